Context: an optimization exercise on an open-source flow, tuned for small area and a short achievable clock period. The choices shown serve that exercise and are no tape-out recipe.
In this exercise RTL edits were held to simulation tests only and were not proved equivalent to the original.
Runs are listed by start time; runs that overlapped did not see each other's results, and the first one shown may already differ from the original design.
Not every run is shown, and edits may drop behaviour that the tests do not exercise.
Power and IR drop assume default switching activity.

==> flow/design.v <==
module invert (input wire i, output wire o);
   assign o = !i;
endmodule
module and2 (input wire i0, i1, output wire o);
  assign o = i0 & i1;
endmodule
module or2 (input wire i0, i1, output wire o);
  assign o = i0 | i1;
endmodule
module xor2 (input wire i0, i1, output wire o);
  assign o = i0 ^ i1;
endmodule
module nand2 (input wire i0, i1, output wire o);
   wire t;
   and2 and2_0 (i0, i1, t);
   invert invert_0 (t, o);
endmodule
module nor2 (input wire i0, i1, output wire o);
   wire t;
   or2 or2_0 (i0, i1, t);
   invert invert_0 (t, o);
endmodule
module xnor2 (input wire i0, i1, output wire o);
   wire t;
   xor2 xor2_0 (i0, i1, t);
   invert invert_0 (t, o);
endmodule
module and3 (input wire i0, i1, i2, output wire o);
   wire t;
   and2 and2_0 (i0, i1, t);
   and2 and2_1 (i2, t, o);
endmodule
module or3 (input wire i0, i1, i2, output wire o);
   wire t;
   or2 or2_0 (i0, i1, t);
   or2 or2_1 (i2, t, o);
endmodule
module nor3 (input wire i0, i1, i2, output wire o);
   wire t;
   or2 or2_0 (i0, i1, t);
   nor2 nor2_0 (i2, t, o);
endmodule
module nand3 (input wire i0, i1, i2, output wire o);
   wire t;
   and2 and2_0 (i0, i1, t);
   nand2 nand2_1 (i2, t, o);
endmodule
module xor3 (input wire i0, i1, i2, output wire o);
   wire t;
   xor2 xor2_0 (i0, i1, t);
   xor2 xor2_1 (i2, t, o);
endmodule
module xnor3 (input wire i0, i1, i2, output wire o);
   wire t;
   xor2 xor2_0 (i0, i1, t);
   xnor2 xnor2_0 (i2, t, o);
endmodule
module mux2 (input wire i0, i1, j, output wire o);
  assign o = (j==0)?i0:i1;
endmodule
module mux4 (input wire [0:3] i, input wire j1, j0, output wire o);
  wire  t0, t1;
  mux2 mux2_0 (i[0], i[1], j1, t0);
  mux2 mux2_1 (i[2], i[3], j1, t1);
  mux2 mux2_2 (t0, t1, j0, o);
endmodule
module mux8 (input wire [0:7] i, input wire j2, j1, j0, output wire o);
  wire  t0, t1;
  mux4 mux4_0 (i[0:3], j2, j1, t0);
  mux4 mux4_1 (i[4:7], j2, j1, t1);
  mux2 mux2_0 (t0, t1, j0, o);
endmodule
module demux2 (input wire i, j, output wire o0, o1);
  assign o0 = (j==0)?i:1'b0;
  assign o1 = (j==1)?i:1'b0;
endmodule
module demux4 (input wire i, j1, j0, output wire [0:3] o);
  wire  t0, t1;
  demux2 demux2_0 (i, j1, t0, t1);
  demux2 demux2_1 (t0, j0, o[0], o[1]);
  demux2 demux2_2 (t1, j0, o[2], o[3]);
endmodule
module demux8 (input wire i, j2, j1, j0, output wire [0:7] o);
  wire  t0, t1;
  demux2 demux2_0 (i, j2, t0, t1);
  demux4 demux4_0 (t0, j1, j0, o[0:3]);
  demux4 demux4_1 (t1, j1, j0, o[4:7]);
endmodule
module df (input wire clk, in, output wire out);
  reg df_out;
  always@(posedge clk) df_out <= in;
  assign out = df_out;
endmodule
module dfr (input wire clk, reset, in, output wire out);
  wire reset_, df_in;
  invert invert_0 (reset, reset_);
  and2 and2_0 (in, reset_, df_in);
  df df_0 (clk, df_in, out);
endmodule
module dfrl (input wire clk, reset, load, in, output wire out);
  wire _in;
  mux2 mux2_0(out, in, load, _in);
  dfr dfr_1(clk, reset, _in, out);
endmodule
module dfs (input wire clk, set, in, output wire out);
  wire dfr_in,dfr_out;
  invert invert_0(in, dfr_in);
  invert invert_1(dfr_out, out);
  dfr dfr_2(clk, set, dfr_in, dfr_out);
endmodule
module dfsl (input wire clk, set, load, in, output wire out);
  wire _in;
  mux2 mux2_0(out, in, load, _in);
  dfs dfs_1(clk, set, _in, out);
endmodule
module fa (input wire i0, i1, cin, output wire sum, cout);
   wire t0, t1, t2;
   xor3 _i0 (i0, i1, cin, sum);
   and2 _i1 (i0, i1, t0);
   and2 _i2 (i1, cin, t1);
   and2 _i3 (cin, i0, t2);
   or3 _i4 (t0, t1, t2, cout);
endmodule
module addsub (input wire addsub, i0, i1, cin, output wire sumdiff, cout);
  wire t;
  fa _i0 (i0, t, cin, sumdiff, cout);
  xor2 _i1 (i1, addsub, t);
endmodule
module alu_slice (input wire [1:0] op, input wire i0, i1, cin, output wire o, cout);
   wire t_sumdiff, t_and, t_or, t_andor;
   addsub _i0 (op[0], i0, i1, cin, t_sumdiff, cout);
   and2 _i1 (i0, i1, t_and);
   or2 _i2 (i0, i1, t_or);
   mux2 _i3 (t_and, t_or, op[0], t_andor);
   mux2 _i4 (t_sumdiff, t_andor, op[1], o);
endmodule
module alu (input wire [1:0] op, input wire [15:0] i0, i1,
    output wire [15:0] o, output wire cout);
   wire	[14:0] c;
   alu_slice _i0 (op, i0[0], i1[0], op[0] , o[0], c[0]);
   alu_slice _i1 (op, i0[1], i1[1], c[0], o[1], c[1]);
   alu_slice _i2 (op, i0[2], i1[2], c[1], o[2], c[2]);
   alu_slice _i3 (op, i0[3], i1[3], c[2], o[3], c[3]);
   alu_slice _i4 (op, i0[4], i1[4], c[3], o[4], c[4]);
   alu_slice _i5 (op, i0[5], i1[5], c[4], o[5], c[5]);
   alu_slice _i6 (op, i0[6], i1[6], c[5], o[6], c[6]);
   alu_slice _i7 (op, i0[7], i1[7], c[6], o[7], c[7]);
   alu_slice _i8 (op, i0[8], i1[8], c[7], o[8], c[8]);
   alu_slice _i9 (op, i0[9], i1[9], c[8], o[9], c[9]);
   alu_slice _i10 (op, i0[10], i1[10], c[9] , o[10], c[10]);
   alu_slice _i11 (op, i0[11], i1[11], c[10], o[11], c[11]);
   alu_slice _i12 (op, i0[12], i1[12], c[11], o[12], c[12]);
   alu_slice _i13 (op, i0[13], i1[13], c[12], o[13], c[13]);
   alu_slice _i14 (op, i0[14], i1[14], c[13], o[14], c[14]);
   alu_slice _i15 (op, i0[15], i1[15], c[14], o[15], cout);
endmodule
module reg_file (input wire clk, reset, wr, input wire [2:0] rd_addr_a, rd_addr_b, wr_addr, input wire [15:0] d_in, output wire [15:0] d_out_a, d_out_b);
	wire [15:0] t0, t1, t2, t3, t4, t5, t6, t7, reg_op0, reg_op1,  reg_op2,  reg_op3,  reg_op4,  reg_op5,  reg_op6,  reg_op7;
	wire [0:7] wrload;
	STBitDemux8 writer(wr_addr, d_in, t0, t1, t2, t3, t4, t5, t6, t7);
	demux8 load_demux(wr, wr_addr[2], wr_addr[1], wr_addr[0], wrload);
	STBitReg reg_0(clk, reset, wrload[0], d_in, reg_op0);
	STBitReg reg_1(clk, reset, wrload[1], d_in, reg_op1);
	STBitReg reg_2(clk, reset, wrload[2], d_in, reg_op2);
	STBitReg reg_3(clk, reset, wrload[3], d_in, reg_op3);
	STBitReg reg_4(clk, reset, wrload[4], d_in, reg_op4);
	STBitReg reg_5(clk, reset, wrload[5], d_in, reg_op5);
	STBitReg reg_6(clk, reset, wrload[6], d_in, reg_op6);
	STBitReg reg_7(clk, reset, wrload[7], d_in, reg_op7);
	STBitMux8 read_a(rd_addr_a, reg_op0, reg_op1,  reg_op2,  reg_op3,  reg_op4,  reg_op5,  reg_op6,  reg_op7, d_out_a);
	STBitMux8 read_b(rd_addr_b, reg_op0, reg_op1,  reg_op2,  reg_op3,  reg_op4,  reg_op5,  reg_op6,  reg_op7, d_out_b);
endmodule
module reg_alu (input wire clk, reset, sel, wr, input wire [1:0] op, input wire [2:0] rd_addr_a,
		rd_addr_b, wr_addr, input wire [15:0] d_in, output wire [15:0] d_out_a, d_out_b, output wire cout);
	wire [15:0] alu_outp, reg_din;
	wire alu_cout;
	reg_file reg_m(clk, reset, wr, rd_addr_a, rd_addr_b, wr_addr, reg_din, d_out_a, d_out_b);
	STBitMux2 din_mux(d_in, alu_outp, sel, reg_din);
	alu alu_m(op, d_out_a, d_out_b, alu_outp, alu_cout);
	dfr cout_dfr(clk, reset, alu_cout, cout);
endmodule
module STBitReg(input wire clk, rst, load, input wire[15:0] inp, output wire [15:0] outp);
	dfrl dfrl_0( clk, rst, load, inp[0], outp[0] );
	dfrl dfrl_1( clk, rst, load, inp[1], outp[1] );
	dfrl dfrl_2( clk, rst, load, inp[2], outp[2] );
	dfrl dfrl_3( clk, rst, load, inp[3], outp[3] );
	dfrl dfrl_4( clk, rst, load, inp[4], outp[4] );
	dfrl dfrl_5( clk, rst, load, inp[5], outp[5] );
	dfrl dfrl_6( clk, rst, load, inp[6], outp[6] );
	dfrl dfrl_7( clk, rst, load, inp[7], outp[7] );
	dfrl dfrl_8( clk, rst, load, inp[8], outp[8] );
	dfrl dfrl_9( clk, rst, load, inp[9], outp[9] );
	dfrl dfrl_10( clk, rst, load, inp[10], outp[10] );
	dfrl dfrl_11( clk, rst, load, inp[11], outp[11] );
	dfrl dfrl_12( clk, rst, load, inp[12], outp[12] );
	dfrl dfrl_13( clk, rst, load, inp[13], outp[13] );
	dfrl dfrl_14( clk, rst, load, inp[14], outp[14] );
	dfrl dfrl_15( clk, rst, load, inp[15], outp[15] );
endmodule
module STBitDemux8(input wire [2:0] s, input wire [15:0] inp, output [15:0] o0, o1, o2, o3, o4, o5, o6, o7);
	demux8 b_0( inp[0], s[2], s[1], s[0], { o0[0], o1[0], o2[0], o3[0], o4[0], o5[0], o6[0], o7[0] } );
	demux8 b_1( inp[1], s[2], s[1], s[0], { o0[1], o1[1], o2[1], o3[1], o4[1], o5[1], o6[1], o7[1] } );
	demux8 b_2( inp[2], s[2], s[1], s[0], { o0[2], o1[2], o2[2], o3[2], o4[2], o5[2], o6[2], o7[2] } );
	demux8 b_3( inp[3], s[2], s[1], s[0], { o0[3], o1[3], o2[3], o3[3], o4[3], o5[3], o6[3], o7[3] } );
	demux8 b_4( inp[4], s[2], s[1], s[0], { o0[4], o1[4], o2[4], o3[4], o4[4], o5[4], o6[4], o7[4] } );
	demux8 b_5( inp[5], s[2], s[1], s[0], { o0[5], o1[5], o2[5], o3[5], o4[5], o5[5], o6[5], o7[5] } );
	demux8 b_6( inp[6], s[2], s[1], s[0], { o0[6], o1[6], o2[6], o3[6], o4[6], o5[6], o6[6], o7[6] } );
	demux8 b_7( inp[7], s[2], s[1], s[0], { o0[7], o1[7], o2[7], o3[7], o4[7], o5[7], o6[7], o7[7] } );
	demux8 b_8( inp[8], s[2], s[1], s[0], { o0[8], o1[8], o2[8], o3[8], o4[8], o5[8], o6[8], o7[8] } );
	demux8 b_9( inp[9], s[2], s[1], s[0], { o0[9], o1[9], o2[9], o3[9], o4[9], o5[9], o6[9], o7[9] } );
	demux8 b_10( inp[10], s[2], s[1], s[0], { o0[10], o1[10], o2[10], o3[10], o4[10], o5[10], o6[10], o7[10] } );
	demux8 b_11( inp[11], s[2], s[1], s[0], { o0[11], o1[11], o2[11], o3[11], o4[11], o5[11], o6[11], o7[11] } );
	demux8 b_12( inp[12], s[2], s[1], s[0], { o0[12], o1[12], o2[12], o3[12], o4[12], o5[12], o6[12], o7[12] } );
	demux8 b_13( inp[13], s[2], s[1], s[0], { o0[13], o1[13], o2[13], o3[13], o4[13], o5[13], o6[13], o7[13] } );
	demux8 b_14( inp[14], s[2], s[1], s[0], { o0[14], o1[14], o2[14], o3[14], o4[14], o5[14], o6[14], o7[14] } );
	demux8 b_15( inp[15], s[2], s[1], s[0], { o0[15], o1[15], o2[15], o3[15], o4[15], o5[15], o6[15], o7[15] } );
endmodule
module STBitMux8(input wire [2:0] s, input wire [15:0] i0, i1, i2, i3, i4, i5, i6, i7, output wire [15:0] out);
	mux8 b_0( { i0[0], i1[0], i2[0], i3[0], i4[0], i5[0], i6[0], i7[0] }, s[0], s[1], s[2], out[0] );
	mux8 b_1( { i0[1], i1[1], i2[1], i3[1], i4[1], i5[1], i6[1], i7[1] }, s[0], s[1], s[2], out[1] );
	mux8 b_2( { i0[2], i1[2], i2[2], i3[2], i4[2], i5[2], i6[2], i7[2] }, s[0], s[1], s[2], out[2] );
	mux8 b_3( { i0[3], i1[3], i2[3], i3[3], i4[3], i5[3], i6[3], i7[3] }, s[0], s[1], s[2], out[3] );
	mux8 b_4( { i0[4], i1[4], i2[4], i3[4], i4[4], i5[4], i6[4], i7[4] }, s[0], s[1], s[2], out[4] );
	mux8 b_5( { i0[5], i1[5], i2[5], i3[5], i4[5], i5[5], i6[5], i7[5] }, s[0], s[1], s[2], out[5] );
	mux8 b_6( { i0[6], i1[6], i2[6], i3[6], i4[6], i5[6], i6[6], i7[6] }, s[0], s[1], s[2], out[6] );
	mux8 b_7( { i0[7], i1[7], i2[7], i3[7], i4[7], i5[7], i6[7], i7[7] }, s[0], s[1], s[2], out[7] );
	mux8 b_8( { i0[8], i1[8], i2[8], i3[8], i4[8], i5[8], i6[8], i7[8] }, s[0], s[1], s[2], out[8] );
	mux8 b_9( { i0[9], i1[9], i2[9], i3[9], i4[9], i5[9], i6[9], i7[9] }, s[0], s[1], s[2], out[9] );
	mux8 b_10( { i0[10], i1[10], i2[10], i3[10], i4[10], i5[10], i6[10], i7[10] }, s[0], s[1], s[2], out[10] );
	mux8 b_11( { i0[11], i1[11], i2[11], i3[11], i4[11], i5[11], i6[11], i7[11] }, s[0], s[1], s[2], out[11] );
	mux8 b_12( { i0[12], i1[12], i2[12], i3[12], i4[12], i5[12], i6[12], i7[12] }, s[0], s[1], s[2], out[12] );
	mux8 b_13( { i0[13], i1[13], i2[13], i3[13], i4[13], i5[13], i6[13], i7[13] }, s[0], s[1], s[2], out[13] );
	mux8 b_14( { i0[14], i1[14], i2[14], i3[14], i4[14], i5[14], i6[14], i7[14] }, s[0], s[1], s[2], out[14] );
	mux8 b_15( { i0[15], i1[15], i2[15], i3[15], i4[15], i5[15], i6[15], i7[15] }, s[0], s[1], s[2], out[15] );
endmodule
module STBitMux2(input [15:0] i0, i1, input s, output [15:0] o);
    mux2 op_0( i0[0], i1[0], s, o[0] );
    mux2 op_1( i0[1], i1[1], s, o[1] );
    mux2 op_2( i0[2], i1[2], s, o[2] );
    mux2 op_3( i0[3], i1[3], s, o[3] );
    mux2 op_4( i0[4], i1[4], s, o[4] );
    mux2 op_5( i0[5], i1[5], s, o[5] );
    mux2 op_6( i0[6], i1[6], s, o[6] );
    mux2 op_7( i0[7], i1[7], s, o[7] );
    mux2 op_8( i0[8], i1[8], s, o[8] );
    mux2 op_9( i0[9], i1[9], s, o[9] );
    mux2 op_10( i0[10], i1[10], s, o[10] );
    mux2 op_11( i0[11], i1[11], s, o[11] );
    mux2 op_12( i0[12], i1[12], s, o[12] );
    mux2 op_13( i0[13], i1[13], s, o[13] );
    mux2 op_14( i0[14], i1[14], s, o[14] );
    mux2 op_15( i0[15], i1[15], s, o[15] );
endmodule
==> flow/run.sh <==
#!/bin/bash
# synth_recipe.tcl (not shown) runs the flow's synth.tcl, then flattens the netlist and writes it again
# the make line also repeats each setting of config.mk as NAME=value (left out here)
make -C /OpenROAD-flow-scripts/flow DESIGN_CONFIG=/design/flow/config.mk WORK_HOME=/design/flow/orfs CLKGATE_MAP_FILE= SYNTH_SCRIPT=/design/flow/synth_recipe.tcl finish
==> flow/config.mk <==
export PLATFORM = sky130hd
export DESIGN_NAME = reg_alu
export DESIGN_NICKNAME = reg_alu
export VERILOG_FILES = /design/flow/design.v
export SDC_FILE = /design/flow/constraint.sdc
export NUM_CORES = 4
export LEC_CHECK = 0
export CAP_MARGIN = 20
export CORE_MARGIN = 2
export CORE_UTILIZATION = 40
export SLEW_MARGIN = 20
==> flow/constraint.sdc <==
create_clock -name core_clock -period 10.0 [get_ports {clk}]
set_input_delay 2.0000 -clock core_clock [delete_from_list [all_inputs] [get_ports {clk}]]
set_output_delay 2.0000 -clock core_clock [all_outputs]
set_load 0.01 [all_outputs]
==> results of run 1 <==
[Yosys cell counts, drive strengths merged (3+ instances only)]
| library cell | count | area (um2) |
|---|---|---|
| a211oi | 3 | 22.5 |
| o2bb2ai | 5 | 43.8 |
| fa | 15 | 300 |
| maj3 | 15 | 169 |
| clkbuf | 53 | 199 |
| inv | 32 | 120 |
| buf | 51 | 427 |
| a311oi | 4 | 35.0 |
| dfxtp | 129 | 2580 |
| o22ai | 3 | 18.8 |
| mux2 | 30 | 394 |
| o21ai | 138 | 691 |
| xnor2 | 12 | 105 |
| nor2 | 126 | 473 |
| xor2 | 3 | 26.3 |
| a21oi | 126 | 631 |
| mux4 | 64 | 1440 |
| nor2b | 6 | 37.5 |
| nand2 | 129 | 484 |
| a22o | 6 | 52.6 |
[worst paths after layout]
path / startpoint / endpoint / slack, ns / cells past startpoint
max: rd_addr_b[2] / reg_m.reg_2.dfrl_15.dfr_1.df_0.df_out / 0.48 / 26
min reg2reg: reg_m.reg_6.dfrl_12.dfr_1.df_0.df_out / reg_m.reg_6.dfrl_12.dfr_1.df_0.df_out / 0.46 / 2
max reg2reg: reg_m.reg_2.dfrl_1.dfr_1.df_0.df_out / reg_m.reg_2.dfrl_15.dfr_1.df_0.df_out / 1.92 / 25
min: reg_m.reg_6.dfrl_12.dfr_1.df_0.df_out / reg_m.reg_6.dfrl_12.dfr_1.df_0.df_out / 0.46 / 2
[per-layer routing]
layer | GRT usage [%] | vias to the layer above | wire [um]
met1 | 30.4 | 3416 | 10700
met3 | 3.80 | 25 | 1420
met2 | 37.0 | 233 | 11600
met4 | 6.14 | 0 | 345
li1 | - | 3387 | -
met5 | 0 | - | 0
[where the power goes]
part           switching, mW  internal, mW  leakage (nW)
clock                  0.224         0.390         0.279
combinational          0.113        0.0756          2.03
sequential           0.00822         0.526          1.04
[metrics by stage]
step	cell area, um2	setup WS, ns
floorplan	8350	0.119
global placement	8950	0.118
detailed placement	8960	-0.00605
CTS	9530	0.431
global route	9530	0.136
finish	9530	0.478
[logic make-up after synthesis]
group                    Yosys count  synth area share, %
XOR/XNOR                          15                 1.57
flip-flops                       129                 30.9
multiplexers                      96                 22.3
adder cells (fa/ha/maj)           30                 5.62
AO/OA/AOI/OAI                    287                 18.2
buffers and inverters            136                 8.93
AND/OR/NAND/NOR                  270                 12.5
[worst min-delay path, delay by kind of cell, from the launching register on]
family           cells  cell delay, ns
AO/OA/AOI/OAI        1            0.05
flip-flops           1            0.31
AND/OR/NAND/NOR      1            0.05
[final cells by class]
class | count | share of cell area, %
timing repair buffer | 101 | 9.32
tap | 270 | 3.55
clock buffer | 25 | 5.20
inverter | 32 | 1.26
multi-input combinational | 698 | 52.8
clock inverter | 5 | 0.814
sequential | 129 | 27.1
==> metrics.md, run 1 <==
| Metric | Value |
|---|---|
| Status | `complete, no violations` |
| Total power | `between 1 and 1.5 mW` |
| Via density | `5.60` |
| Final GP Congestion | `between 0.8 and 0.9` |
| CP startpoint kind | `input pin` |
| All-Layer GR Usage | `approximately 22%` |
| Max Buffers Root-to-Sink | `2` |
| Setup violators final | `0` |
| Syn Area/Cell | `slightly below 9 um2` |
| WP data required | `around 10 ns` |
| Synthesis warning total | `1` |
| Cells after Synth | `963` |
| Setup TNS | `0 ns` |
| Relative slew margins | `a little over a third` |
| I/O Pins | `64` |
| Synthesized flop and latch total | `129` |
| Max H-tree Level | `4` |
| Worst path most repeated cell | `fa_1` |
| Worst slew pin tran | `0.958 ns` |
| Antenna violations before repair | `0` |
| Synth async-reset ratio | `0%` |
| TritonCTS Buffers | `17` |
| Leading cell types in the layout, fill and taps excluded | `o21ai_1 (137), nand2_1 (129), dfxtp_1 (129)` |
| DRC viols | `0` |
| DR iter-0 viols | `roughly 480` |
| Kind of critical path | `in -> reg` |
| Post-CTS Resized | `0` |
| Largest delay share family, worst path | `adder cells` |
| Clk_skew | `approximately 0.0085 ns` |
| GRT overflow | `0` |
| Utilization after layout | `about 47%` |
| Endpoints failing hold | `0` |
| Period minus WS final | `approximately 9.5 ns` |
| Postcts setup bufs | `0` |
| Post-Syn Area | `approximately 8400 um2` |
| Commonest register cell after synthesis | `dfxtp_1` |
| Total die area | `about 22,000 um2` |
| Syn Nets | `a little over 1,000` |
| Slowest CP cell | `mux4_2` |
| CTS sink count | `~130` |
| Critical path peak fanout | `8` |
| Area grow syn2layout | `14.1%` |
| Crit-path max cell delay | `approximately 0.50 ns` |
| Vias | `7,061` |
| Vias in the first global route | `6,769` |
| Maximum number of pins on one net before global-route repair | `86` |
| Hold WC Path Type | `reg -> reg` |
| Worst path arrival time | `~9.8 ns` |
| Post-synth EDFFs | `0` |
| Placed Cells | `roughly 1,200` |
| Die Ht | `roughly 150 um` |
| Synth cell types | `36` |
| Fin nets | `slightly above 1,000` |
| Worst IR Drop VDD | `between 0.1 and 0.15 mV` |
| RSZ-0062 raised after global routing | `no` |
| Diode count | `0` |
| Routed Antenna Nets | `0` |
| Final max-slew violation count | `0` |
| # rows | `52` |
| Multi-input gate area | `between 5000 and 6000 um2` |
| Final period util | `95.2%` |
| WL final | `around 24 mm` |
| Drt pass-1 iters | `5` |
| F_max | `between 100 and 150 MHz` |
| WL/cell | `roughly 19 um` |
| Max-Cap Viols | `0` |
| Most common cell after layout, fill and taps aside | `o21ai_1` |
| Core area | `20,400 um2` |
| Clock slew at reported path FFs | `0.05 ns` |
| Fillers | `about 2,000` |
| Ratio of cells with drive above 1 in the final layout | `between 10% and 20%` |
| Non-Filler Instances | `approximately 1,300` |
| Sequential fraction of the synthesis area | `about 30%` |
| Reg area | `around 2600 um2` |
| Clock latency (worst-skew pair) | `0.42 ns` |
| First-pass GRT wire length | `between 30 and 40 mm` |
| Clk root buf | `clkbuf_16` |
| Hold Slack | `between 0.4 and 0.5 ns` |
| CTS tree | `built` |
| Buffers & Inverters on Critical Path | `4` |
| Hold buffers post-CTS | `0` |
| PD cells | `about 140 nW/um2` |
| Endpoint class of the critical path | `flop` |
| Initial Util | `41.0%` |
| Leak | `between 3 and 4 nW` |
| Die outline width | `about 150 um` |
| Buffers on Ports | `between 60 and 70` |
| HPWL after DPL | `around 16 mm` |
==> run 2: changes to the inputs <==
==> flow/design.v (replaced) <==
module alu (input wire [1:0] op, input wire [15:0] a, b,
            output wire [15:0] y, output wire co);
   wire [15:0] bx = b ^ {16{op[0]}};
   wire [15:0] p  = a ^ bx;
   wire [15:0] g0 = a & bx;
   wire [15:0] t0 = a | bx;
   wire [15:0] G0 = {g0[15:1], g0[0] | (t0[0] & op[0])};
   wire [15:0] P0 = t0;
   wire [15:0] G1, P1, G2, P2, G3, P3, G4, P4;
   genvar i;
   generate
      for (i = 0; i < 16; i = i + 1) begin : pf
         if (i % 2 == 1) begin : l1
            assign G1[i] = G0[i] | (P0[i] & G0[i-1]);
            assign P1[i] = P0[i] & P0[i-1];
         end else begin : l1n
            assign G1[i] = G0[i];
            assign P1[i] = P0[i];
         end
         if (i % 4 >= 2) begin : l2
            assign G2[i] = G1[i] | (P1[i] & G1[(i/4)*4+1]);
            assign P2[i] = P1[i] & P1[(i/4)*4+1];
         end else begin : l2n
            assign G2[i] = G1[i];
            assign P2[i] = P1[i];
         end
         if (i % 8 >= 4) begin : l3
            assign G3[i] = G2[i] | (P2[i] & G2[(i/8)*8+3]);
            assign P3[i] = P2[i] & P2[(i/8)*8+3];
         end else begin : l3n
            assign G3[i] = G2[i];
            assign P3[i] = P2[i];
         end
         if (i % 16 >= 8) begin : l4
            assign G4[i] = G3[i] | (P3[i] & G3[7]);
            assign P4[i] = P3[i] & P3[7];
         end else begin : l4n
            assign G4[i] = G3[i];
            assign P4[i] = P3[i];
         end
      end
   endgenerate
   wire [15:0] ci = {G4[14:0], op[0]};
   wire [15:0] s  = p ^ ci;
   wire [15:0] l  = op[0] ? (a | b) : (a & b);
   assign y  = op[1] ? l : s;
   assign co = G4[15];
endmodule
module reg_alu (input wire clk, reset, sel, wr, input wire [1:0] op,
                input wire [2:0] rd_addr_a, rd_addr_b, wr_addr,
                input wire [15:0] d_in,
                output wire [15:0] d_out_a, d_out_b, output wire cout);
   reg [15:0] r0, r1, r2, r3, r4, r5, r6, r7;
   reg        c_q;
   wire [15:0] a, b, y;
   wire        c;
   rf_read rda (rd_addr_a, r0, r1, r2, r3, r4, r5, r6, r7, a);
   rf_read rdb (rd_addr_b, r0, r1, r2, r3, r4, r5, r6, r7, b);
   alu alu_m (op, a, b, y, c);
   wire [15:0] wd = reset ? 16'h0000 : (sel ? y : d_in);
   wire [7:0]  hit = {8{wr}} & (8'b1 << wr_addr);
   wire [7:0]  en  = hit | {8{reset}};
   always @(posedge clk) begin
      if (en[0]) r0 <= wd;
      if (en[1]) r1 <= wd;
      if (en[2]) r2 <= wd;
      if (en[3]) r3 <= wd;
      if (en[4]) r4 <= wd;
      if (en[5]) r5 <= wd;
      if (en[6]) r6 <= wd;
      if (en[7]) r7 <= wd;
      c_q <= c & ~reset;
   end
   assign d_out_a = a;
   assign d_out_b = b;
   assign cout = c_q;
endmodule
module rf_read (input wire [2:0] s, input wire [15:0] i0, i1, i2, i3, i4, i5, i6, i7,
                output reg [15:0] o);
   always @(*)
      case (s)
        3'd0: o = i0;
        3'd1: o = i1;
        3'd2: o = i2;
        3'd3: o = i3;
        3'd4: o = i4;
        3'd5: o = i5;
        3'd6: o = i6;
        default: o = i7;
      endcase
endmodule
==> metrics.md, run 2 <==
| Metric | Value |
|---|---|
| Status | `complete, no violations` |
| Max H-tree Level | `4 (unchanged)` |
| Commonest register cell after synthesis | `edfxtp_1` |
| Die outline width | `146 um (-2.0%)` |
| Placed Cells | `999 (-19%)` |
| F_max | `136 MHz (+30%)` |
| Initial Util | `40.9% (-0.12 points)` |
| RSZ-0062 raised after global routing | `no` |
| Clock latency (worst-skew pair) | `0.42 ns (about the same)` |
| Syn Nets | `769 (-24%)` |
| Switching Fraction | `30.6% (+4.8 points)` |
| Setup violators final | `0 (unchanged)` |
| Logic pwr share | `26.0% (+12 points)` |
| Vias in the first global route | `5,970 (-12%)` |
| Vias | `6,251 (-11%)` |
| Core area | `19,600 um2 (-3.8%)` |
| Clk root buf | `clkbuf_16` |
| Synthesized flop and latch total | `129 (unchanged)` |
| WP data required | `8.00 ns (-2.28 ns)` |
| CTS tree | `built` |
| Cells after Synth | `706 (-27%)` |
| Maximum number of pins on one net before global-route repair | `50 (-42%)` |
| Fin nets | `817 (-20%)` |
| Clock slew at reported path FFs | `0.06 ns (about the same)` |
| Post-DP Area | `8740 um2 (-2.4%)` |
| Hold WC Path Type | `reg -> reg` |
| Die Ht | `146 um (-2.0%)` |
| Period minus WS final | `7.34 ns (-2.18 ns)` |
| Antenna violations before repair | `0 (unchanged)` |
| Area grow syn2layout | `16.5%` |
| Clk_skew | `0.00730 ns (-0.00120 ns)` |
| DR iter-0 viols | `827 (+73%)` |
| Met2 routed WL | `11.0 mm (-4.8%)` |
| HPWL after DPL | `16.6 mm (+4.5%)` |
| I/O Pins | `64 (unchanged)` |
| Fin area | `9340 um2 (-2.0%)` |
| Worst IR Drop VDD | `0.139 mV (+18%)` |
| Leak | `3.49 nW (+4.0%)` |
| Area leader, netlist | `edfxtp_1` |
| Post-CTS Resized | `0 (unchanged)` |
| PD cells | `193 nW/um2 (+37%)` |
| WL final | `24.2 mm (+0.81%)` |
| DRC viols | `0 (unchanged)` |
| Synthesis warning total | `2 (+1)` |
| Synth cell types | `80 (+120%)` |
| Internal | `1.25 mW (+26%)` |
| All-Layer GR Usage | `22.8% (+0.45 points)` |
| Top cells by instance count after synthesis | `edfxtp_1 (128), nor2_1 (62), inv_1 (49), nand2_1 (41), a21oi_1 (38)` |
| Setup TNS | `0 ns (unchanged)` |
| Via density | `6.06 (+8.1%)` |
| Most common cell after layout, fill and taps aside | `edfxtp_1` |
| Synth area leaders | `edfxtp_1 (48%), ha_1 (4.4%), mux2_2 (3.7%)` |
| Syn Area/Cell | `11.3 um2 (+31%)` |
| Hold buffers post-CTS | `0 (unchanged)` |
| # rows | `51 (-1.9%)` |
| Postcts setup bufs | `0 (unchanged)` |
| Pre-CTS WS | `2.38 ns (+2.39 ns)` |
| Max Buffers Root-to-Sink | `2 (unchanged)` |
| M1 WL | `10.6 mm (-0.52%)` |
| Synth top area share | `48.0% (+17 points)` |
| Buffers on Ports | `63 (unchanged)` |
| Count leader, synth | `edfxtp_1` |
| Final period util | `73.4% (-22 points)` |
| Worst path arrival time | `5.34 ns (-4.46 ns)` |
| Reg power frac | `40.0% (about the same)` |
| Non-Filler Instances | `1,032 (-18%)` |
| Leading cell types in the layout, fill and taps excluded | `edfxtp_1 (128), nor2_1 (62), clkdlybuf4s50_1 (60)` |
| WL/cell | `23.5 um (+23%)` |
| Synth async-reset ratio | `0% (unchanged)` |
| GRT overflow | `0 (unchanged)` |
| Endpoint class of the critical path | `output port` |
| Critical path peak fanout | `20 (+12)` |
| Post-synth EDFFs | `128 (+128)` |
| Max-Cap Viols | `0 (unchanged)` |
| Kind of critical path | `in -> out` |
| Relative slew margins | `20.4% (-16 points)` |
| Endpoints failing hold | `0 (unchanged)` |
| Fin worst setup slack | `2.66 ns (+2.18 ns)` |
| Top routing layer in use | `met4` |
| Routed Antenna Nets | `0 (unchanged)` |
| Total die area | `21,200 um2 (-4.0%)` |
| Total power | `1.80 mW (+35%)` |
| Diode count | `0 (unchanged)` |
| Sequential fraction of the synthesis area | `48.2% (+17 points)` |
| Final GP Congestion | `0.913 (+12%)` |
| NetSw | `0.551 mW (+59%)` |
| Clock power frac | `34.1% (-12 points)` |
| Worst slew pin tran | `1.18 ns (+0.223 ns)` |
| Ratio of cells with drive above 1 in the final layout | `14.1% (-4.3 points)` |
| CP startpoint kind | `input pin` |
| Post-Syn Area | `8010 um2 (-4.1%)` |
| CTS sink count | `129 (unchanged)` |
| Final max-slew violation count | `0 (unchanged)` |
| First-pass GRT wire length | `36.9 mm (-2.4%)` |
| TritonCTS Buffers | `17 (unchanged)` |
| Drt pass-1 iters | `5 (unchanged)` |
| Met3 WL | `1.96 mm (+37%)` |
==> run 2: final timing paths <==
check,startpoint,to,slack (ns),cells past startpoint
hold / removal,r7[15],c_q,1.01,5
setup / recovery,rd_addr_a[0],d_out_a[3],2.66,6
setup reg to reg,r4[1],r4[5],5.71,13
hold reg to reg,r7[15],c_q,1.01,5
==> run 2: per-layer routing <==
layer  GRT usage, %  vias up
met4           8.24        0
met5              0        -
met2           35.4      311
met3           3.86       49
li1               -     2773
met1           32.3     3118
==> run 2: final cells by class <==
type / count / area, um2
well taps: 265 / 332
multi-input cells: 483 / 3680
flip-flops and latches: 129 / 3860
fillers: 1746 / 10300
clock buffers: 17 / 425
inverters: 52 / 195
repair buffers: 71 / 673
clock inverters: 15 / 161
==> run 2: worst max-delay path, stage by stage <==
cell,delay [ns]
clkdlybuf4s50_1,0.98
buf_4,0.39
nor2b_1,0.40
a221oi_1,0.15
o21ai_0,0.71
clkdlybuf4s50_1,0.69
==> run 2: kinds of logic (layout without fill, tap and decap cells) <==
kind of cell	after synthesis	in the layout	synth area share, %
AOI/OAI and AO/OA	191	191	17.6
and+or+nand+nor	173	173	10.1
DFF	129	129	48.2
buffers and inverters	94	155	5.86
muxes	59	59	9.62
adders and majority gates	38	38	6.17
xor gates and xnor gates	22	22	2.41
==> run 2: per-stage QoR <==
| step | utilization [%] | hold WS [ns] |
|---|---|---|
| 4_1_cts | 47.6 | 0.984 |
| 3_5_place_dp | 44.6 | 0.972 |
| 5_1_grt | 47.7 | 1.08 |
| 3_3_place_gp | 44.6 | 0.969 |
| 6_report | 47.7 | 1.01 |
| 2_1_floorplan | - | 0.865 |
==> run 2: power groups by stage <==
stage               logic [mW]  clock network, mW  registers, mW
finish                   0.467              0.612          0.719
global route             0.507              0.641          0.724
CTS                      0.461              0.616          0.717
global placement         0.449                  0          0.726
floorplan                0.310                  0          0.712
detailed placement       0.458                  0          0.726
==> run 3: changes to the inputs <==
==> flow/design.v (replaced) <==
module g_inv (input wire a, output wire y);
   assign y = ~a;
endmodule
module g_nand2 (input wire a, b, output wire y);
   assign y = ~(a & b);
endmodule
module g_nor2 (input wire a, b, output wire y);
   assign y = ~(a | b);
endmodule
module g_and2b (input wire an, b, output wire y);
   assign y = ~an & b;
endmodule
module g_nand3 (input wire a, b, c, output wire y);
   assign y = ~(a & b & c);
endmodule
module g_xor2 (input wire a, b, output wire y);
   assign y = a ^ b;
endmodule
module g_maj3 (input wire a, b, c, output wire y);
   assign y = (a & b) | (a & c) | (b & c);
endmodule
module g_mux2 (input wire a0, a1, s, output wire y);
   assign y = s ? a1 : a0;
endmodule
module g_a22o (input wire a1, a2, b1, b2, output wire y);
   assign y = (a1 & a2) | (b1 & b2);
endmodule
module g_a22oi (input wire a1, a2, b1, b2, output wire y);
   assign y = ~((a1 & a2) | (b1 & b2));
endmodule
module g_a222oi (input wire a1, a2, b1, b2, c1, c2, output wire y);
   assign y = ~((a1 & a2) | (b1 & b2) | (c1 & c2));
endmodule
module dec3 (input wire [2:0] s, output wire [7:0] h);
   assign h = 8'b1 << s;
endmodule
module rdbit (input wire [7:0] h, input wire [7:0] d, output wire o);
   wire y1, y2, y3;
   g_a222oi u1 (h[0], d[0], h[1], d[1], h[2], d[2], y1);
   g_a222oi u2 (h[3], d[3], h[4], d[4], h[5], d[5], y2);
   g_a22oi  u3 (h[6], d[6], h[7], d[7], y3);
   g_nand3  u4 (y1, y2, y3, o);
endmodule
module prefix16 (input wire [15:0] gn, tn, input wire cin, output wire [16:0] c);
   wire [15:0] G0 = {~gn[15:1], ~gn[0] | (~tn[0] & cin)};
   wire [15:0] P0 = ~tn;
   wire [15:0] G1, P1, G2, P2, G3, P3, G4;
   genvar i;
   generate
      for (i = 0; i < 16; i = i + 1) begin : pf
         if (i % 2 == 1) begin : l1
            assign G1[i] = G0[i] | (P0[i] & G0[i-1]);
            assign P1[i] = P0[i] & P0[i-1];
         end else begin : l1n
            assign G1[i] = G0[i];
            assign P1[i] = P0[i];
         end
         if (i % 4 >= 2) begin : l2
            assign G2[i] = G1[i] | (P1[i] & G1[(i/4)*4+1]);
            assign P2[i] = P1[i] & P1[(i/4)*4+1];
         end else begin : l2n
            assign G2[i] = G1[i];
            assign P2[i] = P1[i];
         end
         if (i % 8 >= 4) begin : l3
            assign G3[i] = G2[i] | (P2[i] & G2[(i/8)*8+3]);
            assign P3[i] = P2[i] & P2[(i/8)*8+3];
         end else begin : l3n
            assign G3[i] = G2[i];
            assign P3[i] = P2[i];
         end
         if (i >= 8) begin : l4
            assign G4[i] = G3[i] | (P3[i] & G3[7]);
         end else begin : l4n
            assign G4[i] = G3[i];
         end
      end
   endgenerate
   assign c = {G4, cin};
endmodule
module alu (input wire [1:0] op, input wire [15:0] a, b,
            output wire [15:0] y, output wire co);
   wire [15:0] bx, gn, tn, p, l, s;
   wire [16:0] c;
   wire op1n = ~op[1];
   genvar i;
   generate
      for (i = 0; i < 16; i = i + 1) begin : bs
         g_xor2  ux (b[i], op[0], bx[i]);
         g_nand2 ug (a[i], bx[i], gn[i]);
         g_nor2  ut (a[i], bx[i], tn[i]);
         g_xor2  up (a[i], bx[i], p[i]);
         g_maj3  ul (a[i], b[i], op[0], l[i]);    
         g_xor2  us (p[i], c[i], s[i]);
         g_a22o  uy (op[1], l[i], op1n, s[i], y[i]);
      end
   endgenerate
   prefix16 pfx (gn, tn, op[0], c);
   assign co = c[16];
endmodule
module reg_alu (input wire clk, reset, sel, wr, input wire [1:0] op,
                input wire [2:0] rd_addr_a, rd_addr_b, wr_addr,
                input wire [15:0] d_in,
                output wire [15:0] d_out_a, d_out_b, output wire cout);
   reg  [15:0] r [0:7];
   reg         c_q;
   wire [7:0]  ha, hb, hw;
   wire [15:0] a, b, y, wd;
   wire [15:0] nx [0:7];
   wire        c;
   dec3 deca (rd_addr_a, ha);
   dec3 decb (rd_addr_b, hb);
   dec3 decw (wr_addr, hw);
   genvar i, j;
   generate
      for (i = 0; i < 16; i = i + 1) begin : rd
         rdbit ua (ha, {r[7][i], r[6][i], r[5][i], r[4][i], r[3][i], r[2][i], r[1][i], r[0][i]}, a[i]);
         rdbit ub (hb, {r[7][i], r[6][i], r[5][i], r[4][i], r[3][i], r[2][i], r[1][i], r[0][i]}, b[i]);
      end
   endgenerate
   alu alu_m (op, a, b, y, c);
   wire s1 = sel & ~reset;
   wire s0 = ~sel & ~reset;
   generate
      for (i = 0; i < 16; i = i + 1) begin : wdb
         g_a22o uw (s1, y[i], s0, d_in[i], wd[i]);
      end
   endgenerate
   wire [7:0] en  = ({8{wr}} & hw) | {8{reset}};
   wire [7:0] enn = ~en;
   generate
      for (j = 0; j < 8; j = j + 1) begin : rg
         for (i = 0; i < 16; i = i + 1) begin : bt
            g_a22o uh (en[j], wd[i], enn[j], r[j][i], nx[j][i]);
         end
         always @(posedge clk) r[j] <= nx[j];
      end
   endgenerate
   always @(posedge clk) c_q <= c & ~reset;
   assign d_out_a = a;
   assign d_out_b = b;
   assign cout = c_q;
endmodule
--- a/flow/config.mk
+++ b/flow/config.mk
@@ -8,4 +8,7 @@
 export CAP_MARGIN = 20
 export CORE_MARGIN = 2
 export CORE_UTILIZATION = 40
+export CTS_BUF_LIST = sky130_fd_sc_hd__clkbuf_4
+export SETUP_SLACK_MARGIN = 4.5
 export SLEW_MARGIN = 20
+export SYNTH_HIERARCHICAL = 1
==> metrics.md, run 3 <==
| Metric | Value |
|---|---|
| Status | `complete, no violations` |
| Relative slew margins | `16.0% (-4.4 points)` |
| Critical path peak fanout | `9 (-55%)` |
| HPWL after DPL | `15.0 mm (-9.3%)` |
| Setup TNS | `0 ns (unchanged)` |
| DR iter-0 viols | `1,358 (+64%)` |
| Clock latency (worst-skew pair) | `0.56 ns (+0.14 ns)` |
| First-pass GRT wire length | `41.0 mm (+11%)` |
| WL/cell | `27.9 um (+19%)` |
| Pre-CTS WS | `3.59 ns (+1.21 ns)` |
| Count leader, synth | `a22o_1` |
| Top routing layer in use | `met4` |
| Area grow syn2layout | `27.6%` |
| Ratio of cells with drive above 1 in the final layout | `27.2% (+13 points)` |
| Vias in the first global route | `6,851 (+15%)` |
| Leading cell types in the layout, fill and taps excluded | `a22o_1 (160), dfxtp_1 (129), buf_4 (68)` |
| Period minus WS final | `5.50 ns (-1.84 ns)` |
| Sequential fraction of the synthesis area | `39.1% (-9.2 points)` |
| Via density | `6.99 (+15%)` |
| HP Start | `r[1][11]` |
| Post-synth EDFFs | `0 (-100%)` |
| TritonCTS Buffers | `17 (unchanged)` |
| Worst hold path cell count | `1 (-4)` |
| Met2 routed WL | `12.6 mm (+14%)` |
| Final max-slew violation count | `0 (unchanged)` |
| Most common cell after layout, fill and taps aside | `a22o_1` |
| Die Ht | `133 um (-8.9%)` |
| Clock slew at reported path FFs | `0.10 ns (+0.04 ns)` |
| F_max | `182 MHz (+33%)` |
| Hold WC Path Type | `reg -> reg` |
| Synth top area share | `39.1% (-8.9 points)` |
| RSZ-0062 raised after global routing | `no` |
| Hold Slack | `0.514 ns (-0.496 ns)` |
| Fin area | `8440 um2 (-9.6%)` |
| Area leader, netlist | `dfxtp_1` |
| R2r startpoint | `r[0][3]` |
| Clk root buf | `clkbuf_4` |
| Buffers on Ports | `63 (unchanged)` |
| Cells after Synth | `610 (-14%)` |
| WHS Endpoint | `r[1][11]` |
| Kind of critical path | `in -> out` |
| Max-Cap Viols | `0 (unchanged)` |
| All-Layer GR Usage | `30.9% (+8.1 points)` |
| CTS sink count | `129 (unchanged)` |
| Die outline width | `133 um (-8.9%)` |
| # rows | `47 (-7.8%)` |
| WL final | `27.7 mm (+14%)` |
| Max H-tree Level | `4 (unchanged)` |
| DRC viols | `0 (unchanged)` |
| Max FFs per register | `about 130` |
| Max Buffers Root-to-Sink | `2 (unchanged)` |
| Fin nets | `791 (-3.2%)` |
| Routed Antenna Nets | `0 (unchanged)` |
| Vias | `6,929 (+11%)` |
| Post-DP Area | `7610 um2 (-13%)` |
| Hold buffers post-CTS | `0 (unchanged)` |
| Endpoint class of the critical path | `output port` |
| M1 WL | `10.8 mm (+1.6%)` |
| Synth async-reset ratio | `0% (unchanged)` |
| Worst path arrival time | `3.50 ns (-1.84 ns)` |
| Setup violators final | `0 (unchanged)` |
| Total die area | `17,600 um2 (-17%)` |
| Worst IR Drop VDD | `0.0914 mV (-34%)` |
| Core area | `16,300 um2 (-17%)` |
| Largest registers | `r: 128 flops, c_q: 1 flops` |
| Leak | `3.56 nW (+2.3%)` |
| Crit Reg-Reg Endpoint | `r[6][13]` |
| Antenna violations before repair | `0 (unchanged)` |
| Met3 WL | `2.91 mm (+49%)` |
| Fin worst setup slack | `4.50 ns (+1.84 ns)` |
| WP data required | `8.00 ns (about the same)` |
| Final period util | `55.0% (-18 points)` |
| FF-to-FF path depth | `13 (unchanged)` |
| Syn Area/Cell | `10.8 um2 (-4.5%)` |
| I/O Pins | `64 (unchanged)` |
| Initial Util | `40.4% (-0.45 points)` |
| Synth area leaders | `dfxtp_1 (39%), a22o_1 (21%), a222oi_1 (9.7%)` |
| Syn Nets | `641 (-17%)` |
| GRT overflow | `0 (unchanged)` |
| Maximum number of pins on one net before global-route repair | `35 (-30%)` |
| CTS tree | `built` |
| PD cells | `188 nW/um2 (-2.4%)` |
| Worst slew pin tran | `1.26 ns (+0.0784 ns)` |
| Post-Syn Area | `6610 um2 (-17%)` |
| Commonest register cell after synthesis | `dfxtp_1` |
| Top cells by instance count after synthesis | `a22o_1 (160), dfxtp_1 (129), a222oi_1 (64), xor2_1 (48)` |
| Utilization after layout | `51.6% (+4.0 points)` |
| Clk_skew | `0.0131 ns (+0.00578 ns)` |
| Endpoints failing hold | `0 (unchanged)` |
| Drt pass-1 iters | `10 (+5)` |
| Diode count | `0 (unchanged)` |
| Synth cell types | `40 (-50%)` |
| Largest Register | `r` |
| CP startpoint kind | `input pin` |
| Synthesis warning total | `9 (+7)` |
| Final GP Congestion | `0.812 (-11%)` |
| Synthesized flop and latch total | `129 (unchanged)` |
| Setup slack, reg-to-reg | `6.30 ns (+0.59 ns)` |
run 3: cell types whose count changed after synthesis, sizes merged, moves of 28 or more:
cell,change
buf,-29
ha,-28
edfxtp,-128
dfxtp,+128
a21oi,-28
a22o,+159
xor2,+43
mux2,-28
inv,-44
a222oi,+64
nor2,-46
run 3: repair_timing:
item                       CTS  global route
buffers inserted            52             9
gates cloned                 2             0
pin swaps                   54            17
setup endpoints to repair  112            59
gates resized for setup     90            16
run 3: cell families (layout without fill, tap and decap cells):
logic type                 Yosys count  after routing  synth area share [%]
buffers and inverters               12            171                  1.25
adders and majority gates           16             16                  2.72
AOI/OAI and AO/OA                  299            299                  41.8
and+or+nand+nor                    106            108                  8.80
xor gates and xnor gates            48             48                  6.36
DFF                                129            129                  39.1
run 3: per-module statistics from Yosys (local to each module, per instance), a selection:
| module | cells inside | times used | cell area [um2] |
|---|---|---|---|
| dec3 | 8 | 3 | 65.1 |
| g_a22oi | 1 | 32 | 12.5 |
| g_a22o | 1 | 160 | 8.76 |
| g_nand3 | 1 | 32 | 5.00 |
| g_nand2 | 1 | 16 | 3.75 |
| alu | 1 | 1 | 3.75 |
run 3: stage by stage:
step	cells	power, mW
3_3_place_gp	898	1.18
6_report	991	1.59
3_5_place_dp	898	1.20
2_1_floorplan	610	1.02
4_1_cts	982	1.56
5_1_grt	991	1.65
run 3: critical path, stage by stage:
cell and delay, ns:
buf_4 0.16, and3b_4 0.29, buf_4 0.17, a222oi_1 0.38
nand3_1 0.18, clkdlybuf4s15_1 0.32
run 3: routing by layer:
| layer | track usage (%) | vias up |
|---|---|---|
| li1 | - | 2936 |
| met1 | 38.5 | 3361 |
| met2 | 48.8 | 514 |
| met3 | 7.55 | 118 |
| met4 | 17.9 | 0 |
| met5 | 0 | - |
run 3: how the worst max path moves through the flow:
stage            startpoint  cells past startpoint  slack, ns           to
2_1_floorplan  rd_addr_a[0]                     12       4.51     r[0][11]
3_3_place_gp   rd_addr_b[1]                     14       3.65     r[1][13]
3_5_place_dp   rd_addr_b[2]                     14       3.59     r[3][12]
4_1_cts        rd_addr_a[1]                      6       4.50   d_out_a[7]
5_1_grt        rd_addr_a[2]                      6       4.50  d_out_a[11]
6_report       rd_addr_b[2]                      6       4.50   d_out_b[6]
run 3: report_power, final:
part           switching (mW)  internal (mW)  total, mW  leakage, nW
sequential             0.0746          0.599      0.673         1.07
clock                   0.191          0.145      0.336        0.137
combinational           0.308          0.270      0.578         2.36
run 3: layout make-up:
class / instances / area (um2)
clock buffer: 19 / 143
inverter: 7 / 26.3
tap: 220 / 275
multi-input combinational: 471 / 4140
timing repair buffer: 134 / 1170
sequential: 129 / 2580
clock inverter: 11 / 97.6
fill: 1525 / 7910
==> run 4: changes to the inputs <==
--- a/flow/design.v
+++ b/flow/design.v
@@ -34,69 +34,190 @@
 module dec3 (input wire [2:0] s, output wire [7:0] h);
    assign h = 8'b1 << s;
 endmodule
+module dec3f (input wire [2:0] s, output wire [7:0] h);
+   wire [2:0] sn;
+   wire [7:0] hn;
+   g_inv i0 (s[0], sn[0]);
+   g_inv i1 (s[1], sn[1]);
+   g_inv i2 (s[2], sn[2]);
+   genvar j;
+   generate
+      for (j = 0; j < 8; j = j + 1) begin : ln
+         g_nand3 un (j[2] ? s[2] : sn[2], j[1] ? s[1] : sn[1], j[0] ? s[0] : sn[0], hn[j]);
+         g_inv   ui (hn[j], h[j]);
+      end
+   endgenerate
+endmodule
 module rdbit (input wire [7:0] h, input wire [7:0] d, output wire o);
-   wire y1, y2, y3;
-   g_a222oi u1 (h[0], d[0], h[1], d[1], h[2], d[2], y1);
-   g_a222oi u2 (h[3], d[3], h[4], d[4], h[5], d[5], y2);
-   g_a22oi  u3 (h[6], d[6], h[7], d[7], y3);
-   g_nand3  u4 (y1, y2, y3, o);
-endmodule
-module prefix16 (input wire [15:0] gn, tn, input wire cin, output wire [16:0] c);
-   wire [15:0] G0 = {~gn[15:1], ~gn[0] | (~tn[0] & cin)};
-   wire [15:0] P0 = ~tn;
-   wire [15:0] G1, P1, G2, P2, G3, P3, G4;
-   genvar i;
-   generate
-      for (i = 0; i < 16; i = i + 1) begin : pf
-         if (i % 2 == 1) begin : l1
-            assign G1[i] = G0[i] | (P0[i] & G0[i-1]);
-            assign P1[i] = P0[i] & P0[i-1];
-         end else begin : l1n
-            assign G1[i] = G0[i];
-            assign P1[i] = P0[i];
-         end
-         if (i % 4 >= 2) begin : l2
-            assign G2[i] = G1[i] | (P1[i] & G1[(i/4)*4+1]);
-            assign P2[i] = P1[i] & P1[(i/4)*4+1];
-         end else begin : l2n
-            assign G2[i] = G1[i];
-            assign P2[i] = P1[i];
-         end
-         if (i % 8 >= 4) begin : l3
-            assign G3[i] = G2[i] | (P2[i] & G2[(i/8)*8+3]);
-            assign P3[i] = P2[i] & P2[(i/8)*8+3];
-         end else begin : l3n
-            assign G3[i] = G2[i];
-            assign P3[i] = P2[i];
-         end
-         if (i >= 8) begin : l4
-            assign G4[i] = G3[i] | (P3[i] & G3[7]);
-         end else begin : l4n
-            assign G4[i] = G3[i];
-         end
-      end
-   endgenerate
-   assign c = {G4, cin};
+   assign o = |(h & d);
+endmodule
+module g_xnor2 (input wire a, b, output wire y);
+   assign y = ~(a ^ b);
+endmodule
+module g_a21oi (input wire a1, a2, b1, output wire y);
+   assign y = ~((a1 & a2) | b1);
+endmodule
+module g_o21ai (input wire a1, a2, b1, output wire y);
+   assign y = ~((a1 | a2) & b1);
 endmodule
 module alu (input wire [1:0] op, input wire [15:0] a, b,
             output wire [15:0] y, output wire co);
-   wire [15:0] bx, gn, tn, p, l, s;
-   wire [16:0] c;
+   wire [15:0] bx, gn, tn, g, p, l, s;
+   wire cinn = ~op[0];
    wire op1n = ~op[1];
+   wire g0c;
+   wire g0c_i;
+   wire G1_1;
+   wire G1_3;
+   wire P1_3;
+   wire G1_5;
+   wire P1_5;
+   wire G1_7;
+   wire P1_7;
+   wire G1_9;
+   wire P1_9;
+   wire G1_11;
+   wire P1_11;
+   wire G1_13;
+   wire P1_13;
+   wire G1_15;
+   wire P1_15;
+   wire G1_1_i;
+   wire G2_2;
+   wire G2_3;
+   wire G1_5_i;
+   wire G2_6;
+   wire P1_5_i;
+   wire P2_6;
+   wire G2_7;
+   wire P2_7;
+   wire G1_9_i;
+   wire G2_10;
+   wire P1_9_i;
+   wire P2_10;
+   wire G2_11;
+   wire P2_11;
+   wire G1_13_i;
+   wire G2_14;
+   wire P1_13_i;
+   wire P2_14;
+   wire G2_15;
+   wire P2_15;
+   wire G3_4;
+   wire G3_5;
+   wire G2_3_i;
+   wire G3_6;
+   wire G3_7;
+   wire G3_12;
+   wire P3_12;
+   wire G3_13;
+   wire P3_13;
+   wire G2_14_i;
+   wire P2_14_i;
+   wire G3_14;
+   wire P3_14;
+   wire G3_15;
+   wire P3_15;
+   wire G3_7_i;
+   wire G4_8;
+   wire G4_9;
+   wire G4_10;
+   wire G4_11;
+   wire G4_12;
+   wire G4_13;
+   wire G4_14;
+   wire G4_15;
    genvar i;
    generate
       for (i = 0; i < 16; i = i + 1) begin : bs
          g_xor2  ux (b[i], op[0], bx[i]);
          g_nand2 ug (a[i], bx[i], gn[i]);
          g_nor2  ut (a[i], bx[i], tn[i]);
-         g_xor2  up (a[i], bx[i], p[i]);
+         g_inv   uq (gn[i], g[i]);
+         g_nor2  up (tn[i], g[i], p[i]);           
          g_maj3  ul (a[i], b[i], op[0], l[i]);    
-         g_xor2  us (p[i], c[i], s[i]);
          g_a22o  uy (op[1], l[i], op1n, s[i], y[i]);
       end
    endgenerate
-   prefix16 pfx (gn, tn, op[0], c);
-   assign co = c[16];
+   g_o21ai u_o21ai_0 (tn[0], cinn, gn[0], g0c);
+   g_inv u_inv_0 (g0c, g0c_i);
+   g_o21ai u_o21ai_1 (tn[1], g0c_i, gn[1], G1_1);
+   g_o21ai u_o21ai_2 (tn[3], gn[2], gn[3], G1_3);
+   g_nor2 u_nor2_0 (tn[3], tn[2], P1_3);
+   g_o21ai u_o21ai_3 (tn[5], gn[4], gn[5], G1_5);
+   g_nor2 u_nor2_1 (tn[5], tn[4], P1_5);
+   g_o21ai u_o21ai_4 (tn[7], gn[6], gn[7], G1_7);
+   g_nor2 u_nor2_2 (tn[7], tn[6], P1_7);
+   g_o21ai u_o21ai_5 (tn[9], gn[8], gn[9], G1_9);
+   g_nor2 u_nor2_3 (tn[9], tn[8], P1_9);
+   g_o21ai u_o21ai_6 (tn[11], gn[10], gn[11], G1_11);
+   g_nor2 u_nor2_4 (tn[11], tn[10], P1_11);
+   g_o21ai u_o21ai_7 (tn[13], gn[12], gn[13], G1_13);
+   g_nor2 u_nor2_5 (tn[13], tn[12], P1_13);
+   g_o21ai u_o21ai_8 (tn[15], gn[14], gn[15], G1_15);
+   g_nor2 u_nor2_6 (tn[15], tn[14], P1_15);
+   g_inv u_inv_1 (G1_1, G1_1_i);
+   g_o21ai u_o21ai_9 (tn[2], G1_1_i, gn[2], G2_2);
+   g_a21oi u_a21oi_0 (P1_3, G1_1, G1_3, G2_3);
+   g_inv u_inv_2 (G1_5, G1_5_i);
+   g_o21ai u_o21ai_10 (tn[6], G1_5_i, gn[6], G2_6);
+   g_inv u_inv_3 (P1_5, P1_5_i);
+   g_nor2 u_nor2_7 (tn[6], P1_5_i, P2_6);
+   g_a21oi u_a21oi_1 (P1_7, G1_5, G1_7, G2_7);
+   g_nand2 u_nand2_0 (P1_7, P1_5, P2_7);
+   g_inv u_inv_4 (G1_9, G1_9_i);
+   g_o21ai u_o21ai_11 (tn[10], G1_9_i, gn[10], G2_10);
+   g_inv u_inv_5 (P1_9, P1_9_i);
+   g_nor2 u_nor2_8 (tn[10], P1_9_i, P2_10);
+   g_a21oi u_a21oi_2 (P1_11, G1_9, G1_11, G2_11);
+   g_nand2 u_nand2_1 (P1_11, P1_9, P2_11);
+   g_inv u_inv_6 (G1_13, G1_13_i);
+   g_o21ai u_o21ai_12 (tn[14], G1_13_i, gn[14], G2_14);
+   g_inv u_inv_7 (P1_13, P1_13_i);
+   g_nor2 u_nor2_9 (tn[14], P1_13_i, P2_14);
+   g_a21oi u_a21oi_3 (P1_15, G1_13, G1_15, G2_15);
+   g_nand2 u_nand2_2 (P1_15, P1_13, P2_15);
+   g_o21ai u_o21ai_13 (tn[4], G2_3, gn[4], G3_4);
+   g_o21ai u_o21ai_14 (P1_5_i, G2_3, G1_5_i, G3_5);
+   g_inv u_inv_8 (G2_3, G2_3_i);
+   g_a21oi u_a21oi_4 (P2_6, G2_3_i, G2_6, G3_6);
+   g_o21ai u_o21ai_15 (P2_7, G2_3, G2_7, G3_7);
+   g_o21ai u_o21ai_16 (tn[12], G2_11, gn[12], G3_12);
+   g_nor2 u_nor2_10 (tn[12], P2_11, P3_12);
+   g_o21ai u_o21ai_17 (P1_13_i, G2_11, G1_13_i, G3_13);
+   g_nor2 u_nor2_11 (P1_13_i, P2_11, P3_13);
+   g_inv u_inv_9 (G2_14, G2_14_i);
+   g_inv u_inv_10 (P2_14, P2_14_i);
+   g_o21ai u_o21ai_18 (P2_14_i, G2_11, G2_14_i, G3_14);
+   g_nor2 u_nor2_12 (P2_14_i, P2_11, P3_14);
+   g_o21ai u_o21ai_19 (P2_15, G2_11, G2_15, G3_15);
+   g_nor2 u_nor2_13 (P2_15, P2_11, P3_15);
+   g_inv u_inv_11 (G3_7, G3_7_i);
+   g_o21ai u_o21ai_20 (tn[8], G3_7_i, gn[8], G4_8);
+   g_o21ai u_o21ai_21 (P1_9_i, G3_7_i, G1_9_i, G4_9);
+   g_a21oi u_a21oi_5 (P2_10, G3_7, G2_10, G4_10);
+   g_o21ai u_o21ai_22 (P2_11, G3_7_i, G2_11, G4_11);
+   g_a21oi u_a21oi_6 (P3_12, G3_7, G3_12, G4_12);
+   g_a21oi u_a21oi_7 (P3_13, G3_7, G3_13, G4_13);
+   g_a21oi u_a21oi_8 (P3_14, G3_7, G3_14, G4_14);
+   g_a21oi u_a21oi_9 (P3_15, G3_7, G3_15, G4_15);
+   g_xor2 us_0 (p[0], op[0], s[0]);
+   g_xor2 us_1 (p[1], g0c, s[1]);
+   g_xor2 us_2 (p[2], G1_1, s[2]);
+   g_xor2 us_3 (p[3], G2_2, s[3]);
+   g_xnor2 us_4 (p[4], G2_3, s[4]);
+   g_xor2 us_5 (p[5], G3_4, s[5]);
+   g_xor2 us_6 (p[6], G3_5, s[6]);
+   g_xnor2 us_7 (p[7], G3_6, s[7]);
+   g_xor2 us_8 (p[8], G3_7, s[8]);
+   g_xor2 us_9 (p[9], G4_8, s[9]);
+   g_xor2 us_10 (p[10], G4_9, s[10]);
+   g_xnor2 us_11 (p[11], G4_10, s[11]);
+   g_xor2 us_12 (p[12], G4_11, s[12]);
+   g_xnor2 us_13 (p[13], G4_12, s[13]);
+   g_xnor2 us_14 (p[14], G4_13, s[14]);
+   g_xnor2 us_15 (p[15], G4_14, s[15]);
+   assign co = ~G4_15;
 endmodule
 module reg_alu (input wire clk, reset, sel, wr, input wire [1:0] op,
                 input wire [2:0] rd_addr_a, rd_addr_b, wr_addr,
@@ -108,8 +229,8 @@
    wire [15:0] a, b, y, wd;
    wire [15:0] nx [0:7];
    wire        c;
-   dec3 deca (rd_addr_a, ha);
-   dec3 decb (rd_addr_b, hb);
+   dec3f deca (rd_addr_a, ha);
+   dec3f decb (rd_addr_b, hb);
    dec3 decw (wr_addr, hw);
    genvar i, j;
    generate
==> flow/flow/run.sh (new file) <==
#!/bin/bash
# Standard ORFS layout (standard.sh, synthesis unchanged) with these
# changes to how the layout is made:
#  - port buffers start as buf_1 rather than the delay cell buffer_ports picks
#    by default (the resizer upsizes them where timing or slew needs it);
#  - the resizer may swap a cell for one of a different footprint;
#  - clock tree built from clkbuf_4 only, without dummy balancing loads.
set -euo pipefail
export BUFFER_PORTS_ARGS="-buffer_cell sky130_fd_sc_hd__buf_1"
export CTS_ARGS="-sink_clustering_enable -repair_clock_nets -dont_use_dummy_load -buf_list {sky130_fd_sc_hd__clkbuf_4}"
bash standard.sh MATCH_CELL_FOOTPRINT=0 finish > standard_flow.log 2>&1
==> flow/standard.sh (new file) <==
#!/bin/bash
# synth_recipe.tcl (not shown) runs the flow's synth.tcl, then flattens the netlist and writes it again
# the make line also repeats each setting of config.mk as NAME=value (left out here)
make -C /OpenROAD-flow-scripts/flow DESIGN_CONFIG=/design/flow/config.mk WORK_HOME=/design/flow/orfs CLKGATE_MAP_FILE= SYNTH_SCRIPT=/design/flow/synth_recipe.tcl "${@:-finish}"
--- a/flow/config.mk
+++ b/flow/config.mk
@@ -8,7 +8,6 @@
 export CAP_MARGIN = 20
 export CORE_MARGIN = 2
 export CORE_UTILIZATION = 40
-export CTS_BUF_LIST = sky130_fd_sc_hd__clkbuf_4
-export SETUP_SLACK_MARGIN = 4.5
+export SETUP_SLACK_MARGIN = 4.3
 export SLEW_MARGIN = 20
 export SYNTH_HIERARCHICAL = 1
removed: flow/run.sh
==> metrics.md, run 4 <==
| Metric | Value |
|---|---|
| Clk_skew | `0.0253 ns (+0.0122 ns)` |
| TritonCTS Buffers | `17 (unchanged)` |
| Area leader, netlist | `dfxtp_1` |
| Fin area | `7320 um2 (-13%)` |
| Synth top area share | `39.3% (+0.21 points)` |
| Period minus WS final | `5.57 ns (+0.0697 ns)` |
| Simple-gate share of the synthesized area | `9.28% (+0.48 points)` |
| WHS Endpoint | `r[7][5]` |
| R2r startpoint | `r[2][0]` |
| Final GP Congestion | `0.866 (+6.6%)` |
| Worst path arrival time | `3.57 ns (+0.07 ns)` |
| Logic pwr share | `34.1% (-2.3 points)` |
| Clock power frac | `17.7% (-3.4 points)` |
| F_max | `180 MHz (-1.3%)` |
| NetSw | `0.512 mW (-11%)` |
| DRC viols | `0 (unchanged)` |
| Post-Syn Area | `6580 um2 (-0.53%)` |
| Syn Area/Cell | `9.46 um2 (-13%)` |
| Post-DP Area | `7150 um2 (-6.1%)` |
| Clk root buf | `clkbuf_4` |
| Final max-slew violation count | `0 (unchanged)` |
| First-pass GRT wire length | `36.9 mm (-10%)` |
| Fillers | `1,626 (+6.6%)` |
| Max-Cap Viols | `0 (unchanged)` |
| Post-Synth Adder-Cell Area | `2.74% (+0.015 points)` |
| Setup violators final | `0 (unchanged)` |
| Total die area | `17,500 um2 (-0.51%)` |
| FF-to-FF path depth | `15 (+2)` |
| Hold WC Path Type | `reg -> reg` |
| GRT overflow | `0 (unchanged)` |
| Leading cell types in the layout, fill and taps excluded | `a22o_1 (160), dfxtp_1 (129), a22oi_1 (128)` |
| WP data required | `8.00 ns (about the same)` |
| Clock latency (worst-skew pair) | `0.55 ns (about the same)` |
| Endpoints failing hold | `0 (unchanged)` |
| Die Ht | `132 um (-0.26%)` |
| Via density | `6.67 (-4.7%)` |
| Max Buffers Root-to-Sink | `2 (unchanged)` |
| Max H-tree Level | `4 (unchanged)` |
| RSZ-0062 raised after global routing | `no` |
| Diode count | `0 (unchanged)` |
| Top cells by instance count after synthesis | `a22o_1 (160), dfxtp_1 (129), a22oi_1 (128), inv_1 (53), nor2_1 (47)` |
| Die outline width | `132 um (-0.26%)` |
| Clock slew at reported path FFs | `0.09 ns (about the same)` |
| Largest registers | `r: 128 flops, c_q: 1 flops` |
| Setup slack, reg-to-reg | `6.62 ns (+0.32 ns)` |
| Internal | `0.860 mW (-15%)` |
| Most common cell after layout, fill and taps aside | `a22o_1` |
| All-Layer GR Usage | `27.5% (-3.4 points)` |
| Reg area | `2580 um2 (unchanged)` |
| Kind of critical path | `in -> out` |
| Critical path peak fanout | `16 (+7)` |
| # rows | `46 (-2.1%)` |
| CP startpoint kind | `input pin` |
| Switching Fraction | `37.3% (+1.2 points)` |
| I/O Pins | `64 (unchanged)` |
| PD cells | `188 nW/um2 (-0.24%)` |
| Relative slew margins | `19.2% (+3.2 points)` |
| CTS tree | `built` |
| CTS sink count | `129 (unchanged)` |
| Ratio of cells with drive above 1 in the final layout | `9.96% (-17 points)` |
| Endpoint class of the critical path | `output port` |
| Vias | `6,660 (-3.9%)` |
| Hold buffers post-CTS | `0 (unchanged)` |
| Largest Register | `r` |
| Synth area leaders | `dfxtp_1 (39%), a22o_1 (21%), a22oi_1 (15%)` |
| Antenna violations before repair | `0 (unchanged)` |
| Commonest register cell after synthesis | `dfxtp_1` |
| Worst slew pin tran | `1.21 ns (-0.0480 ns)` |
| Crit Reg-Reg Endpoint | `r[6][14]` |
| Area grow syn2layout | `11.3%` |
| Core area | `16,000 um2 (-2.1%)` |
| Routed Antenna Nets | `0 (unchanged)` |
| Compound-Gate Fraction of Synth Area | `40.7% (-1.1 points)` |
| WL/cell | `24.4 um (-13%)` |
| Status | `complete, no violations` |
| Buffers on Ports | `63 (unchanged)` |
| XOR/XNOR Fraction of Synth Area | `4.26% (-2.1 points)` |
| Initial Util | `41.1% (+0.66 points)` |
| Sequential fraction of the synthesis area | `39.3% (+0.21 points)` |
| Maximum number of pins on one net before global-route repair | `35 (unchanged)` |
| Synth async-reset ratio | `0% (unchanged)` |
| Cells after Synth | `695 (+14%)` |
| Drt pass-1 iters | `7 (-3)` |
| Leak | `3.00 nW (-16%)` |
| Worst hold path cell count | `1 (unchanged)` |
| HPWL after DPL | `14.9 mm (-1.1%)` |
| Synthesized flop and latch total | `129 (unchanged)` |
| Multi-input gate area | `3810 um2 (-8.1%)` |
| Fin nets | `816 (+3.2%)` |
| Syn Nets | `726 (+13%)` |
| Reg power frac | `48.2% (+5.8 points)` |
| Vias in the first global route | `6,548 (-4.4%)` |
| WL final | `24.3 mm (-12%)` |
| Fraction of synthesized area in multiplexers | `0% (unchanged)` |
| Utilization after layout | `45.7% (-5.9 points)` |
| Synth cell types | `23 (-43%)` |
| Max FFs per register | `128 (unchanged)` |
| Count leader, synth | `a22o_1` |
| Final period util | `55.7% (+0.70 points)` |
| Worst IR Drop VDD | `0.0716 mV (-22%)` |
| Synthesis warning total | `9 (unchanged)` |
| Post-synth EDFFs | `0 (unchanged)` |
| DR iter-0 viols | `939 (-31%)` |
| Largest family of logic cells by synthesized area | `compound AO/OA/AOI/OAI gates` |
| HP Start | `r[7][5]` |
| Setup TNS | `0 ns (unchanged)` |
[run 4: cell types whose count changed in the layout (fill, tap and decap cells not counted), sizes merged, moves of 8 or more]
| cell | delta |
|---|---|
| and3b | -8 |
| clkinv | -9 |
| nand4 | +32 |
| xor2 | -22 |
| nor2 | +28 |
| dlygate4sd2 | -22 |
| a222oi | -64 |
| a22oi | +96 |
| nand3 | -16 |
| clkdlybuf4s50 | -24 |
| inv | +45 |
| o21ai | +17 |
[run 4: layout make-up]
cell class,instances,area share [%]
well taps,216,3.69
repair buffers,75,4.48
clock buffers,17,1.74
multi-input cells,509,52.0
flip-flops and latches,129,35.3
inverters,53,2.77
[run 4: metal layers]
| metal | GRT usage (%) | routed length (um) | vias to the layer above |
|---|---|---|---|
| met5 | 0 | 0 | - |
| met4 | 13.0 | 962 | 0 |
| met3 | 9.65 | 3010 | 100 |
| met2 | 42.5 | 10600 | 462 |
| met1 | 34.3 | 9770 | 3140 |
| li1 | - | - | 2958 |
[run 4: how the worst max path moves through the flow]
| stage | startpoint | endpoint | slack, ns | cells past startpoint |
|---|---|---|---|---|
| final | rd_addr_a[0] | d_out_a[7] | 4.43 | 7 |
| after global routing | rd_addr_a[0] | d_out_a[5] | 4.32 | 7 |
| after floorplan | rd_addr_b[2] | r[0][10] | 4.73 | 18 |
| after global placement | rd_addr_b[2] | r[7][10] | 3.77 | 19 |
| after CTS | rd_addr_a[2] | d_out_a[11] | 4.43 | 7 |
| after detailed placement | rd_addr_b[2] | r[1][10] | 3.58 | 19 |
[run 4: through the flow]
step,instances,power [mW],hold slack [ns],setup slack (ns)
after floorplan,695,0.984,0.463,4.73
after global placement,979,1.10,0.476,3.77
after detailed placement,979,1.12,0.479,3.58
after CTS,996,1.36,0.501,4.43
after global routing,999,1.44,0.522,4.32
final,999,1.37,0.509,4.43
[run 4: repair_timing]
item	CTS	global route
pin swaps	0	1
endpoints found under the setup margin	24	57
resized for setup	1	2
buffers inserted	0	3
[run 4: kinds of logic (layout without fill, tap and decap cells)]
kind of cell,after synthesis,after routing
AND/OR/NAND/NOR,124,124
buffers and inverters,57,145
flip-flops,129,129
adder cells (fa/ha/maj),16,16
AO/OA/AOI/OAI,337,337
XOR/XNOR,32,32
[run 4: power by group through the flow]
stage / Sequential, mW / Combinational, mW / Clock, mW
6_report: 0.662 / 0.468 / 0.242
5_1_grt: 0.669 / 0.508 / 0.266
4_1_cts: 0.657 / 0.456 / 0.243
3_5_place_dp: 0.667 / 0.453 / 0
3_3_place_gp: 0.664 / 0.439 / 0
2_1_floorplan: 0.652 / 0.332 / 0
[run 4: Yosys stat by module, one instance, submodules excluded, a selection]
module / flops+latches / area (um2) / cells / times used
rdbit: 0 / 36.3 / 5 / 32
g_nand2: 0 / 3.75 / 1 / 19
g_a21oi: 0 / 8.76 / 1 / 10
g_inv: 0 / 3.75 / 1 / 50
g_nand3: 0 / 5.00 / 1 / 16
reg_alu: 129 / 2760 / 152 / 1
[run 4: worst max-delay path, cell delays in order]
cell and delay [ns]:
buf_1 0.12, inv_1 0.13, nand3_1 0.10, inv_1 0.53, a22oi_1 0.21, nand4_1 0.28
buf_1 0.19
==> run 5: changes to the inputs <==
--- a/flow/design.v
+++ b/flow/design.v
@@ -60,11 +60,11 @@
 module g_o21ai (input wire a1, a2, b1, output wire y);
    assign y = ~((a1 | a2) & b1);
 endmodule
-module alu (input wire [1:0] op, input wire [15:0] a, b,
-            output wire [15:0] y, output wire co);
-   wire [15:0] bx, gn, tn, g, p, l, s;
-   wire cinn = ~op[0];
-   wire op1n = ~op[1];
+module alu (input wire op0, input wire [15:0] a, b,
+            output wire [15:0] s, l, output wire co);
+   wire [15:0] bx, gn, tn, g, p;
+   wire [1:0] op = {1'b0, op0};
+   wire cinn = ~op0;
    wire g0c;
    wire g0c_i;
    wire G1_1;
@@ -136,7 +136,6 @@
          g_inv   uq (gn[i], g[i]);
          g_nor2  up (tn[i], g[i], p[i]);           
          g_maj3  ul (a[i], b[i], op[0], l[i]);    
-         g_a22o  uy (op[1], l[i], op1n, s[i], y[i]);
       end
    endgenerate
    g_o21ai u_o21ai_0 (tn[0], cinn, gn[0], g0c);
@@ -226,7 +225,7 @@
    reg  [15:0] r [0:7];
    reg         c_q;
    wire [7:0]  ha, hb, hw;
-   wire [15:0] a, b, y, wd;
+   wire [15:0] a, b, wd;
    wire [15:0] nx [0:7];
    wire        c;
    dec3f deca (rd_addr_a, ha);
@@ -239,12 +238,15 @@
          rdbit ub (hb, {r[7][i], r[6][i], r[5][i], r[4][i], r[3][i], r[2][i], r[1][i], r[0][i]}, b[i]);
       end
    endgenerate
-   alu alu_m (op, a, b, y, c);
-   wire s1 = sel & ~reset;
+   wire [15:0] sm, lg, wdn;
+   alu alu_m (op[0], a, b, sm, lg, c);
+   wire sl = sel & ~reset & op[1];
+   wire ss = sel & ~reset & ~op[1];
    wire s0 = ~sel & ~reset;
    generate
       for (i = 0; i < 16; i = i + 1) begin : wdb
-         g_a22o uw (s1, y[i], s0, d_in[i], wd[i]);
+         g_a222oi uw (ss, sm[i], sl, lg[i], s0, d_in[i], wdn[i]);
+         g_inv    uv (wdn[i], wd[i]);
       end
    endgenerate
    wire [7:0] en  = ({8{wr}} & hw) | {8{reset}};
--- a/flow/config.mk
+++ b/flow/config.mk
@@ -8,6 +8,6 @@
 export CAP_MARGIN = 20
 export CORE_MARGIN = 2
 export CORE_UTILIZATION = 40
-export SETUP_SLACK_MARGIN = 4.3
-export SLEW_MARGIN = 20
+export SETUP_SLACK_MARGIN = 4.7
+export SLEW_MARGIN = 80
 export SYNTH_HIERARCHICAL = 1
==> metrics.md, run 5 <==
| Metric | Value |
|---|---|
| Status | `complete, no violations` |
| Final max-slew violation count | `0 (unchanged)` |
| Period minus WS final | `5.22 ns (-0.351 ns)` |
| Synth async-reset ratio | `0% (unchanged)` |
| Synth area leaders | `dfxtp_1 (40%), a22o_1 (17%), a22oi_1 (15%)` |
| Clk root buf | `clkbuf_4` |
| Largest delay share family, worst path | `buffers and inverters` |
| Max Buffers Root-to-Sink | `2 (unchanged)` |
| Setup TNS | `0 ns (unchanged)` |
| Fillers | `1,523 (-6.3%)` |
| Count leader, synth | `dfxtp_1` |
| Met3 WL | `2.38 mm (-21%)` |
| Largest registers | `r: 128 flops, c_q: 1 flops` |
| Hold buffers post-CTS | `0 (unchanged)` |
| Critical path peak fanout | `16 (unchanged)` |
| Leak | `3.10 nW (+3.6%)` |
| Top routing layer in use | `met4` |
| Compound-Gate Fraction of Synth Area | `39.2% (-1.5 points)` |
| Vias in the first global route | `6,242 (-4.7%)` |
| TritonCTS Buffers | `17 (unchanged)` |
| Clk_skew | `0.0331 ns (+0.00777 ns)` |
| Post-Syn Area | `6500 um2 (-1.1%)` |
| Syn Area/Cell | `9.36 um2 (-1.1%)` |
| RSZ-0062 raised after global routing | `yes` |
| Via density | `6.60 (-0.97%)` |
| Fraction of synthesized area in multiplexers | `0% (unchanged)` |
| PD cells | `186 nW/um2 (-0.93%)` |
| CP cell instances | `clkbuf_2 > inv_1 > nand3_1 > inv_6 > a22oi_1 > nand4_1 > buf_2` |
| DR iter-0 viols | `920 (-2.0%)` |
| Reg power frac | `48.1% (about the same)` |
| Core area | `15,900 um2 (-0.72%)` |
| Die outline width | `132 um (-0.54%)` |
| Sequential fraction of the synthesis area | `39.7% (+0.44 points)` |
| Synth top area share | `39.7% (+0.44 points)` |
| CTS sink count | `129 (unchanged)` |
| Buffers & Inverters on Critical Path | `4 (unchanged)` |
| Final GP Congestion | `0.876 (+1.1%)` |
| Synthesized flop and latch total | `129 (unchanged)` |
| Routed Antenna Nets | `0 (unchanged)` |
| Fin area | `7550 um2 (+3.2%)` |
| Post-Synth Adder-Cell Area | `2.77% (+0.031 points)` |
| WL final | `24.2 mm (-0.42%)` |
| Post-DP Area | `7280 um2 (+1.9%)` |
| Post-synth EDFFs | `0 (unchanged)` |
| WL/cell | `23.9 um (-1.8%)` |
| CTS tree | `built` |
| DRC viols | `0 (unchanged)` |
| XOR/XNOR Fraction of Synth Area | `4.31% (+0.048 points)` |
| Endpoint class of the critical path | `output port` |
| # rows | `46 (unchanged)` |
| Max-Cap Viols | `0 (unchanged)` |
| Simple-gate share of the synthesized area | `9.46% (+0.18 points)` |
| Clock power frac | `17.0% (-0.7 points)` |
| Initial Util | `40.9% (-0.16 points)` |
| Leading cell types in the layout, fill and taps excluded | `dfxtp_1 (129), a22o_1 (128), a22oi_1 (125)` |
| All-Layer GR Usage | `27.3% (-0.18 points)` |
| Hold WC Path Type | `reg -> reg` |
| CP startpoint kind | `input pin` |
| NetSw | `0.526 mW (+2.6%)` |
| Diode count | `0 (unchanged)` |
| First-pass GRT wire length | `36.4 mm (-1.3%)` |
| Most common cell after layout, fill and taps aside | `dfxtp_1` |
| Antenna violations before repair | `0 (unchanged)` |
| HPWL after DPL | `14.9 mm (+0.24%)` |
| Commonest register cell after synthesis | `dfxtp_1` |
| Synth cell types | `25 (+8.7%)` |
| Area leader, netlist | `dfxtp_1` |
| Maximum number of pins on one net before global-route repair | `21 (-40%)` |
| Worst IR Drop VDD | `0.0700 mV (-2.3%)` |
| Drt pass-1 iters | `6 (-1)` |
| Non-Filler Instances | `1,013 (+1.4%)` |
| GRT overflow | `0 (unchanged)` |
| M1 WL | `10.1 mm (+3.8%)` |
| Ratio of cells with drive above 1 in the final layout | `15.9% (+6.0 points)` |
| Die Ht | `132 um (-0.54%)` |
| Endpoints failing hold | `0 (unchanged)` |
| Fin nets | `830 (+1.7%)` |
| Total die area | `17,300 um2 (-1.1%)` |
| Setup violators final | `0 (unchanged)` |
| Internal | `0.877 mW (+1.9%)` |
| WP data required | `8.00 ns (about the same)` |
| Largest family of logic cells by synthesized area | `compound AO/OA/AOI/OAI gates` |
| Logic pwr share | `34.9% (+0.8 points)` |
| Max H-tree Level | `4 (unchanged)` |
| Switching Fraction | `37.5% (+0.16 points)` |
| I/O Pins | `64 (unchanged)` |
| Slowest CP cell | `nand4_1` |
| Cells after Synth | `695 (unchanged)` |
| Area grow syn2layout | `16.1%` |
| Crit-path max cell delay | `0.26 ns (-0.27 ns)` |
| Largest Register | `r` |
| Vias | `6,688 (+0.42%)` |
| Synthesis warning total | `9 (unchanged)` |
| Worst path arrival time | `3.22 ns (-0.35 ns)` |
| Worst slew pin tran | `0.363 ns (-0.848 ns)` |
| Clock latency (worst-skew pair) | `0.55 ns (about the same)` |
| Max FFs per register | `128 (unchanged)` |
| Final period util | `52.2% (-3.5 points)` |
| Top cells by instance count after synthesis | `dfxtp_1 (129), a22o_1 (128), a22oi_1 (128), inv_1 (68), nor2_1 (47)` |
| Met2 routed WL | `11.1 mm (+5.0%)` |
| Kind of critical path | `in -> out` |
| Relative slew margins | `75.8% (+57 points)` |
| Placed Cells | `989 (+1.0%)` |
| F_max | `192 MHz (+6.7%)` |
| Syn Nets | `726 (unchanged)` |
| Buffers on Ports | `63 (unchanged)` |
| Clock slew at reported path FFs | `0.09 ns (about the same)` |
==> run 5: cell count changes in the layout (fill, tap and decap cells not counted), sizes merged, moves of 2 or more <==
cell    before  now
a22o       160  128
and2b        2    0
a222oi       0   16
inv         52   67
clkbuf      18   31
==> run 5: timing repair <==
action	4_1_cts	5_1_grt
gates resized for setup	4	17
pin swaps	3	4
setup buffers	3	0
setup endpoints to repair	10	61
==> run 5: layer usage <==
layer  vias up  GRT usage, %
met5         -             0
met4         0          10.3
met3        55          7.48
met2       413          42.0
met1      3245          36.4
li1       2975             -
==> run 5: final timing paths <==
path / from / end / slack [ns] / cells after the start
worst max-delay path: rd_addr_a[2] / d_out_a[11] / 4.78 / 7
worst min-delay path: r[1][10] / r[1][10] / 0.50 / 1
worst max register to register: r[0][0] / r[3][10] / 6.63 / 17
worst min register to register: r[1][10] / r[1][10] / 0.50 / 1
==> run 5: worst reg2reg max path, stage by stage, from the launching register on <==
cell and delay [ns]:
dfxtp_1 0.34, a22oi_1 0.17, nand4_1 0.17, xor2_1 0.20, nor2_1 0.09, o21ai_2 0.19, inv_1 0.10, o21ai_4 0.22
a21oi_4 0.12, o21ai_4 0.14, clkbuf_4 0.20, clkbuf_4 0.21, inv_1 0.08, o21ai_1 0.16, xor2_1 0.09, a222oi_1 0.31
inv_1 0.21, a22o_1 0.26
==> run 5: per-module statistics from Yosys, one instance, submodules excluded, a selection <==
module    flip-flops and latches  times used  cell area [um2]  cells inside
g_a21oi                        0          10             8.76             1
rdbit                          0          32             36.3             5
g_o21ai                        0          23             5.00             1
g_nor2                         0          46             3.75             1
g_maj3                         0          16             11.3             1
g_a22o                         0         128             8.76             1
dec3                           0           1             65.1             8
g_inv                          0          66             3.75             1
g_xnor2                        0           6             8.76             1
g_a222oi                       0          16             10.0             1
alu                            0           1             7.51             2
reg_alu                      129           1             2760           153
==> run 5: final cells by class <==
type	instances	area (um2)	share of cell area (%)
Clock buffer	17	128	1.69
Sequential cell	129	2580	34.2
Multi-Input combinational cell	494	3790	50.3
Inverter	68	295	3.91
Tap cell	216	270	3.58
Timing Repair Buffer	89	479	6.35
==> run 5: cell families after synthesis <==
family          Yosys count
compound gates          321
flops                   129
simple gates            125
buf+inv                  72
xor+xnor                 32
fa+ha+maj                16
==> run 5: power groups by stage <==
| stage | logic (mW) | registers [mW] | clock network (mW) |
|---|---|---|---|
| after detailed placement | 0.469 | 0.679 | 0 |
| after global placement | 0.436 | 0.677 | 0 |
| final | 0.490 | 0.675 | 0.238 |
| after global routing | 0.529 | 0.683 | 0.264 |
| after CTS | 0.477 | 0.669 | 0.244 |
| after floorplan | 0.329 | 0.661 | 0 |
==> run 5: per-stage QoR <==
step	power (mW)	hold WS (ns)	util [%]	worst slack, ns
floorplan	0.990	0.463	-	4.72
global placement	1.11	0.475	44.5	3.57
detailed placement	1.15	0.482	45.8	3.78
CTS	1.39	0.502	46.9	4.68
global route	1.48	0.520	47.5	4.70
finish	1.40	0.505	47.5	4.78
==> run 6: changes to the inputs <==
==> flow/design.v (replaced) <==
module g_inv (input wire a, output wire y);
   assign y = ~a;
endmodule
module g_nand2 (input wire a, b, output wire y);
   assign y = ~(a & b);
endmodule
module g_nor2 (input wire a, b, output wire y);
   assign y = ~(a | b);
endmodule
module g_and2b (input wire an, b, output wire y);
   assign y = ~an & b;
endmodule
module g_nand3 (input wire a, b, c, output wire y);
   assign y = ~(a & b & c);
endmodule
module g_xor2 (input wire a, b, output wire y);
   assign y = a ^ b;
endmodule
module g_maj3 (input wire a, b, c, output wire y);
   assign y = (a & b) | (a & c) | (b & c);
endmodule
module g_mux2 (input wire a0, a1, s, output wire y);
   assign y = s ? a1 : a0;
endmodule
module g_a22o (input wire a1, a2, b1, b2, output wire y);
   assign y = (a1 & a2) | (b1 & b2);
endmodule
module g_a22oi (input wire a1, a2, b1, b2, output wire y);
   assign y = ~((a1 & a2) | (b1 & b2));
endmodule
module g_a222oi (input wire a1, a2, b1, b2, c1, c2, output wire y);
   assign y = ~((a1 & a2) | (b1 & b2) | (c1 & c2));
endmodule
module dec3 (input wire [2:0] s, output wire [7:0] h);
   assign h = 8'b1 << s;
endmodule
module dec3f (input wire [2:0] s, output wire [7:0] h);
   wire [2:0] sn;
   wire [7:0] hn;
   g_inv i0 (s[0], sn[0]);
   g_inv i1 (s[1], sn[1]);
   g_inv i2 (s[2], sn[2]);
   genvar j;
   generate
      for (j = 0; j < 8; j = j + 1) begin : ln
         g_nand3 un (j[2] ? s[2] : sn[2], j[1] ? s[1] : sn[1], j[0] ? s[0] : sn[0], hn[j]);
         g_inv   ui (hn[j], h[j]);
      end
   endgenerate
endmodule
module rdbit (input wire [7:0] h, input wire [7:0] d, output wire o);
   assign o = |(h & d);
endmodule
module g_xnor2 (input wire a, b, output wire y);
   assign y = ~(a ^ b);
endmodule
module g_a21oi (input wire a1, a2, b1, output wire y);
   assign y = ~((a1 & a2) | b1);
endmodule
module g_o21ai (input wire a1, a2, b1, output wire y);
   assign y = ~((a1 | a2) & b1);
endmodule
module g_ha (input wire a, b, output wire co, s);
   assign co = a & b;
   assign s = a ^ b;
endmodule
module alu (input wire op0, input wire [15:0] a, b,
            output wire [15:0] s, l, output wire co);
   wire [15:0] bx, g, p;
   wire [1:0] op = {1'b0, op0};
   wire g0cn;
   wire g0cn_i;
   wire G1_1;
   wire G1_3;
   wire P1_3;
   wire G1_5;
   wire P1_5;
   wire G1_7;
   wire P1_7;
   wire G1_9;
   wire P1_9;
   wire G1_11;
   wire P1_11;
   wire G1_13;
   wire P1_13;
   wire G1_15;
   wire P1_15;
   wire G1_1_i;
   wire G2_2;
   wire G2_3;
   wire g_6_i;
   wire p_6_i;
   wire G2_6;
   wire P2_6;
   wire G2_7;
   wire P2_7;
   wire g_10_i;
   wire p_10_i;
   wire G2_10;
   wire P2_10;
   wire G2_11;
   wire P2_11;
   wire g_14_i;
   wire p_14_i;
   wire G2_14;
   wire P2_14;
   wire G2_15;
   wire P2_15;
   wire G3_4;
   wire G2_3_i;
   wire G3_5;
   wire G3_6;
   wire G3_7;
   wire G3_12;
   wire P3_12;
   wire G2_11_i;
   wire G3_13;
   wire P2_11_i;
   wire P3_13;
   wire G3_14;
   wire P3_14;
   wire G3_15;
   wire P3_15;
   wire G3_7_i;
   wire G4_8;
   wire G4_9;
   wire G4_10;
   wire G4_11;
   wire G4_12;
   wire G4_13;
   wire G4_14;
   wire G4_15;
   genvar i;
   generate
      for (i = 0; i < 16; i = i + 1) begin : bs
         g_xor2  ux (b[i], op[0], bx[i]);
         g_ha    uh (a[i], bx[i], g[i], p[i]);
         g_maj3  ul (a[i], b[i], op[0], l[i]);    
      end
   endgenerate
   g_a21oi u_a21oi_0 (p[0], op0, g[0], g0cn);
   g_inv u_inv_0 (g0cn, g0cn_i);
   g_a21oi u_a21oi_1 (p[1], g0cn_i, g[1], G1_1);
   g_a21oi u_a21oi_2 (p[3], g[2], g[3], G1_3);
   g_nand2 u_nand2_0 (p[3], p[2], P1_3);
   g_a21oi u_a21oi_3 (p[5], g[4], g[5], G1_5);
   g_nand2 u_nand2_1 (p[5], p[4], P1_5);
   g_a21oi u_a21oi_4 (p[7], g[6], g[7], G1_7);
   g_nand2 u_nand2_2 (p[7], p[6], P1_7);
   g_a21oi u_a21oi_5 (p[9], g[8], g[9], G1_9);
   g_nand2 u_nand2_3 (p[9], p[8], P1_9);
   g_a21oi u_a21oi_6 (p[11], g[10], g[11], G1_11);
   g_nand2 u_nand2_4 (p[11], p[10], P1_11);
   g_a21oi u_a21oi_7 (p[13], g[12], g[13], G1_13);
   g_nand2 u_nand2_5 (p[13], p[12], P1_13);
   g_a21oi u_a21oi_8 (p[15], g[14], g[15], G1_15);
   g_nand2 u_nand2_6 (p[15], p[14], P1_15);
   g_inv u_inv_1 (G1_1, G1_1_i);
   g_a21oi u_a21oi_9 (p[2], G1_1_i, g[2], G2_2);
   g_o21ai u_o21ai_0 (P1_3, G1_1, G1_3, G2_3);
   g_inv u_inv_2 (g[6], g_6_i);
   g_inv u_inv_3 (p[6], p_6_i);
   g_o21ai u_o21ai_1 (p_6_i, G1_5, g_6_i, G2_6);
   g_nor2 u_nor2_0 (p_6_i, P1_5, P2_6);
   g_o21ai u_o21ai_2 (P1_7, G1_5, G1_7, G2_7);
   g_nor2 u_nor2_1 (P1_7, P1_5, P2_7);
   g_inv u_inv_4 (g[10], g_10_i);
   g_inv u_inv_5 (p[10], p_10_i);
   g_o21ai u_o21ai_3 (p_10_i, G1_9, g_10_i, G2_10);
   g_nor2 u_nor2_2 (p_10_i, P1_9, P2_10);
   g_o21ai u_o21ai_4 (P1_11, G1_9, G1_11, G2_11);
   g_nor2 u_nor2_3 (P1_11, P1_9, P2_11);
   g_inv u_inv_6 (g[14], g_14_i);
   g_inv u_inv_7 (p[14], p_14_i);
   g_o21ai u_o21ai_5 (p_14_i, G1_13, g_14_i, G2_14);
   g_nor2 u_nor2_4 (p_14_i, P1_13, P2_14);
   g_o21ai u_o21ai_6 (P1_15, G1_13, G1_15, G2_15);
   g_nor2 u_nor2_5 (P1_15, P1_13, P2_15);
   g_a21oi u_a21oi_10 (p[4], G2_3, g[4], G3_4);
   g_inv u_inv_8 (G2_3, G2_3_i);
   g_o21ai u_o21ai_7 (P1_5, G2_3_i, G1_5, G3_5);
   g_a21oi u_a21oi_11 (P2_6, G2_3, G2_6, G3_6);
   g_a21oi u_a21oi_12 (P2_7, G2_3, G2_7, G3_7);
   g_a21oi u_a21oi_13 (p[12], G2_11, g[12], G3_12);
   g_nand2 u_nand2_7 (p[12], P2_11, P3_12);
   g_inv u_inv_9 (G2_11, G2_11_i);
   g_o21ai u_o21ai_8 (P1_13, G2_11_i, G1_13, G3_13);
   g_inv u_inv_10 (P2_11, P2_11_i);
   g_nor2 u_nor2_6 (P1_13, P2_11_i, P3_13);
   g_a21oi u_a21oi_14 (P2_14, G2_11, G2_14, G3_14);
   g_nand2 u_nand2_8 (P2_14, P2_11, P3_14);
   g_a21oi u_a21oi_15 (P2_15, G2_11, G2_15, G3_15);
   g_nand2 u_nand2_9 (P2_15, P2_11, P3_15);
   g_inv u_inv_11 (G3_7, G3_7_i);
   g_a21oi u_a21oi_16 (p[8], G3_7_i, g[8], G4_8);
   g_o21ai u_o21ai_9 (P1_9, G3_7, G1_9, G4_9);
   g_a21oi u_a21oi_17 (P2_10, G3_7_i, G2_10, G4_10);
   g_o21ai u_o21ai_10 (P2_11_i, G3_7, G2_11_i, G4_11);
   g_o21ai u_o21ai_11 (P3_12, G3_7, G3_12, G4_12);
   g_a21oi u_a21oi_18 (P3_13, G3_7_i, G3_13, G4_13);
   g_o21ai u_o21ai_12 (P3_14, G3_7, G3_14, G4_14);
   g_o21ai u_o21ai_13 (P3_15, G3_7, G3_15, G4_15);
   g_xor2 us_0 (p[0], op[0], s[0]);
   g_xnor2 us_1 (p[1], g0cn, s[1]);
   g_xnor2 us_2 (p[2], G1_1, s[2]);
   g_xnor2 us_3 (p[3], G2_2, s[3]);
   g_xor2 us_4 (p[4], G2_3, s[4]);
   g_xnor2 us_5 (p[5], G3_4, s[5]);
   g_xor2 us_6 (p[6], G3_5, s[6]);
   g_xnor2 us_7 (p[7], G3_6, s[7]);
   g_xnor2 us_8 (p[8], G3_7, s[8]);
   g_xnor2 us_9 (p[9], G4_8, s[9]);
   g_xor2 us_10 (p[10], G4_9, s[10]);
   g_xnor2 us_11 (p[11], G4_10, s[11]);
   g_xor2 us_12 (p[12], G4_11, s[12]);
   g_xor2 us_13 (p[13], G4_12, s[13]);
   g_xnor2 us_14 (p[14], G4_13, s[14]);
   g_xor2 us_15 (p[15], G4_14, s[15]);
   assign co = G4_15;
endmodule
module reg_alu (input wire clk, reset, sel, wr, input wire [1:0] op,
                input wire [2:0] rd_addr_a, rd_addr_b, wr_addr,
                input wire [15:0] d_in,
                output wire [15:0] d_out_a, d_out_b, output wire cout);
   reg  [15:0] r [0:7];
   reg         c_q;
   wire [7:0]  ha, hb, hw;
   wire [15:0] a, b, wd;
   wire [15:0] nx [0:7];
   wire        c;
   dec3f deca (rd_addr_a, ha);
   dec3f decb (rd_addr_b, hb);
   dec3 decw (wr_addr, hw);
   genvar i, j;
   generate
      for (i = 0; i < 16; i = i + 1) begin : rd
         rdbit ua (ha, {r[7][i], r[6][i], r[5][i], r[4][i], r[3][i], r[2][i], r[1][i], r[0][i]}, a[i]);
         rdbit ub (hb, {r[7][i], r[6][i], r[5][i], r[4][i], r[3][i], r[2][i], r[1][i], r[0][i]}, b[i]);
      end
   endgenerate
   wire [15:0] sm, lg, wdn;
   alu alu_m (op[0], a, b, sm, lg, c);
   wire sl = sel & ~reset & op[1];
   wire ss = sel & ~reset & ~op[1];
   wire s0 = ~sel & ~reset;
   generate
      for (i = 0; i < 16; i = i + 1) begin : wdb
         g_a222oi uw (ss, sm[i], sl, lg[i], s0, d_in[i], wdn[i]);
         g_inv    uv (wdn[i], wd[i]);
      end
   endgenerate
   wire [7:0] en  = ({8{wr}} & hw) | {8{reset}};
   wire [7:0] enn = ~en;
   generate
      for (j = 0; j < 8; j = j + 1) begin : rg
         for (i = 0; i < 16; i = i + 1) begin : bt
            g_a22o uh (en[j], wd[i], enn[j], r[j][i], nx[j][i]);
         end
         always @(posedge clk) r[j] <= nx[j];
      end
   endgenerate
   always @(posedge clk) c_q <= c & ~reset;
   assign d_out_a = a;
   assign d_out_b = b;
   assign cout = c_q;
endmodule
==> metrics.md, run 6 <==
| Metric | Value |
|---|---|
| TritonCTS Buffers | `17 (unchanged)` |
| DRC viols | `0 (unchanged)` |
| F_max | `190 MHz (-0.90%)` |
| Leading cell types in the layout, fill and taps excluded | `dfxtp_1 (129), a22oi_1 (128), a22o_1 (128)` |
| Hold WC Path Type | `reg -> reg` |
| All-Layer GR Usage | `28.3% (+1.0 points)` |
| Largest registers | `r: 128 flops, c_q: 1 flops` |
| Setup TNS | `0 ns (unchanged)` |
| Hold Slack | `0.505 ns (+0.000119 ns)` |
| Maximum number of pins on one net before global-route repair | `23 (+9.5%)` |
| Largest Register | `r` |
| Max FFs per register | `128 (unchanged)` |
| Die outline width | `131 um (-0.10%)` |
| PD cells | `191 nW/um2 (+2.8%)` |
| Relative slew margins | `75.6% (-0.17 points)` |
| Critical path peak fanout | `16 (unchanged)` |
| RSZ-0062 raised after global routing | `no` |
| Vias | `6,575 (-1.7%)` |
| Fraction of synthesized area in multiplexers | `0% (unchanged)` |
| Syn Area/Cell | `10.1 um2 (+7.5%)` |
| DR iter-0 viols | `1,069 (+16%)` |
| Post-Synth Adder-Cell Area | `5.86% (+3.1 points)` |
| Syn Nets | `692 (-4.7%)` |
| Synth async-reset ratio | `0% (unchanged)` |
| Worst path arrival time | `3.26 ns (+0.04 ns)` |
| Fin worst setup slack | `4.74 ns (-0.0472 ns)` |
| Clock slew at reported path FFs | `0.08 ns (about the same)` |
| Routed Antenna Nets | `0 (unchanged)` |
| Leak | `3.03 nW (-2.5%)` |
| Final max-slew violation count | `0 (unchanged)` |
| WL final | `25.0 mm (+3.1%)` |
| Fillers | `1,564 (+2.7%)` |
| Via density | `6.78 (+2.7%)` |
| Setup violators final | `0 (unchanged)` |
| Die Ht | `131 um (-0.10%)` |
| Total die area | `17,300 um2 (-0.21%)` |
| Fin area | `7550 um2 (about the same)` |
| WL/cell | `25.8 um (+7.7%)` |
| Status | `complete, no violations` |
| GRT overflow | `0 (unchanged)` |
| Area grow syn2layout | `16.3%` |
| Worst IR Drop VDD | `0.0853 mV (+22%)` |
| CP startpoint kind | `input pin` |
| First-pass GRT wire length | `37.3 mm (+2.3%)` |
| Total power | `1.44 mW (+2.9%)` |
| Final period util | `52.6% (+0.47 points)` |
| Clk_skew | `0.0379 ns (+0.00483 ns)` |
| Final GP Congestion | `0.827 (-5.6%)` |
| CTS sink count | `129 (unchanged)` |
| WP data required | `8.00 ns (about the same)` |
| Clk root buf | `clkbuf_4` |
| Max Buffers Root-to-Sink | `2 (unchanged)` |
| Count leader, synth | `dfxtp_1` |
| Cells after Synth | `645 (-7.2%)` |
| Most common cell after layout, fill and taps aside | `dfxtp_1` |
| Clock latency (worst-skew pair) | `0.53 ns (-0.02 ns)` |
| Buffers on Ports | `63 (unchanged)` |
| # rows | `46 (unchanged)` |
| Synth area leaders | `dfxtp_1 (40%), a22o_1 (17%), a22oi_1 (15%)` |
| Max H-tree Level | `4 (unchanged)` |
| Endpoints failing hold | `0 (unchanged)` |
| Antenna violations before repair | `1 (+1)` |
| CTS tree | `built` |
| Crit-path max cell delay | `0.26 ns (about the same)` |
| Endpoint class of the critical path | `output port` |
| Synthesis warning total | `9 (unchanged)` |
| Area leader, netlist | `dfxtp_1` |
| HPWL after DPL | `15.0 mm (+0.66%)` |
| Post-synth EDFFs | `0 (unchanged)` |
| Largest family of logic cells by synthesized area | `compound AO/OA/AOI/OAI gates` |
| Simple-gate share of the synthesized area | `6.71% (-2.8 points)` |
| Max-Cap Viols | `0 (unchanged)` |
| I/O Pins | `64 (unchanged)` |
| Post-Syn Area | `6490 um2 (-0.21%)` |
| Vias in the first global route | `6,155 (-1.4%)` |
| XOR/XNOR Fraction of Synth Area | `4.32% (+0.0091 points)` |
| Sequential fraction of the synthesis area | `39.8% (+0.084 points)` |
| Compound-Gate Fraction of Synth Area | `39.8% (+0.60 points)` |
| Top cells by instance count after synthesis | `dfxtp_1 (129), a22o_1 (128), a22oi_1 (128), inv_1 (50), nand4_1 (32)` |
| Commonest register cell after synthesis | `dfxtp_1` |
| Synth top area share | `39.8% (+0.084 points)` |
| Fin nets | `802 (-3.4%)` |
| Ratio of cells with drive above 1 in the final layout | `18.7% (+2.8 points)` |
| CP cell instances | `clkbuf_2 > inv_1 > nand3_1 > inv_4 > a22oi_1 > nand4_1 > buf_4 > buf_1` |
| Slowest CP cell | `inv_4` |
| Pre-CTS WS | `4.27 ns (+0.487 ns)` |
| Kind of critical path | `in -> out` |
| Drt pass-1 iters | `8 (+2)` |
| Synth cell types | `26 (+4.0%)` |
| Core area | `15,900 um2 (unchanged)` |
| Worst slew pin tran | `0.366 ns (+0.00248 ns)` |
| Post-DP Area | `7280 um2 (about the same)` |
| Initial Util | `40.9% (-0.087 points)` |
| Period minus WS final | `5.26 ns (+0.0472 ns)` |
| Synthesized flop and latch total | `129 (unchanged)` |
run 6: cell types whose count changed after synthesis:
cell / previous run / this run
inv_1: 68 / 50
a21oi_2: 11 / 20
xor2_1: 26 / 23
xnor2_1: 6 / 9
nand2_1: 19 / 10
nor2_1: 47 / 8
o21ai_1: 23 / 14
ha_1: 0 / 16
run 6: final timing paths:
path         cells after the start  slack (ns)    startpoint          to
max                              8        4.74  rd_addr_b[2]  d_out_b[0]
min                              1        0.50      r[0][13]    r[0][13]
max reg2reg                     16        6.55       r[2][0]    r[6][11]
min reg2reg                      1        0.50      r[0][13]    r[0][13]
run 6: kinds of logic after synthesis:
kind of cell | count (synthesis)
adder cells (fa/ha/maj) | 32
XOR/XNOR | 32
flip-flops | 129
buffers and inverters | 54
AO/OA/AOI/OAI | 321
AND/OR/NAND/NOR | 77
run 6: stage by stage:
step | std cells | util [%]
after global routing | 970 | 47.5
after detailed placement | 942 | 45.8
after CTS | 959 | 46.6
after floorplan | 645 | -
final | 970 | 47.5
after global placement | 929 | 44.3
run 6: repair_timing:
item                       4_1_cts  5_1_grt
hold buffers                     0        0
gates resized for setup          0       15
setup buffers                    0        6
setup endpoints to repair        0       85
run 6: report_power, final:
part	internal [mW]	switching, mW
registers	0.606	0.0741
logic	0.220	0.303
clock network	0.0777	0.161
total	0.904	0.538
run 6: critical path, delay by kind of cell:
family | cells | cell delay [ns]
buf+inv | 5 | 0.78
simple gates | 2 | 0.32
compound gates | 1 | 0.15
run 6: layout make-up:
| type | count | area [um2] | area share, % |
|---|---|---|---|
| tap | 216 | 270 | 3.58 |
| inverter | 50 | 238 | 3.15 |
| antenna | 1 | 2.50 | 0.0331 |
| timing repair buffer | 95 | 508 | 6.73 |
| clock buffer | 17 | 128 | 1.69 |
| multi-input combinational | 462 | 3820 | 50.6 |
| sequential | 129 | 2580 | 34.2 |
run 6: Yosys stat by module (local to each module, per instance), a selection:
module	flip-flops and latches	cell area [um2]	cells	times used
g_nor2	0	3.75	1	7
g_a222oi	0	10.0	1	16
g_nand3	0	5.00	1	16
g_a22o	0	8.76	1	128
g_ha	0	12.5	1	16
reg_alu	129	2760	153	1
g_xnor2	0	8.76	1	9
g_o21ai	0	5.00	1	14
g_inv	0	3.75	1	50
g_nand2	0	3.75	1	10
g_a21oi	0	8.76	1	19
rdbit	0	36.3	5	32
run 6: layer usage:
metal,wire length (um),track usage (%),vias up
met1,10400,37.9,3247
met3,2830,8.26,51
li1,-,-,2870
met2,11300,42.8,407
met5,0,0,-
met4,510,11.5,0
==> run 7: changes to the inputs <==
==> flow/design.v: back to that of run 5 <==
--- a/flow/config.mk
+++ b/flow/config.mk
@@ -8,6 +8,6 @@
 export CAP_MARGIN = 20
 export CORE_MARGIN = 2
 export CORE_UTILIZATION = 40
-export SETUP_SLACK_MARGIN = 4.7
-export SLEW_MARGIN = 80
+export SETUP_SLACK_MARGIN = 4.6
+export SLEW_MARGIN = 60
 export SYNTH_HIERARCHICAL = 1
==> metrics.md, run 7 <==
| Metric | Value |
|---|---|
| Post-Syn Area | `6500 um2 (+0.21%)` |
| CTS tree | `built` |
| WL/cell | `23.7 um (-7.9%)` |
| Endpoint class of the critical path | `output port` |
| Relative slew margins | `63.9% (-12 points)` |
| Clock latency (worst-skew pair) | `0.53 ns (about the same)` |
| Clk_skew | `0.0281 ns (-0.00984 ns)` |
| Final max-slew violation count | `0 (unchanged)` |
| Total die area | `17,300 um2 (+0.21%)` |
| Clk root buf | `clkbuf_4` |
| DRC viols | `0 (unchanged)` |
| Drt pass-1 iters | `6 (-2)` |
| Sequential fraction of the synthesis area | `39.7% (-0.084 points)` |
| Largest delay share family, worst path | `buffers and inverters` |
| Synth area leaders | `dfxtp_1 (40%), a22o_1 (17%), a22oi_1 (15%)` |
| TritonCTS Buffers | `17 (unchanged)` |
| Total power | `1.40 mW (-2.7%)` |
| CP startpoint kind | `input pin` |
| I/O Pins | `64 (unchanged)` |
| Logic pwr share | `35.0% (-1.3 points)` |
| Max FFs per register | `128 (unchanged)` |
| Area grow syn2layout | `14.1%` |
| # rows | `46 (unchanged)` |
| Period minus WS final | `5.33 ns (+0.0622 ns)` |
| DR iter-0 viols | `948 (-11%)` |
| Crit-path max cell delay | `0.26 ns (about the same)` |
| Largest registers | `r: 128 flops, c_q: 1 flops` |
| Die outline width | `132 um (+0.10%)` |
| Hold WC Path Type | `reg -> reg` |
| F_max | `188 MHz (-1.2%)` |
| Switching Fraction | `37.2% (-0.11 points)` |
| Maximum number of pins on one net before global-route repair | `21 (-8.7%)` |
| Area leader, netlist | `dfxtp_1` |
| Syn Area/Cell | `9.36 um2 (-7.0%)` |
| Buffers & Inverters on Critical Path | `4 (-1)` |
| Cells after Synth | `695 (+7.8%)` |
| First-pass GRT wire length | `36.5 mm (-2.1%)` |
| Max-Cap Viols | `0 (unchanged)` |
| Final period util | `53.3% (+0.62 points)` |
| Synthesized flop and latch total | `129 (unchanged)` |
| Worst IR Drop VDD | `0.0941 mV (+10%)` |
| RSZ-0062 raised after global routing | `yes` |
| Fillers | `1,560 (-0.26%)` |
| Largest Register | `r` |
| Initial Util | `40.9% (+0.087 points)` |
| Max H-tree Level | `4 (unchanged)` |
| Critical path peak fanout | `16 (unchanged)` |
| Setup violators final | `0 (unchanged)` |
| CP cell instances | `buf_1 > inv_1 > nand3_1 > inv_2 > a22oi_1 > nand4_1 > clkbuf_2` |
| Reg power frac | `48.0% (+0.8 points)` |
| HPWL after DPL | `14.8 mm (-1.4%)` |
| Diode count | `0 (-1)` |
| Most common cell after layout, fill and taps aside | `dfxtp_1` |
| Leak | `3.11 nW (+2.9%)` |
| Synth top area share | `39.7% (-0.084 points)` |
| Internal | `0.882 mW (-2.5%)` |
| GRT overflow | `0 (unchanged)` |
| Die Ht | `132 um (+0.10%)` |
| Via density | `6.48 (-4.3%)` |
| Setup TNS | `0 ns (unchanged)` |
| Vias | `6,620 (+0.68%)` |
| Pre-CTS WS | `4.17 ns (-0.104 ns)` |
| Synth cell types | `25 (-3.8%)` |
| Worst slew pin tran | `0.542 ns (+0.176 ns)` |
| Buffers on Ports | `63 (unchanged)` |
| PD cells | `189 nW/um2 (-1.0%)` |
| Fin nets | `838 (+4.5%)` |
| All-Layer GR Usage | `27.2% (-1.1 points)` |
| Count leader, synth | `dfxtp_1` |
| Slowest CP cell | `nand4_1` |
| NetSw | `0.522 mW (-3.0%)` |
| Clock power frac | `17.0% (+0.5 points)` |
| Routed Antenna Nets | `0 (unchanged)` |
| Commonest register cell after synthesis | `dfxtp_1` |
| Fin worst setup slack | `4.67 ns (-0.0622 ns)` |
| Final GP Congestion | `0.876 (+5.9%)` |
| Max Buffers Root-to-Sink | `2 (unchanged)` |
| Syn Nets | `726 (+4.9%)` |
| Ratio of cells with drive above 1 in the final layout | `14.7% (-4.1 points)` |
| Endpoints failing hold | `0 (unchanged)` |
| Status | `complete, no violations` |
| Synth async-reset ratio | `0% (unchanged)` |
| Worst path arrival time | `3.33 ns (+0.07 ns)` |
| WL final | `24.2 mm (-3.1%)` |
| Clock slew at reported path FFs | `0.07 ns (about the same)` |
| Vias in the first global route | `6,247 (+1.5%)` |
| Core area | `15,900 um2 (unchanged)` |
| Synthesis warning total | `9 (unchanged)` |
| Leading cell types in the layout, fill and taps excluded | `dfxtp_1 (129), a22o_1 (128), a22oi_1 (125)` |
| Kind of critical path | `in -> out` |
| WP data required | `8.00 ns (about the same)` |
| Antenna violations before repair | `0 (-1)` |
| CTS sink count | `129 (unchanged)` |
| Top cells by instance count after synthesis | `dfxtp_1 (129), a22o_1 (128), a22oi_1 (128), inv_1 (68), nor2_1 (47)` |
| Post-synth EDFFs | `0 (unchanged)` |
[run 7: stage by stage]
stage / utilization (%) / cells / hold slack [ns] / instance area, um2
4_1_cts: 45.6 / 1000 / 0.506 / 7240
3_5_place_dp: 44.8 / 983 / 0.482 / 7110
2_1_floorplan: - / 695 / 0.463 / 6500
3_3_place_gp: 44.5 / 982 / 0.475 / 7070
5_1_grt: 46.7 / 1021 / 0.525 / 7420
6_report: 46.7 / 1021 / 0.507 / 7420
[run 7: power groups by stage]
stage | combinational, mW | sequential [mW] | clock (mW)
floorplan | 0.329 | 0.661 | 0
global route | 0.532 | 0.683 | 0.264
global placement | 0.436 | 0.677 | 0
CTS | 0.457 | 0.669 | 0.242
finish | 0.491 | 0.674 | 0.239
detailed placement | 0.455 | 0.679 | 0
[run 7: final cells by class]
class	count	area (um2)	area share (%)
Clock buffer	17	128	1.72
Inverter	68	260	3.51
Timing Repair Buffer	97	504	6.79
Sequential cell	129	2580	34.8
Multi-Input combinational cell	494	3680	49.6
Tap cell	216	270	3.64
[run 7: path summary, 6_finish.rpt]
path	start	end	slack, ns	cells after the start
max	rd_addr_b[1]	d_out_b[11]	4.67	7
min reg2reg	r[1][3]	r[1][3]	0.51	1
min	r[1][3]	r[1][3]	0.51	1
max reg2reg	r[3][0]	r[5][11]	6.67	14
[run 7: Yosys stat by module, one instance, submodules excluded, a selection]
module / cells / flip-flops and latches / times used
alu: 2 / 0 / 1
g_a21oi: 1 / 0 / 10
g_a222oi: 1 / 0 / 16
g_a22o: 1 / 0 / 128
g_inv: 1 / 0 / 66
g_maj3: 1 / 0 / 16
g_nand2: 1 / 0 / 19
g_nand3: 1 / 0 / 16
g_nor2: 1 / 0 / 46
g_o21ai: 1 / 0 / 23
g_xnor2: 1 / 0 / 6
g_xor2: 1 / 0 / 26
rdbit: 5 / 0 / 32
reg_alu: 153 / 129 / 1
[run 7: what timing repair did]
action	in CTS	in global routing
hold buffers	0	0
gates resized for setup	0	12
buffers inserted	0	21
setup endpoints to repair	0	61
[run 7: routing by layer]
metal | track usage (%) | vias to the layer above | part of all wire, % | wire length, um
met2 | 41.9 | 420 | 46 | 11000
met3 | 7.18 | 61 | 10 | 2440
met1 | 36.8 | 3141 | 42 | 10100
met5 | 0 | - | 0 | 0
li1 | - | 2998 | - | -
met4 | 9.48 | 0 | 2.6 | 632
[run 7: worst register-to-register path, stage by stage (launching register included)]
cell,delay [ns]
dfxtp_1,0.34
a22oi_1,0.20
nand4_1,0.20
xor2_1,0.21
nor2_1,0.09
o21ai_1,0.23
inv_1,0.09
o21ai_2,0.21
a21oi_2,0.15
o21ai_4,0.32
a21oi_2,0.12
xnor2_1,0.14
a222oi_1,0.43
inv_1,0.25
a22o_1,0.26
[run 7: cell families (layout without fill, tap and decap cells)]
family	after synthesis	in the layout	synth area share, %
compound gates	321	321	39.2
xor+xnor	32	32	4.31
fa+ha+maj	16	16	2.77
buf+inv	72	182	4.58
flops	129	129	39.7
simple gates	125	125	9.46
==> run 8: changes to the inputs <==
--- a/flow/config.mk
+++ b/flow/config.mk
@@ -8,6 +8,6 @@
 export CAP_MARGIN = 20
 export CORE_MARGIN = 2
 export CORE_UTILIZATION = 40
-export SETUP_SLACK_MARGIN = 4.6
-export SLEW_MARGIN = 60
+export SETUP_SLACK_MARGIN = 4.7
+export SLEW_MARGIN = 75
 export SYNTH_HIERARCHICAL = 1
==> metrics.md, run 8 <==
| Metric | Value |
|---|---|
| Antenna violations before repair | `0 (unchanged)` |
| Die Ht | `132 um (unchanged)` |
| Area leader, netlist | `dfxtp_1` |
| I/O Pins | `64 (unchanged)` |
| Synthesis warning total | `9 (unchanged)` |
| All-Layer GR Usage | `27.7% (+0.50 points)` |
| WHS Endpoint | `r[5][14]` |
| Fin worst setup slack | `4.76 ns (+0.0858 ns)` |
| Core area | `15,900 um2 (unchanged)` |
| Sequential fraction of the synthesis area | `39.7% (unchanged)` |
| Commonest register cell after synthesis | `dfxtp_1` |
| Final max-slew violation count | `0 (unchanged)` |
| Status | `complete, no violations` |
| Synth area leaders | `dfxtp_1 (40%), a22o_1 (17%), a22oi_1 (15%)` |
| Leak | `3.11 nW (-0.11%)` |
| Clk_skew | `0.0364 ns (+0.00832 ns)` |
| Crit Reg-Reg Endpoint | `r[2][12]` |
| Cells after Synth | `695 (unchanged)` |
| Area grow syn2layout | `15.2%` |
| Total power | `1.41 mW (+0.10%)` |
| Final period util | `52.4% (-0.86 points)` |
| Endpoints failing hold | `0 (unchanged)` |
| Hold Slack | `0.509 ns (+0.00293 ns)` |
| Pre-CTS WS | `3.68 ns (-0.490 ns)` |
| DRC viols | `0 (unchanged)` |
| Worst slew pin tran | `0.356 ns (-0.186 ns)` |
| Kind of critical path | `in -> out` |
| Max FFs per register | `128 (unchanged)` |
| CP startpoint kind | `input pin` |
| Syn Area/Cell | `9.36 um2 (unchanged)` |
| Count leader, synth | `dfxtp_1` |
| Final GP Congestion | `0.876 (unchanged)` |
| Most common cell after layout, fill and taps aside | `dfxtp_1` |
| Post-Syn Area | `6500 um2 (unchanged)` |
| Vias in the first global route | `6,233 (-0.22%)` |
| Setup slack, reg-to-reg | `6.66 ns (about the same)` |
| Maximum number of pins on one net before global-route repair | `21 (unchanged)` |
| Setup TNS | `0 ns (unchanged)` |
| Synth cell types | `25 (unchanged)` |
| Clock latency (worst-skew pair) | `0.54 ns (about the same)` |
| Largest Register | `r` |
| Worst path arrival time | `3.24 ns (-0.09 ns)` |
| GRT overflow | `0 (unchanged)` |
| Fin nets | `830 (-0.95%)` |
| Leading cell types in the layout, fill and taps excluded | `dfxtp_1 (129), a22o_1 (128), a22oi_1 (126)` |
| Max Buffers Root-to-Sink | `2 (unchanged)` |
| Drt pass-1 iters | `8 (+2)` |
| Buffers & Inverters on Critical Path | `4 (unchanged)` |
| Period minus WS final | `5.24 ns (-0.0858 ns)` |
| Worst hold path cell count | `1 (unchanged)` |
| FF-to-FF path depth | `16 (+2)` |
| Max H-tree Level | `4 (unchanged)` |
| Buffers on Ports | `63 (unchanged)` |
| Total die area | `17,300 um2 (unchanged)` |
| Critical path peak fanout | `16 (unchanged)` |
| Max-Cap Viols | `0 (unchanged)` |
| TritonCTS Buffers | `17 (unchanged)` |
| HPWL after DPL | `14.9 mm (+0.52%)` |
| Syn Nets | `726 (unchanged)` |
| Fillers | `1,573 (+0.83%)` |
| CTS tree | `built` |
| Setup violators final | `0 (unchanged)` |
| CTS sink count | `129 (unchanged)` |
| Endpoint class of the critical path | `output port` |
| Synth async-reset ratio | `0% (unchanged)` |
| Clk root buf | `clkbuf_4` |
| Via density | `6.58 (+1.5%)` |
| Die outline width | `132 um (unchanged)` |
| Routed Antenna Nets | `0 (unchanged)` |
| Hold WC Path Type | `reg -> reg` |
| CP cell instances | `clkbuf_2 > inv_1 > nand3_1 > inv_4 > a22oi_2 > nand4_1 > buf_2` |
| Crit-path max cell delay | `0.27 ns (about the same)` |
| PD cells | `188 nW/um2 (-0.82%)` |
| RSZ-0062 raised after global routing | `no` |
| Vias | `6,664 (+0.66%)` |
| Largest delay share family, worst path | `buffers and inverters` |
| Synth top area share | `39.7% (unchanged)` |
| Relative slew margins | `76.3% (+12 points)` |
| WL final | `24.5 mm (+1.1%)` |
| WP data required | `8.00 ns (about the same)` |
| # rows | `46 (unchanged)` |
| DR iter-0 viols | `1,072 (+13%)` |
| Initial Util | `40.9% (unchanged)` |
| F_max | `191 MHz (+1.6%)` |
| Diode count | `0 (unchanged)` |
| HP Start | `r[5][14]` |
| R2r startpoint | `r[3][0]` |
| Slowest CP cell | `nand4_1` |
| Clock slew at reported path FFs | `0.09 ns (+0.02 ns)` |
| WL/cell | `24.2 um (+1.9%)` |
| Post-synth EDFFs | `0 (unchanged)` |
| Reg area | `2580 um2 (unchanged)` |
| First-pass GRT wire length | `36.9 mm (+1.0%)` |
| Synthesized flop and latch total | `129 (unchanged)` |
| Worst IR Drop VDD | `0.0980 mV (+4.1%)` |
| Largest registers | `r: 128 flops, c_q: 1 flops` |
| Top cells by instance count after synthesis | `dfxtp_1 (129), a22o_1 (128), a22oi_1 (128), inv_1 (68), nor2_1 (47)` |
| Multi-input gate area | `3760 um2 (+2.1%)` |
| Ratio of cells with drive above 1 in the final layout | `14.9% (+0.27 points)` |
## run 8: cell counts after synthesis
No cell type changed its count.
## run 8: final cells by class
class	instances	area share (%)
multi-input cells	494	50.2
flip-flops and latches	129	34.5
repair buffers	89	6.16
inverters	68	3.91
well taps	216	3.61
clock buffers	17	1.70
## run 8: how the worst max path moves through the flow
stage               slack, ns    startpoint  depth (start not counted)     endpoint
detailed placement       3.68  rd_addr_b[2]                         20     r[7][11]
CTS                      4.70  rd_addr_b[2]                          8   d_out_b[4]
global route             4.69  rd_addr_a[2]                          7  d_out_a[11]
global placement         3.57  rd_addr_b[2]                         19     r[4][10]
floorplan                4.72  rd_addr_b[2]                         18     r[0][10]
finish                   4.76  rd_addr_a[2]                          7  d_out_a[11]
## run 8: what timing repair did
| action | 4_1_cts | 5_1_grt |
|---|---|---|
| buffers inserted | 3 | 7 |
| pin swaps | 5 | 6 |
| hold buffers | 0 | 0 |
| endpoints found under the setup margin | 64 | 72 |
| resized for setup | 16 | 17 |
## run 8: metrics by stage
step / cells / cell area [um2] / util (%)
after global placement: 982 / 7070 / 44.5
after floorplan: 695 / 6500 / -
after CTS: 1006 / 7380 / 46.4
final: 1013 / 7490 / 47.2
after detailed placement: 986 / 7200 / 45.3
after global routing: 1013 / 7490 / 47.2
## run 8: report_power, final
part / total, mW / internal [mW] / switching [mW]
Combinational: 0.490 / 0.199 / 0.291
Sequential: 0.675 / 0.601 / 0.0736
Clock: 0.241 / 0.0775 / 0.164
Total: 1.41 / 0.877 / 0.528
## run 8: logic make-up after synthesis
family	share of synthesized area [%]
xor+xnor	4.31
buf+inv	4.58
flops	39.7
fa+ha+maj	2.77
simple gates	9.46
compound gates	39.2
## run 8: per-layer routing
metal  global-route usage [%]  part of all wire, %  wire length [um]  vias to the layer above
li1                         -                    -                 -                     2982
met1                     37.7                   41             10000                     3168
met2                     42.3                   45             11100                      456
met3                     7.18                   12              2820                       58
met4                     10.1                  2.4               586                        0
met5                        0                    0                 0                        -
## run 8: modules after synthesis (local to each module, per instance), excerpt
module	cell area (um2)	cells	times used	flops+latches
g_xnor2	8.76	1	6	0
g_nor2	3.75	1	46	0
g_maj3	11.3	1	16	0
g_o21ai	5.00	1	23	0
g_a222oi	10.0	1	16	0
g_a22o	8.76	1	128	0
g_inv	3.75	1	66	0

==> static timing again, ports no longer ideal <==
No port has a modelled driver above. Below, the same layouts with a new extraction and two added sets of constraints.
Step 1 (the two cells are an assumption about what drives the block):
set clk [get_ports {clk}]
set_driving_cell -lib_cell sky130_fd_sc_hd__clkbuf_16 $clk
set_driving_cell -lib_cell sky130_fd_sc_hd__buf_2 [delete_from_list [all_inputs] $clk]
Step 2 also shifts input and output timing later by t, the mid clock arrival at the registers, as if the neighbouring blocks saw the same clock.
Three values: ideal, step 1, step 2; two values: the first two.
| run | t, ns | setup WS [ns] | pins driven straight from the clock port |
|---|---|---|---|
| run 1 | 0.460 | 0.478 / 0.476 / 0.016 | 1 |
| run 2 | 0.454 | 2.660 / 2.632 / 2.259 | 1 |
| run 3 | 0.593 | 4.502 / 4.468 / 4.063 | 1 |
| run 4 | 0.575 | 4.432 / 4.410 / 4.112 | 1 |
| run 5 | 0.568 | 4.783 / 4.758 / 4.404 | 1 |
| run 6 | 0.544 | 4.735 / 4.708 / 4.305 | 1 |
| run 7 | 0.552 | 4.673 / 4.651 / 4.354 | 1 |
| run 8 | 0.563 | 4.759 / 4.734 / 4.436 | 1 |
After both steps setup and hold are still met in every run listed. The setup slack of run 1, which loses most, moves by -0.002 ns with the drivers and by -0.462 ns with both steps.
